Source: an optimization exercise on an open RTL-to-GDS flow (aim: small area and few clock cycles). Production flows keep margins and buffers that such runs may drop.
Where RTL was checked, it was by simulation tests only, not by an equivalence proof against the original.
Order is by start time. A run may have started before the one above it ended, and the first run may already hold edits.
Some runs may be left out. An edit can pass the tests and still lose a function that they never use.
No functional check of the RTL was part of runs 4, 5 and 7.
No activity file was given, so power comes from the tool's default toggle rates. The flow treats the clock pin as an ideal source, which a real chip does not have.

==> flow/design.v <==
module fifo (i_clk, i_reset, i_wr, i_data, i_rd,  o_data );
  parameter WIDTH = 8;  
  parameter M_WIDTH  = 8;  
  input wire i_clk;
  input wire i_reset;
  input wire i_wr;
  input wire [(WIDTH-1):0] i_data;
  input wire i_rd;
  output reg [(WIDTH-1):0] o_data;
  reg o_full;
  reg o_empty;
  reg [(WIDTH-1):0] fifo_mem [0:(1<<M_WIDTH)-1];  
  wire w_wr = (i_wr && !o_full);  
  wire w_rd = i_rd &&!o_empty;    
  reg [M_WIDTH:0] wr_addr;  
  reg [M_WIDTH:0] rd_addr;
  always @ (posedge i_clk) begin
    if (i_reset) begin
        wr_addr <= 0;
        rd_addr <= 0;
    end else begin
    if (w_wr)
        wr_addr <= wr_addr + 1;
    if (w_rd)
        rd_addr <= rd_addr + 1;
    end
  end
  always @ (posedge i_clk) begin
    if (w_wr)
        fifo_mem[wr_addr[M_WIDTH-1:0]] <= i_data;
    if (w_rd)
        o_data <= fifo_mem[rd_addr[M_WIDTH-1:0]];
  end
  reg [M_WIDTH:0] o_fill;
  always @ (*)
    o_fill = wr_addr - rd_addr;
  always @ (*)
    o_empty = (o_fill == 0);
  always @ (*)
    o_full = (o_fill == {1'b1,{(M_WIDTH){1'b0}} });
endmodule  
module dive2d (i_clk, i_reset, i_datax, i_datay, i_start, o_read, o_data, o_address, o_valid, o_bussy);
  input  wire        i_clk;
  input  wire        i_reset;
  input  wire [31:0] i_datax;
  input  wire [31:0] i_datay;
  input  wire        i_start;
  output wire        o_read;
  output wire [31:0] o_data;
  output wire [11:0] o_address;
  output wire        o_valid;
  output wire        o_bussy;
  reg  [31:0] dl [0:63];    
  reg  [31:0] py;           
  reg  [31:0] c0;           
  reg  [31:0] r_data;
  reg  [11:0] r_addr;
  reg         r_valid;
  reg  [12:0] cnt;          
  reg         busy, rd, dv;
  wire x0   = (cnt[5:0] == 6'd0);
  wire fin  = busy & cnt[12] & cnt[6] & (cnt[5:0] == 6'd0) & ~dv;  
  wire last = busy & cnt[12] & cnt[6] & (cnt[5:0] == 6'd1);        
  wire [31:0] t = dl[63] - i_datax - i_datay;
  integer i;
  always @(posedge i_clk) begin
    dl[0] <= i_datax;
    for (i = 1; i < 64; i = i + 1)
      dl[i] <= dl[i-1];
    py <= i_datay;
    if (x0)
      c0 <= t;
    r_data <= (x0 ? c0 : t) + py;
    r_addr[5:0] <= cnt[5:0];
    if (!x0)
      r_addr[11:6] <= cnt[11:6];
  end
  always @(posedge i_clk) begin
    if (i_reset) begin
      busy    <= 1'b0;
      rd      <= 1'b0;
      dv      <= 1'b0;
      r_valid <= 1'b0;
    end else begin
      dv      <= rd;
      r_valid <= (dv & (cnt[12:6] != 7'd0) & (~x0 | (cnt[12:7] != 6'd0))) | fin;
      if (i_start) begin
        busy <= 1'b1;
        rd   <= 1'b1;
      end else begin
        if (last)
          busy <= 1'b0;
        if (cnt[12] & ~cnt[6] & (cnt[5:0] == 6'd62))
          rd <= 1'b0;
      end
    end
  end
  always @(posedge i_clk) begin
    if (i_start)
      cnt <= 13'h1fff;
    else if (busy)
      cnt <= cnt + 13'd1;
  end
  assign o_read    = rd;
  assign o_bussy   = busy;
  assign o_valid   = r_valid;
  assign o_data    = r_data;
  assign o_address = r_addr;
endmodule
==> flow/run.sh <==
#!/bin/bash
# synth_recipe.tcl (not shown) runs the flow's synth.tcl, then flattens the netlist and writes it again
# the make line also repeats each setting of config.mk as NAME=value (left out here)
make -C /OpenROAD-flow-scripts/flow DESIGN_CONFIG=/design/flow/config.mk WORK_HOME=/design/flow/orfs CLKGATE_MAP_FILE= SYNTH_SCRIPT=/design/flow/synth_recipe.tcl finish
==> flow/config.mk <==
export PLATFORM = sky130hd
export DESIGN_NAME = dive2d
export DESIGN_NICKNAME = dive2d
export VERILOG_FILES = /design/flow/design.v
export SDC_FILE = /design/flow/constraint.sdc
export NUM_CORES = 4
export LEC_CHECK = 0
export CAP_MARGIN = 20
export CORE_MARGIN = 2
export CORE_UTILIZATION = 40
export SLEW_MARGIN = 20
==> flow/constraint.sdc <==
create_clock -name core_clock -period 10.0 [get_ports {i_clk}]
set_input_delay 2.0000 -clock core_clock [delete_from_list [all_inputs] [get_ports {i_clk}]]
set_output_delay 2.0000 -clock core_clock [all_outputs]
set_load 0.01 [all_outputs]
==> results by group, run 1 <==
Worst setup path
  – Startpoint Class: input port
  – Slowest-stage cell, CP: fa_1
  – CP endpoint kind: register
  – Critical path's top delay family: compound AO/OA/AOI/OAI gates
  – WP data required: ~11000 ps
  – Most used cell, CP: xnor2_1
  – R2R Path Start: dl[63][2]$_DFF_P_
  – R2R depth: 18
  – Max Fanout on Critical Path: 5
  – Largest stage delay on the critical path: about 600 ps
  – Buf/Inv on CP: 2
  – Crit Path Class: input port to register
  – Worst EP arrival: roughly 7200 ps
  – FF-to-FF End: r_data[31]$_DFF_P_
  – Critical-path cell list: clkdlybuf4s50_1, inv_1, fa_1, ha_1, nor2b_1, o31a_4, o21a_4, nor2_4, o31ai_2, a311oi_2, xnor2_1, mux2_2, ha_1, nand2_1, or3_1, nor3_1, a2111oi_4, o31ai_1, xnor2_1, xnor2_1
  – Reg2Reg Setup Slack: ~5000 ps

STA
  – Final WS setup: ~3500 ps
  – Max-slew headroom: 0.571
  – Worst-Margin Slew: roughly 640 ps
  – Setup_tns: 0 ps
  – Final Cycle Share: 0.654
  – Hold_ws: 313 ps
  – Unrepaired setup endpoints after global routing: no
  – Skew final: 24.3 ps
  – Slew Limit Fails: 0
  – Final-report hold violation count: 0
  – Achievable frequency: 0.153 GHz
  – Final setup fails: 0
  – Tmin final: 6540 ps

Place
  – Detail Placement HPWL: 40500 µm
  – Post-Place Cell Area: 52100 µm²
  – Port bufs: 113
  – Place WS: 2740 ps
  – GPL Wtd Cong: 0.776

Cells and area
  – Final instance area: 58600 µm²
  – Share of cells above drive strength 1: 0.107
  – Synth-to-Final Area Change: 19.6%
  – Most frequent cells in the layout: dfxtp_1 (2135), clkbuf_16 (198), clkdlybuf4s50_1 (113), inv_1 (86), nand2_1 (83)
  – Nets: around 3300
  – Most common cell after layout, fill and taps aside: dfxtp_1

Clocking
  – Max Root-Sink Buffers: 3
  – H-tree depth: 4
  – CTS Buf Count: between 150 and 200
  – Setup bufs post-CTS: 0
  – Clock transition at path regs: 60 ps
  – CTS Sinks: 2173
  – Worst-Skew Late Latency: 760 ps
  – Post-CTS Resized: 0
  – CTS tree: yes
  – Clock root buffer: clkbuf_16
  – CTS Hold Buffers Added: 0

Route
  – Remaining DRCs: 0
  – Final WL: ~66000 µm
  – Vias: ~19000
  – Routed Antenna Nets: 0
  – WL per Instance: between 10 and 15 µm
  – TritonRoute pass-1 iters: 11
  – Vias per cell: ~3.9
  – Initial DRC Count: between 700 and 800

Global routing
  – Most Used Layer, Global Route: met1
  – First-pass GRT wire length: ~110000 µm
  – Initial antenna violation count: 5
  – Vias in the first global route: just under 20000
  – GRT overflow: 0
  – Met3 GRT Util: 0.0315
  – M1 GR Usage: 0.156
  – Global Route met2 Usage: 0.147
  – GRT Util Overall: 0.108
  – Largest net degree at the start of global routing: 41

Run status
  – Status: timing/DRC/antenna clean

Yosys
  – Synth unique cells: 70
  – Ys async rst share: 0
  – Post-Syn Area: approximately 50000 µm²
  – Post-synth EDFFs: 38
  – Syn Nets: 3037
  – Yosys Warn Count: 2
  – Mapped Avg Cell Area: roughly 17 µm²
  – Seq/Total Area, Yosys: 0.896
  – Yosys reg bits: approximately 2200
  – Cells after Synth: 2868
  – Post-synth top flop: dfxtp_1

Job
  – Max Cap Violations: 0

Die
  – Core area: between 100000 and 150000 µm²
  – Top Ports: about 110
  – Die H: 354 µm
  – Initial core utilization: 0.402
  – Chip width: 354 µm
  – Row count: 128
  – Die area: approximately 130000 µm²

Power
  – P_leak: roughly 0.024 µW
  – Tot Pwr: 17400 µW
  – P per Cell Area: about 300 nW/µm²
  – Peak supply drop: 0.164 mV

Min path
  – Hold Path End: dl[35][21]$_DFF_P_
  – WHS Path Cells: 0
  – Hold path startpoint: dl[34][21]$_DFF_P_
  – Min-Delay Path Class: register to register
-- kinds of logic after synthesis --
family / synth area share
compound gates: 0.0311
simple gates: 0.0193
buf+inv: 0.00766
fa+ha+maj: 0.0310
mux: 0.00250
xor+xnor: 0.0125
flops: 0.896
-- synth_stat cells (all sizes together), types with 2 or more instances --
cell | n | area share
nor2b | 6 | 0.00077
nand2 | 84 | 0.0064
a2111oi | 7 | 0.0027
or2 | 2 | 0.00026
mux2 | 10 | 0.0023
edfxtp | 38 | 0.023
o211a | 3 | 0.00061
a21oi | 59 | 0.0063
nor2 | 53 | 0.0043
a31oi | 6 | 0.00089
a221oi | 2 | 0.00036
o21bai | 15 | 0.0024
o2111ai | 4 | 0.0011
o31ai | 5 | 0.00097
a211oi | 12 | 0.0020
clkbuf | 10 | 0.00077
a22o | 2 | 0.00036
xnor2 | 44 | 0.0079
nand2b | 4 | 0.00051
inv | 86 | 0.0066
o21a | 9 | 0.0015
or3 | 5 | 0.00064
fa | 32 | 0.013
dfxtp | 2135 | 0.87
and2 | 6 | 0.00079
o211ai | 2 | 0.00031
o2111a | 4 | 0.00092
nor3 | 8 | 0.00092
a211o | 3 | 0.00054
nand4 | 7 | 0.00089
ha | 70 | 0.018
buf | 2 | 0.00023
a21o | 25 | 0.0038
o21ai | 42 | 0.0044
xor2 | 26 | 0.0046
and3 | 7 | 0.00089
nand3 | 14 | 0.0014
nor4 | 3 | 0.00038
-- layout make-up --
type	count	area, µm²
timing repair buffer	115	1150
fill	10400	63100
tap	1625	2030
multi-input combinational	596	4720
clock buffer	276	5690
inverter	87	327
clock inverter	71	766
antenna	1	2.50
sequential	2173	43900
-- how the worst max path moves through the flow --
stage | from | cells after the start | endpoint
finish | i_datax[2] | 20 | r_data[31]$_DFF_P_
global route | i_datax[12] | 21 | r_data[28]$_DFF_P_
CTS | i_datax[2] | 20 | r_data[31]$_DFF_P_
detailed placement | i_datax[2] | 20 | r_data[31]$_DFF_P_
global placement | i_datax[12] | 20 | r_data[31]$_DFF_P_
floorplan | i_datax[2] | 19 | r_data[31]$_DFF_P_
-- power breakdown --
group,total (µW),switching [µW],internal (µW)
Clock,7270,3020,4250
Combinational,884,485,399
Sequential,9270,146,9130
Total,17400,3650,13800
-- sequential cells by signal, indices dropped and copies added (netlist names) --
| register | cells |
|---|---|
| rd | 1 |
| r_addr | 12 |
| py | 32 |
| r_data | 32 |
| cnt | 13 |
| c0 | 32 |
| dl | 2048 |
| dv | 1 |
| r_valid | 1 |
| busy | 1 |
-- metal layers --
layer	vias up	routed length, µm
li1	9809	-
met2	351	26100
met4	2	2310
met5	-	14
met3	170	3280
met1	8982	34800
-- metrics by stage --
stage	instances	utilization
after floorplan	2868	-
after global placement	4596	0.428
after detailed placement	4596	0.428
after CTS	4943	0.481
after global routing	4943	0.481
final	4944	0.481
Testbench counts, summed over its fixed seeds: cycles 99,912.
==> run 2, diff against run 1 <==
--- a/flow/config.mk
+++ b/flow/config.mk
@@ -8,4 +8,6 @@
 export CAP_MARGIN = 20
 export CORE_MARGIN = 2
 export CORE_UTILIZATION = 40
+export CTS_CLUSTER_DIAMETER = 60
+export CTS_CLUSTER_SIZE = 30
 export SLEW_MARGIN = 20
==> run 2 against run 1 <==
  * First-iteration DRC count up 5.9%
  * Count of clock-buffer cells in the layout down 150
  * Combinational power about the same
  * Non-clock buffer count unchanged
  * Via count down 3.2%
  * Clock skew up 18 ps
  * Critical path depth unchanged
  * Global-route usage down 0.48 points
  * Sequential power about the same
  * Critical endpoint unchanged
  * Highest routed layer unchanged
  * Cell count down 2.8%
==> results by group, run 2 <==
Clocking
  – Setup bufs post-CTS: 0
  – Max Root-Sink Buffers: 3
  – Clock root buffer: clkbuf_16
  – Clock transition at path regs: about 100 ps
  – CTS Buf Count: 113
  – H-tree depth: 3
  – Post-CTS Resized: 0
  – CTS Hold Buffers Added: 0
  – Worst-Skew Late Latency: about 730 ps
  – CTS Sinks: roughly 2200
  – CTS tree: yes

Global routing
  – Largest net degree at the start of global routing: 41
  – GRT overflow: 0
  – Initial antenna violation count: 5
  – GRT Util Overall: 0.104
  – First-pass GRT wire length: between 100000 and 150000 µm
  – Vias in the first global route: around 19000

STA
  – Final-report hold violation count: 0
  – Slew Limit Fails: 0
  – Final Cycle Share: 0.656
  – Setup_tns: 0 ps
  – Max-slew headroom: 0.595
  – Skew final: ~42 ps
  – Unrepaired setup endpoints after global routing: no
  – Tmin final: 6560 ps
  – Worst-Margin Slew: about 600 ps
  – Achievable frequency: between 0.15 and 0.2 GHz
  – Final setup fails: 0

Worst setup path
  – Max Fanout on Critical Path: 5
  – Crit Path Class: input port to register
  – Reg2Reg Setup Slack: 4980 ps
  – WP data required: approximately 11000 ps
  – Critical path launch point: i_datax[2]
  – Startpoint Class: input port
  – FF-to-FF End: r_data[31]$_DFF_P_
  – R2R Path Start: dl[63][2]$_DFF_P_
  – Worst EP arrival: approximately 7100 ps
  – R2R depth: 18
  – CP endpoint kind: register

Die
  – Initial core utilization: 0.402
  – Core area: ~120000 µm²
  – Top Ports: around 110
  – Row count: about 130
  – Die area: between 100000 and 150000 µm²
  – Die H: between 300 and 400 µm
  – Chip width: 354 µm

Power
  – P_sw: 3630 µW
  – Peak supply drop: 0.161 mV
  – P per Cell Area: between 200 and 300 nW/µm²
  – P_leak: 0.0232 µW
  – Clock power share: 0.349
  – Sw Ratio: 0.233
  – Seq pwr share: 0.594
  – Tot Pwr: between 15000 and 20000 µW
  – P_int: ~12000 µW
  – Comb power frac: 0.057

Cells and area
  – Top reg by flops: dl
  – Most common cell after layout, fill and taps aside: dfxtp_1
  – Share of cells above drive strength 1: 0.0755
  – Fill cells: 10600
  – Fin cells: 4804
  – Nets: 3255
  – Most frequent cells in the layout: dfxtp_1 (2135), clkbuf_16 (113), clkdlybuf4s50_1 (113), inv_1 (86), nand2_1 (83)
  – Max reg flops: between 2000 and 2500
  – Synth-to-Final Area Change: 15.0%

Yosys
  – Post-synth EDFFs: 38
  – Mapped Avg Cell Area: 17.1 µm²
  – Seq/Total Area, Yosys: 0.896
  – Ys async rst share: 0
  – Post-synth top flop: dfxtp_1
  – Syn Nets: 3037
  – Most common cell in the synthesized netlist: dfxtp_1
  – Top post-synthesis cells by area: dfxtp_1 (87%), edfxtp_1 (2.3%), ha_1 (1.8%), fa_1 (1.3%), xnor2_1 (0.79%)
  – Synth top cells by count: dfxtp_1 (2135), inv_1 (86), nand2_1 (84), ha_1 (70), a21oi_1 (58)
  – Post-synth top area share: 0.873
  – Yosys reg bits: around 2200
  – Synth area leader: dfxtp_1
  – Yosys Warn Count: 2
  – Post-Syn Area: between 40000 and 50000 µm²
  – Cells after Synth: around 2900
  – Synth unique cells: 70

Route
  – Final WL: roughly 64000 µm
  – Remaining DRCs: 0
  – TritonRoute pass-1 iters: 5
  – Vias per cell: 3.89
  – Initial DRC Count: around 820
  – WL per Instance: between 10 and 15 µm
  – Vias: between 15000 and 20000
  – Routed Antenna Nets: 0

Min path
  – Min-Delay Path Class: register to register
  – Hold Path End: dl[42][0]$_DFF_P_
  – Hold path startpoint: dl[41][0]$_DFF_P_
  – WHS Path Cells: 0

Place
  – Port bufs: ~110
  – Dpl cells: about 4600
  – GPL Wtd Cong: 0.776
  – Detail Placement HPWL: 40500 µm

Job
  – Max Cap Violations: 0

Run status
  – Status: timing/DRC/antenna clean
## run 2: how the worst max path moves through the flow
stage | to | cells past startpoint
6_report | r_data[31]$_DFF_P_ | 20
5_1_grt | r_data[28]$_DFF_P_ | 21
4_1_cts | r_data[31]$_DFF_P_ | 20
3_5_place_dp | r_data[31]$_DFF_P_ | 20
3_3_place_gp | r_data[31]$_DFF_P_ | 20
2_1_floorplan | r_data[31]$_DFF_P_ | 19
## run 2: kinds of logic (layout without fill, tap and decap cells)
logic type      Yosys count  in the layout  share of synthesized area
xor+xnor                 70             70                     0.0125
flops                  2173           2173                      0.896
other cells               0              1                          0
compound gates          208            208                     0.0311
mux                      11             11                    0.00250
simple gates            205            205                     0.0193
buf+inv                  99            409                    0.00766
fa+ha+maj               102            102                     0.0310
## run 2: area by class of cell
class / instances / area, µm² / area share
Sequential cell: 2173 / 43900 / 0.779
Multi-Input combinational cell: 596 / 4720 / 0.0839
Clock buffer: 126 / 2930 / 0.0520
Tap cell: 1625 / 2030 / 0.0361
Clock inverter: 81 / 1290 / 0.0229
Timing Repair Buffer: 115 / 1150 / 0.0203
Inverter: 87 / 327 / 0.00580
Antenna cell: 1 / 2.50 / 0.0000444
## run 2: power groups by stage
stage | sequential (µW) | clock [µW] | combinational, µW
2_1_floorplan | 9420 | 0 | 487
3_3_place_gp | 9470 | 0 | 889
3_5_place_dp | 9470 | 0 | 893
4_1_cts | 9280 | 5650 | 898
5_1_grt | 9310 | 5970 | 972
6_report | 9260 | 5440 | 884
## run 2: layer usage
layer | vias up | share of wire | global-route usage
met5 | - | 0.00020 | 0
met4 | 2 | 0.030 | 0.0378
met3 | 122 | 0.041 | 0.0257
met2 | 256 | 0.39 | 0.145
met1 | 8743 | 0.54 | 0.155
li1 | 9579 | - | -
## run 2: metrics by stage
stage | setup WS [ps] | hold WS, ps | cell area, µm² | utilization
after floorplan | 3810 | 310 | 49000 | -
after global placement | 2800 | 310 | 52100 | 0.428
after detailed placement | 2740 | 312 | 52100 | 0.428
after CTS | 3510 | 287 | 56300 | 0.463
after global routing | 3170 | 290 | 56300 | 0.463
final | 3440 | 294 | 56300 | 0.463
## run 2: critical path: stages
cell	delay, ps
clkdlybuf4s50_1	480
inv_1	60
fa_1	600
ha_1	420
nor2b_1	230
o31a_4	180
o21a_4	160
nor2_4	50
o31ai_2	500
a311oi_2	180
xnor2_1	170
mux2_2	290
ha_1	340
nand2_1	100
or3_1	330
nor3_1	340
a2111oi_4	160
o31ai_1	310
xnor2_1	170
xnor2_1	80
==> run 3, diff against run 2 <==
--- a/flow/config.mk
+++ b/flow/config.mk
@@ -7,7 +7,8 @@
 export LEC_CHECK = 0
 export CAP_MARGIN = 20
 export CORE_MARGIN = 2
-export CORE_UTILIZATION = 40
+export CORE_UTILIZATION = 70
 export CTS_CLUSTER_DIAMETER = 60
 export CTS_CLUSTER_SIZE = 30
+export PLACE_DENSITY = 0.8
 export SLEW_MARGIN = 20
==> run 3 against run 2 <==
  * Sequential power about the same
  * Cell count fell by 16%
  * Utilization rose by 32 points
  * Worst setup slack got worse by 120 ps
  * Still clean
  * Combinational power fell by 2.6%
  * Routed wire length grew 16%
  * Cell area decreased by 4.3%
  * Via count is 2.4% higher
==> results by group, run 3 <==
Cells and area
  – Most frequent cells in the layout: dfxtp_1 (2135), clkdlybuf4s50_1 (113), clkbuf_16 (91), inv_1 (86), nand2_1 (83)
  – Synth-to-Final Area Change: 10.0%
  – Final instance area: about 54000 µm²
  – Nets: 3229
  – Max reg flops: between 2000 and 2500
  – Area of the multi-input gates: roughly 4700 µm²
  – Top reg by flops: dl
  – Fill cells: between 3000 and 4000
  – Core Util, Final: 0.782
  – Fin cells: 4030
  – Most common cell after layout, fill and taps aside: dfxtp_1
  – Share of cells above drive strength 1: 0.0504
  – Register area: about 44000 µm²

Yosys
  – Top post-synthesis cells by area: dfxtp_1 (87%), edfxtp_1 (2.3%), ha_1 (1.8%), fa_1 (1.3%), xnor2_1 (0.79%)
  – Post-synth EDFFs: 38
  – Syn Nets: between 3000 and 4000
  – Post-Syn Area: about 49000 µm²
  – Most common cell in the synthesized netlist: dfxtp_1
  – Synth top cells by count: dfxtp_1 (2135), inv_1 (86), nand2_1 (84), ha_1 (70), a21oi_1 (58)
  – Yosys reg bits: between 2000 and 2500
  – Post-synth top area share: 0.873
  – Yosys Warn Count: 2
  – Seq/Total Area, Yosys: 0.896
  – Cells after Synth: ~2900
  – Synth area leader: dfxtp_1
  – Mapped Avg Cell Area: roughly 17 µm²
  – Post-synth top flop: dfxtp_1
  – Synth unique cells: 70
  – Ys async rst share: 0

Global routing
  – Largest net degree at the start of global routing: 58
  – Initial antenna violation count: 0
  – First-pass GRT wire length: 118000 µm
  – GRT Util Overall: 0.214
  – GRT overflow: 0
  – Vias in the first global route: ~21000

Worst setup path
  – Worst EP arrival: about 7200 ps
  – CP endpoint kind: register
  – Crit Path Class: input port to register
  – Startpoint Class: input port
  – Slowest-stage cell, CP: clkdlybuf4s50_1
  – WP data required: around 11000 ps
  – Critical path's top delay family: compound AO/OA/AOI/OAI gates
  – Largest stage delay on the critical path: approximately 630 ps
  – Critical-path cell list: clkdlybuf4s50_1, inv_1, fa_1, ha_1, a21oi_1, nand2_1, a211o_1, a31o_2, nor2_1, nor2_1, xor2_1, mux2_2, ha_1, nand2_1, or3_1, nor3_1, a2111oi_4, o31ai_1, a21oi_1, xnor2_1
  – Buf/Inv on CP: 2
  – Max Fanout on Critical Path: 6

STA
  – Unrepaired setup endpoints after global routing: no
  – Hold_ws: roughly 310 ps
  – Achievable frequency: 0.150 GHz
  – Worst-Margin Slew: 749 ps
  – Skew final: approximately 53 ps
  – Final setup fails: 0
  – Setup_tns: 0 ps
  – Final Cycle Share: 0.668
  – Final-report hold violation count: 0
  – Max-slew headroom: 0.501
  – Tmin final: 6680 ps
  – Slew Limit Fails: 0

Power
  – Sw Ratio: 0.219
  – P per Cell Area: between 200 and 300 nW/µm²
  – P_leak: between 0.02 and 0.025 µW
  – Comb power frac: 0.060
  – Seq pwr share: 0.642
  – P_sw: around 3200 µW
  – Peak supply drop: roughly 0.29 mV
  – P_int: ~11000 µW
  – Clock power share: 0.299

Clocking
  – Max Root-Sink Buffers: 3
  – CTS Buf Count: 87
  – Setup bufs post-CTS: 0
  – CTS Hold Buffers Added: 0
  – Post-CTS Resized: 0
  – Clock transition at path regs: approximately 100 ps
  – Worst-Skew Late Latency: roughly 700 ps
  – Clock root buffer: clkbuf_16
  – H-tree depth: 3
  – CTS Sinks: between 2000 and 2500
  – CTS tree: yes

Route
  – Highest metal layer with signal wires: met4
  – Final WL: roughly 75000 µm
  – Initial DRC Count: 1170
  – Vias: 19200
  – Routed Antenna Nets: 0
  – Metal3 WL: 2210 µm
  – Vias per cell: approximately 4.8
  – Remaining DRCs: 0
  – WL per Instance: between 15 and 20 µm
  – Met1 WL: approximately 34000 µm
  – Met2 WL: between 30000 and 40000 µm
  – TritonRoute pass-1 iters: 5

Die
  – Die H: between 200 and 300 µm
  – Chip width: approximately 270 µm
  – Initial core utilization: 0.710
  – Core area: around 69000 µm²
  – Row count: between 90 and 100
  – Top Ports: 114
  – Die area: between 70000 and 80000 µm²

Min path
  – Min-Delay Path Class: register to register

Job
  – Max Cap Violations: 0

Place
  – GPL Wtd Cong: about 0.85
  – Detail Placement HPWL: 41200 µm
  – Dpl cells: 3902
  – Post-Place Cell Area: 51200 µm²
  – Port bufs: between 100 and 150

Run status
  – Status: timing/DRC/antenna clean
[run 3: power groups by stage]
stage / clock network [µW] / registers [µW] / logic (µW)
2_1_floorplan: 0 / 9420 / 487
5_1_grt: 4670 / 9320 / 935
6_report: 4320 / 9290 / 861
3_3_place_gp: 0 / 9450 / 825
3_5_place_dp: 0 / 9470 / 847
4_1_cts: 4400 / 9300 / 860
[run 3: per-stage QoR]
step / worst slack (ps) / total power (µW)
6_report: 3320 / 14500
5_1_grt: 3100 / 14900
4_1_cts: 3440 / 14600
3_5_place_dp: 2800 / 10300
3_3_place_gp: 2940 / 10300
2_1_floorplan: 3810 / 9910
[run 3: kinds of logic (layout without fill, tap and decap cells)]
| family | Yosys count | count (layout) | share of synthesized area |
|---|---|---|---|
| AO/OA/AOI/OAI | 208 | 208 | 0.0311 |
| XOR/XNOR | 70 | 70 | 0.0125 |
| adder cells (fa/ha/maj) | 102 | 102 | 0.0310 |
| buffers and inverters | 99 | 329 | 0.00766 |
| multiplexers | 11 | 11 | 0.00250 |
| flip-flops | 2173 | 2173 | 0.896 |
| other | 0 | 1 | 0 |
| AND/OR/NAND/NOR | 205 | 205 | 0.0193 |
[run 3: path summary, 6_finish.rpt]
check                                   startpoint            endpoint  slack (ps)  depth (start not counted)
worst max register to register   dl[63][8]$_DFF_P_  r_data[27]$_DFF_P_        5010                         17
worst min register to register  dl[48][30]$_DFF_P_  dl[49][30]$_DFF_P_         310                          0
worst min-delay path            dl[48][30]$_DFF_P_  dl[49][30]$_DFF_P_         310                          0
worst max-delay path                   i_datax[12]  r_data[27]$_DFF_P_        3320                         20
[run 3: final cells by class]
type / count / share of cell area
Timing Repair Buffer: 115 / 0.0213
Clock buffer: 104 / 0.0433
Clock inverter: 23 / 0.00592
Antenna cell: 1 / 0.0000464
Inverter: 87 / 0.00606
Tap cell: 931 / 0.0216
Sequential cell: 2173 / 0.814
Multi-Input combinational cell: 596 / 0.0876
[run 3: per-layer routing]
layer	up-vias	global-route usage
met5	-	0
met4	0	0.0580
met3	125	0.0318
met2	313	0.363
met1	9250	0.293
li1	9466	-
==> run 4, diff against run 3 <==
--- a/flow/design.v
+++ b/flow/design.v
@@ -61,7 +61,32 @@
   wire x0   = (cnt[5:0] == 6'd0);
   wire fin  = busy & cnt[12] & cnt[6] & (cnt[5:0] == 6'd0) & ~dv;  
   wire last = busy & cnt[12] & cnt[6] & (cnt[5:0] == 6'd1);        
-  wire [31:0] t = dl[63] - i_datax - i_datay;
+  wire [31:0] a = dl[63];
+  wire [31:0] b = ~i_datax;
+  wire [31:0] e = ~i_datay;
+  wire [31:0] cs_s = a ^ b ^ e;
+  wire [31:0] cs_c = (a & b) | (a & e) | (b & e);
+  wire [31:0] u = {cs_c[30:0], 1'b1};    
+  wire [32:0] k1;                        
+  wire [31:0] t;
+  assign k1[0] = 1'b1;
+  genvar g;
+  generate
+    for (g = 0; g < 32; g = g + 1) begin : rc1
+      assign t[g]    = cs_s[g] ^ u[g] ^ k1[g];
+      assign k1[g+1] = (cs_s[g] & u[g]) | (cs_s[g] & k1[g]) | (u[g] & k1[g]);
+    end
+  endgenerate
+  wire [31:0] m = x0 ? c0 : t;
+  wire [32:0] k2;
+  wire [31:0] r;
+  assign k2[0] = 1'b0;
+  generate
+    for (g = 0; g < 32; g = g + 1) begin : rc2
+      assign r[g]    = m[g] ^ py[g] ^ k2[g];
+      assign k2[g+1] = (m[g] & py[g]) | (m[g] & k2[g]) | (py[g] & k2[g]);
+    end
+  endgenerate
   integer i;
   always @(posedge i_clk) begin
     dl[0] <= i_datax;
@@ -70,7 +95,7 @@
     py <= i_datay;
     if (x0)
       c0 <= t;
-    r_data <= (x0 ? c0 : t) + py;
+    r_data <= r;
     r_addr[5:0] <= cnt[5:0];
     if (!x0)
       r_addr[11:6] <= cnt[11:6];
==> flow/flow/run.sh (new file) <==
#!/bin/bash
# Standard ORFS layout (standard.sh), with CTS run without dummy loads
# and larger sink clusters, and the ports buffered with buf_1.
set -uo pipefail
export CTS_ARGS="-sink_clustering_enable -repair_clock_nets -dont_use_dummy_load -sink_clustering_size 30 -sink_clustering_max_diameter 60"
export BUFFER_PORTS_ARGS="-buffer_cell sky130_fd_sc_hd__buf_1"
bash standard.sh > standard.log 2>&1
==> flow/standard.sh (new file) <==
#!/bin/bash
# synth_recipe.tcl (not shown) runs the flow's synth.tcl, then flattens the netlist and writes it again
# the make line also repeats each setting of config.mk as NAME=value (left out here)
make -C /OpenROAD-flow-scripts/flow DESIGN_CONFIG=/design/flow/config.mk WORK_HOME=/design/flow/orfs CLKGATE_MAP_FILE= SYNTH_SCRIPT=/design/flow/synth_recipe.tcl "${@:-finish}"
--- a/flow/config.mk
+++ b/flow/config.mk
@@ -8,7 +8,5 @@
 export CAP_MARGIN = 20
 export CORE_MARGIN = 2
 export CORE_UTILIZATION = 70
-export CTS_CLUSTER_DIAMETER = 60
-export CTS_CLUSTER_SIZE = 30
 export PLACE_DENSITY = 0.8
 export SLEW_MARGIN = 20
removed: flow/run.sh
==> run 4 against run 3 <==
  * Now fails the layout checks on negative setup slack
  * Sequential power barely moved
  * Cell count fell by 12%
  * Synthesized cell count shrank 14%
  * Fmax shrank 51%
  * Sequential cell count unchanged
  * Utilization down 1.3 points
==> results by group, run 4 <==
Run status
  – Status: finished with violations
  – Fail Reasons: negative setup slack

Global routing
  – Initial antenna violation count: 5
  – First-pass GRT wire length: 95600 µm
  – GRT Util Overall: 0.179
  – Vias in the first global route: ~17000
  – Largest net degree at the start of global routing: 41
  – GRT overflow: 0

Worst setup path
  – Startpoint Class: input port
  – Crit Path Class: input port to register
  – Largest stage delay on the critical path: approximately 450 ps
  – R2R depth: 37
  – CP endpoint kind: register
  – Worst EP arrival: 14080 ps
  – Slowest-stage cell, CP: fa_1
  – WP data required: 10580 ps
  – Most used cell, CP: fa_2
  – Max Fanout on Critical Path: 2

STA
  – Final setup fails: 20
  – Max-slew headroom: 0.601
  – Final Cycle Share: 1.35
  – Achievable frequency: about 0.074 GHz
  – Tmin final: 13500 ps
  – Skew final: a little over 50 ps
  – Final-report hold violation count: 0
  – Final WS setup: -3500 ps
  – Slew Limit Fails: 0
  – Unrepaired setup endpoints after global routing: yes
  – Setup_tns: -36020 ps
  – Worst-Margin Slew: between 500 and 600 ps

Yosys
  – Post-synth top flop: dfxtp_1
  – Synth unique cells: 37
  – Seq/Total Area, Yosys: 0.935
  – Mapped Avg Cell Area: between 15 and 20 µm²
  – Synth top cells by count: dfxtp_1 (2135), fa_1 (90), inv_1 (85), edfxtp_1 (38), mux2_2 (27)
  – Yosys Warn Count: 2
  – Syn Nets: between 2000 and 3000
  – Top post-synthesis cells by area: dfxtp_1 (91%), fa_1 (3.8%), edfxtp_1 (2.4%), inv_1 (0.68%), mux2_2 (0.65%)
  – Yosys reg bits: about 2200
  – Post-synth EDFFs: 38
  – Post-synth top area share: 0.911
  – Post-Syn Area: 46900 µm²
  – Ys async rst share: 0
  – Synth area leader: dfxtp_1
  – Cells after Synth: approximately 2500
  – Most common cell in the synthesized netlist: dfxtp_1

Power
  – Sw Ratio: 0.201
  – P_leak: between 0.02 and 0.025 µW
  – Seq pwr share: 0.683
  – Clock power share: 0.283
  – Tot Pwr: roughly 14000 µW
  – Comb power frac: 0.034
  – P_sw: approximately 2700 µW
  – P_int: 10800 µW
  – P per Cell Area: roughly 270 nW/µm²
  – Peak supply drop: 0.214 mV

Clocking
  – CTS Hold Buffers Added: 0
  – CTS Sinks: ~2200
  – Clock root buffer: clkbuf_16
  – CTS Buf Count: 84
  – Clock transition at path regs: ~110 ps
  – CTS tree: yes
  – Max Root-Sink Buffers: 3
  – Worst-Skew Late Latency: about 650 ps
  – H-tree depth: 3

Route
  – Remaining DRCs: 0
  – Final WL: about 60000 µm
  – Vias per cell: between 4 and 5
  – TritonRoute pass-1 iters: 4
  – Vias: approximately 16000
  – WL per Instance: approximately 17 µm
  – Routed Antenna Nets: 0
  – Initial DRC Count: between 700 and 800

Cells and area
  – Max reg flops: between 2000 and 2500
  – Top reg by flops: dl
  – Most frequent cells in the layout: dfxtp_1 (2135), buf_1 (109), clkbuf_16 (84), inv_1 (80), fa_2 (57)
  – Fill cells: between 3000 and 4000
  – Share of cells above drive strength 1: 0.0764
  – Nets: about 2800
  – Synth-to-Final Area Change: 8.29%
  – Most common cell after layout, fill and taps aside: dfxtp_1

Die
  – Die H: between 200 and 300 µm
  – Die area: 69100 µm²
  – Core area: roughly 66000 µm²
  – Top Ports: about 110
  – Row count: between 90 and 100
  – Initial core utilization: 0.710
  – Chip width: 263 µm

Place
  – GPL Wtd Cong: 0.796
  – Port bufs: around 110
  – Detail Placement HPWL: around 32000 µm

Job
  – Max Cap Violations: 0

Min path
  – Min-Delay Path Class: register to register
  – WHS Path Cells: 0
[run 4: cell types whose count changed after synthesis, moves of 22 or more]
cell / delta
xor2_1: -22
o21ai_0: -28
a21o_1: -25
a21oi_1: -55
ha_1: -64
fa_1: +58
xnor2_1: -35
nand2_1: -67
nor2_1: -50
[run 4: logic make-up after synthesis]
logic type | share of synthesized area
AOI/OAI and AO/OA | 0.00168
DFF | 0.935
and+or+nand+nor | 0.00547
muxes | 0.00669
adders and majority gates | 0.0400
buffers and inverters | 0.00797
xor gates and xnor gates | 0.00291
[run 4: cell type report]
type	instances	area, µm²	area share
Multi-Input combinational cell	195	2830	0.0557
Antenna cell	2	5.00	0.0000985
Timing Repair Buffer	131	581	0.0114
Inverter	86	325	0.00640
Sequential cell	2173	43900	0.864
Clock buffer	84	2100	0.0414
Tap cell	864	1080	0.0213
[run 4: layer usage]
metal / track usage / vias to the layer above / share of wire
met5: 0 / - / 0.00063
met4: 0.0525 / 6 / 0.027
met3: 0.0387 / 115 / 0.039
met2: 0.290 / 214 / 0.46
met1: 0.248 / 7647 / 0.47
li1: - / 7883 / -
[run 4: path summary, 6_finish.rpt]
check / startpoint / end / slack (ps)
worst max-delay path: i_datax[1] / r_data[30]$_DFF_P_ / -3500
worst min-delay path: dl[15][12]$_DFF_P_ / dl[16][12]$_DFF_P_ / 300
worst max register to register: dl[63][1]$_DFF_P_ / r_data[30]$_DFF_P_ / -2430
worst min register to register: dl[15][12]$_DFF_P_ / dl[16][12]$_DFF_P_ / 300
[run 4: timing repair]
| item | 4_1_cts | 5_1_grt |
|---|---|---|
| setup endpoints to repair | 21 | 21 |
| buffers inserted | 1 | 0 |
| pin swaps | 0 | 0 |
| resized for setup | 8 | 3 |
[run 4: critical path, delay by kind of cell]
family | cells | cell delay (ps)
fa+ha+maj | 32 | 11460
buf+inv | 4 | 300
mux | 1 | 290
[run 4: stage by stage]
step / cell area [µm²] / instances / hold slack [ps] / worst slack (ps) / util
5_1_grt: 50800 / 3533 / 309 / -3700 / 0.769
2_1_floorplan: 47100 / 2461 / 310 / -3530 / -
3_3_place_gp: 48700 / 3448 / 310 / -4010 / 0.736
6_report: 50800 / 3535 / 301 / -3500 / 0.769
4_1_cts: 50800 / 3533 / 298 / -3570 / 0.768
3_5_place_dp: 48700 / 3448 / 312 / -4270 / 0.736
[run 4: power by group through the flow]
stage / Combinational [µW] / Clock (µW) / Sequential [µW]
6_report: 467 / 3840 / 9260
4_1_cts: 471 / 3920 / 9270
3_5_place_dp: 464 / 0 / 9450
5_1_grt: 513 / 4190 / 9310
2_1_floorplan: 218 / 0 / 9430
3_3_place_gp: 420 / 0 / 9440
==> run 5, diff against run 4 <==
==> flow/run.sh (new file) <==
#!/bin/bash
# synth_recipe.tcl (not shown) runs the flow's synth.tcl, then flattens the netlist and writes it again
# the make line also repeats each setting of config.mk as NAME=value (left out here)
make -C /OpenROAD-flow-scripts/flow DESIGN_CONFIG=/design/flow/config.mk WORK_HOME=/design/flow/orfs CLKGATE_MAP_FILE= SYNTH_SCRIPT=/design/flow/synth_recipe.tcl finish
--- a/flow/config.mk
+++ b/flow/config.mk
@@ -8,5 +8,7 @@
 export CAP_MARGIN = 20
 export CORE_MARGIN = 2
 export CORE_UTILIZATION = 70
+export CTS_CLUSTER_DIAMETER = 60
+export CTS_CLUSTER_SIZE = 30
 export PLACE_DENSITY = 0.8
 export SLEW_MARGIN = 20
removed: flow/flow/run.sh
removed: flow/standard.sh
==> run 5 against run 4 <==
  * Still fails the layout checks on negative setup slack
  * Sequential share of layout area down 1.6 points
  * Total power up 2.3%
  * Highest routed layer unchanged
  * Clock skew down 24 ps
  * Non-clock buffer count down 2
  * Area after synthesis unchanged
  * Largest power group unchanged
  * Sequential cell count unchanged
  * Worst setup slack better by 90 ps
  * Sequential power about the same
  * Register-to-register slack better by 20 ps
==> results by group, run 5 <==
Route
  – TritonRoute pass-1 iters: 4
  – Vias per cell: approximately 4.5
  – Vias: about 16000
  – Final WL: 59800 µm
  – Routed Antenna Nets: 0
  – Initial DRC Count: 828
  – WL per Instance: between 15 and 20 µm
  – Remaining DRCs: 0

Run status
  – Fail Reasons: negative setup slack
  – Status: finished with violations

Worst setup path
  – Crit Path Class: input port to register
  – R2R Path Start: dl[63][1]$_DFF_P_
  – Most used cell, CP: fa_2
  – CP endpoint kind: register
  – Largest stage delay on the critical path: approximately 460 ps
  – Max Fanout on Critical Path: 2
  – R2R depth: 38
  – WP data required: ~11000 ps
  – Reg2Reg Setup Slack: -2410 ps
  – Worst EP arrival: 14000 ps
  – Slowest-stage cell, CP: fa_1
  – FF-to-FF End: r_data[31]$_DFF_P_
  – Startpoint Class: input port

Yosys
  – Synth area leader: dfxtp_1
  – Cells after Synth: around 2500
  – Ys async rst share: 0
  – Synth unique cells: 37
  – Syn Nets: ~2600
  – Seq/Total Area, Yosys: 0.935
  – Yosys reg bits: 2173
  – Top post-synthesis cells by area: dfxtp_1 (91%), fa_1 (3.8%), edfxtp_1 (2.4%), inv_1 (0.68%), mux2_2 (0.65%)
  – Post-synth EDFFs: 38
  – Post-Syn Area: between 40000 and 50000 µm²
  – Mapped Avg Cell Area: ~19 µm²
  – Post-synth top area share: 0.911
  – Most common cell in the synthesized netlist: dfxtp_1
  – Yosys Warn Count: 2
  – Synth top cells by count: dfxtp_1 (2135), fa_1 (90), inv_1 (85), edfxtp_1 (38), mux2_2 (27)
  – Post-synth top flop: dfxtp_1

Global routing
  – M1 GR Usage: 0.251
  – Met3 GRT Util: 0.0325
  – GRT overflow: 0
  – Initial antenna violation count: 6
  – Most Used Layer, Global Route: met2
  – First-pass GRT wire length: approximately 96000 µm
  – Vias in the first global route: 17400
  – Global Route met2 Usage: 0.291
  – GRT Util Overall: 0.178
  – Largest net degree at the start of global routing: between 40 and 50

STA
  – Achievable frequency: 0.0745 GHz
  – Tmin final: 13410 ps
  – Max-slew headroom: 0.590
  – Slew Limit Fails: 0
  – Unrepaired setup endpoints after global routing: yes
  – Worst-Margin Slew: ~620 ps
  – Final-report hold violation count: 0
  – Final WS setup: -3410 ps
  – Skew final: roughly 28 ps
  – Final setup fails: 20
  – Final Cycle Share: 1.34

Cells and area
  – Most common cell after layout, fill and taps aside: dfxtp_1
  – Diode count: 0
  – Share of cells above drive strength 1: 0.0834
  – Max reg flops: 2048
  – Top reg by flops: dl
  – Fill cells: 3437
  – Nets: 2832
  – Synth-to-Final Area Change: 10.3%
  – Final instance area: 51700 µm²
  – Most frequent cells in the layout: dfxtp_1 (2135), clkdlybuf4s50_1 (105), clkbuf_16 (84), inv_1 (78), fa_2 (57)

Clocking
  – CTS Buf Count: between 80 and 90
  – Clock transition at path regs: about 100 ps
  – Worst-Skew Late Latency: 670 ps
  – Max Root-Sink Buffers: 3
  – H-tree depth: 3
  – CTS tree: yes
  – CTS Sinks: roughly 2200
  – Clock root buffer: clkbuf_16

Die
  – Chip width: approximately 260 µm
  – Die H: between 200 and 300 µm
  – Top Ports: ~110
  – Core area: between 60000 and 70000 µm²
  – Die area: 69100 µm²
  – Initial core utilization: 0.710
  – Row count: 94

Job
  – Max Cap Violations: 0

Min path
  – Hold path startpoint: dl[51][6]$_DFF_P_
  – Hold Path End: dl[52][6]$_DFF_P_
  – WHS Path Cells: 0
  – Min-Delay Path Class: register to register

Place
  – Post-Place Cell Area: about 49000 µm²
  – Port bufs: around 110
  – Detail Placement HPWL: 31900 µm
  – GPL Wtd Cong: 0.802

Power
  – Tot Pwr: roughly 14000 µW
  – Sw Ratio: 0.203
  – P_leak: 0.0213 µW
  – P_sw: between 2000 and 3000 µW
  – Seq pwr share: 0.668
  – P_int: roughly 11000 µW
  – Comb power frac: 0.041
  – Peak supply drop: between 0.2 and 0.3 mV
  – Clock power share: 0.291
  – P per Cell Area: 268 nW/µm²
[run 5: how the worst max path moves through the flow]
stage | from | endpoint | slack, ps | cells past startpoint
2_1_floorplan | i_datax[1] | r_data[30]$_DFF_P_ | -3530 | 36
6_report | i_datax[1] | r_data[31]$_DFF_P_ | -3410 | 38
4_1_cts | i_datax[1] | r_data[31]$_DFF_P_ | -3460 | 38
5_1_grt | i_datax[1] | r_data[31]$_DFF_P_ | -3630 | 38
3_5_place_dp | i_datay[1] | r_data[31]$_DFF_P_ | -4570 | 38
3_3_place_gp | i_datax[1] | r_data[30]$_DFF_P_ | -4390 | 37
[run 5: critical path: cells and delay by family]
family,cells,cell delay [ps]
buffers and inverters,3,230
multiplexers,1,290
adder cells (fa/ha/maj),32,11210
XOR/XNOR,2,260
[run 5: kinds of logic after synthesis]
kind of cell,Yosys count,synth area share
buffers and inverters,93,0.00797
adder cells (fa/ha/maj),96,0.0400
flip-flops,2173,0.935
multiplexers,28,0.00669
AO/OA/AOI/OAI,14,0.00168
XOR/XNOR,14,0.00291
AND/OR/NAND/NOR,43,0.00547
[run 5: timing repair]
action	4_1_cts	5_1_grt
endpoints found under the hold margin	0	0
setup endpoints to repair	22	20
gates resized for setup	31	2
hold buffers	0	0
setup buffers	2	0
[run 5: through the flow]
stage          utilization  setup WS [ps]  hold slack [ps]  setup TNS, ps  std cells
3_3_place_gp         0.747          -4390              310         -55910       3445
6_report             0.783          -3410              326         -33630       3561
5_1_grt              0.783          -3630              332         -37020       3561
3_5_place_dp         0.747          -4570              312         -58940       3445
2_1_floorplan            -          -3530              310         -37720       2461
4_1_cts              0.783          -3460              325         -34330       3561
[run 5: per-layer routing]
metal  share of wire  vias up
li1                -     7907
met1            0.48     7665
met2            0.47      233
met3           0.034       98
met4           0.022        2
met5         0.00022        -
[run 5: area by class of cell]
class	count	area (µm²)	area share
sequential	2173	43900	0.848
multi-input combinational	195	2850	0.0550
clock buffer	96	2160	0.0417
timing repair buffer	129	1240	0.0240
tap	864	1080	0.0209
inverter	86	325	0.00629
clock inverter	18	210	0.00406
[run 5: power groups by stage]
stage / Sequential (µW) / Clock (µW) / Combinational [µW]
2_1_floorplan: 9430 / 0 / 218
3_3_place_gp: 9440 / 0 / 524
3_5_place_dp: 9450 / 0 / 564
4_1_cts: 9280 / 4130 / 577
5_1_grt: 9310 / 4400 / 615
6_report: 9270 / 4040 / 568
==> run 6, diff against run 5 <==
--- a/flow/design.v
+++ b/flow/design.v
@@ -61,32 +61,7 @@
   wire x0   = (cnt[5:0] == 6'd0);
   wire fin  = busy & cnt[12] & cnt[6] & (cnt[5:0] == 6'd0) & ~dv;  
   wire last = busy & cnt[12] & cnt[6] & (cnt[5:0] == 6'd1);        
-  wire [31:0] a = dl[63];
-  wire [31:0] b = ~i_datax;
-  wire [31:0] e = ~i_datay;
-  wire [31:0] cs_s = a ^ b ^ e;
-  wire [31:0] cs_c = (a & b) | (a & e) | (b & e);
-  wire [31:0] u = {cs_c[30:0], 1'b1};    
-  wire [32:0] k1;                        
-  wire [31:0] t;
-  assign k1[0] = 1'b1;
-  genvar g;
-  generate
-    for (g = 0; g < 32; g = g + 1) begin : rc1
-      assign t[g]    = cs_s[g] ^ u[g] ^ k1[g];
-      assign k1[g+1] = (cs_s[g] & u[g]) | (cs_s[g] & k1[g]) | (u[g] & k1[g]);
-    end
-  endgenerate
-  wire [31:0] m = x0 ? c0 : t;
-  wire [32:0] k2;
-  wire [31:0] r;
-  assign k2[0] = 1'b0;
-  generate
-    for (g = 0; g < 32; g = g + 1) begin : rc2
-      assign r[g]    = m[g] ^ py[g] ^ k2[g];
-      assign k2[g+1] = (m[g] & py[g]) | (m[g] & k2[g]) | (py[g] & k2[g]);
-    end
-  endgenerate
+  wire [31:0] t = dl[63] - i_datax - i_datay;
   integer i;
   always @(posedge i_clk) begin
     dl[0] <= i_datax;
@@ -95,7 +70,7 @@
     py <= i_datay;
     if (x0)
       c0 <= t;
-    r_data <= r;
+    r_data <= (x0 ? c0 : t) + py;
     r_addr[5:0] <= cnt[5:0];
     if (!x0)
       r_addr[11:6] <= cnt[11:6];
==> flow/flow/run.sh (new file) <==
#!/bin/bash
# Standard ORFS layout (standard.sh), with CTS run without dummy loads
# and larger sink clusters, and the ports buffered with buf_1.
set -uo pipefail
export CTS_ARGS="-sink_clustering_enable -repair_clock_nets -dont_use_dummy_load -sink_clustering_size 30 -sink_clustering_max_diameter 60"
export BUFFER_PORTS_ARGS="-buffer_cell sky130_fd_sc_hd__buf_1"
bash standard.sh > standard.log 2>&1
==> flow/standard.sh (new file) <==
#!/bin/bash
# synth_recipe.tcl (not shown) runs the flow's synth.tcl, then flattens the netlist and writes it again
# the make line also repeats each setting of config.mk as NAME=value (left out here)
make -C /OpenROAD-flow-scripts/flow DESIGN_CONFIG=/design/flow/config.mk WORK_HOME=/design/flow/orfs CLKGATE_MAP_FILE= SYNTH_SCRIPT=/design/flow/synth_recipe.tcl "${@:-finish}"
--- a/flow/config.mk
+++ b/flow/config.mk
@@ -8,7 +8,5 @@
 export CAP_MARGIN = 20
 export CORE_MARGIN = 2
 export CORE_UTILIZATION = 70
-export CTS_CLUSTER_DIAMETER = 60
-export CTS_CLUSTER_SIZE = 30
 export PLACE_DENSITY = 0.8
 export SLEW_MARGIN = 20
removed: flow/run.sh
==> run 6 against run 5 <==
  * Now clean on timing, DRC and antenna
  * Worst hold slack got worse by 28 ps
  * First-iteration DRC count rose by 18%
  * Area after synthesis rose by 4.4%
  * Clock power fell by 3%
  * Highest routed layer unchanged
==> results by group, run 6 <==
Run status
  – Status: timing/DRC/antenna clean

Yosys
  – Post-synth top area share: 0.873
  – Synth area leader: dfxtp_1
  – Mapped Avg Cell Area: roughly 17 µm²
  – Post-Syn Area: about 49000 µm²
  – Seq/Total Area, Yosys: 0.896
  – Most common cell in the synthesized netlist: dfxtp_1
  – Syn Nets: around 3000
  – Post-synth EDFFs: 38
  – Synth unique cells: 70
  – Cells after Synth: 2868
  – Top post-synthesis cells by area: dfxtp_1 (87%), edfxtp_1 (2.3%), ha_1 (1.8%), fa_1 (1.3%), xnor2_1 (0.79%)
  – Ys async rst share: 0
  – Post-synth top flop: dfxtp_1
  – Yosys reg bits: about 2200
  – Synth top cells by count: dfxtp_1 (2135), inv_1 (86), nand2_1 (84), ha_1 (70), a21oi_1 (58)
  – Yosys Warn Count: 2

Worst setup path
  – Max Fanout on Critical Path: 6
  – Startpoint Class: input port
  – Crit Path Class: input port to register
  – Worst EP arrival: around 6900 ps
  – WP data required: about 10000 ps
  – CP endpoint kind: register

Cells and area
  – Fin cells: approximately 4000
  – Nets: 3228
  – Max reg flops: 2048
  – Most frequent cells in the layout: dfxtp_1 (2135), buf_1 (113), inv_1 (86), clkbuf_16 (86), nand2_1 (83)
  – Core Util, Final: 0.764
  – Top reg by flops: dl
  – Most common cell after layout, fill and taps aside: dfxtp_1
  – Fill cells: 3756
  – Synth-to-Final Area Change: 7.58%
  – Share of cells above drive strength 1: 0.0415

Place
  – GPL Wtd Cong: 0.850
  – Port bufs: ~110
  – Dpl cells: 3902
  – Detail Placement HPWL: about 40000 µm

Min path
  – Min-Delay Path Class: register to register

Die
  – Core area: about 70000 µm²
  – Top Ports: 114
  – Chip width: around 270 µm
  – Die area: slightly above 70000 µm²
  – Row count: 96
  – Initial core utilization: 0.710
  – Die H: between 200 and 300 µm

Clocking
  – Setup bufs post-CTS: 0
  – Max Root-Sink Buffers: 3
  – Clock transition at path regs: approximately 100 ps
  – Clock root buffer: clkbuf_16
  – H-tree depth: 3
  – CTS Buf Count: 86
  – Worst-Skew Late Latency: 670 ps
  – Post-CTS Resized: 0
  – CTS Sinks: between 2000 and 2500
  – CTS tree: yes
  – CTS Hold Buffers Added: 0

Power
  – P_leak: ~0.022 µW
  – Peak supply drop: 0.227 mV
  – P per Cell Area: 265 nW/µm²

Global routing
  – First-pass GRT wire length: 114000 µm
  – Largest net degree at the start of global routing: 54
  – GRT Util Overall: 0.206
  – Initial antenna violation count: 6
  – GRT overflow: 0
  – Vias in the first global route: just over 20000

STA
  – Setup_tns: 0 ps
  – Tmin final: 6410 ps
  – Final-report hold violation count: 0
  – Final Cycle Share: 0.641
  – Slew Limit Fails: 0
  – Final setup fails: 0
  – Skew final: between 80 and 90 ps
  – Achievable frequency: 0.156 GHz
  – Max-slew headroom: 0.543
  – Worst-Margin Slew: slightly below 700 ps
  – Unrepaired setup endpoints after global routing: no

Route
  – Routed Antenna Nets: 0
  – Remaining DRCs: 0
  – Initial DRC Count: 975
  – Final WL: 72000 µm
  – Vias per cell: approximately 4.7
  – WL per Instance: 18.0 µm
  – TritonRoute pass-1 iters: 5
  – Vias: between 15000 and 20000

Job
  – Max Cap Violations: 0
run 6: cell count changes after synthesis, sizes merged, moves of 12 or more:
| cell | delta |
|---|---|
| nand2 | +66 |
| a211oi | +12 |
| fa | -58 |
| o21ai | +35 |
| xor2 | +22 |
| ha | +64 |
| a21oi | +56 |
| a21o | +25 |
| nor2 | +52 |
| mux2 | -17 |
| xnor2 | +35 |
| o21bai | +15 |
run 6: layout make-up:
cell class | count | area [µm²] | share of cell area
flip-flops and latches | 2173 | 43900 | 0.833
multi-input cells | 596 | 4720 | 0.0896
clock buffers | 86 | 2150 | 0.0408
well taps | 931 | 1160 | 0.0221
repair buffers | 115 | 439 | 0.00833
inverters | 87 | 327 | 0.00620
diodes | 1 | 2.50 | 0.0000475
run 6: worst max-delay path, stage by stage:
cell and delay [ps]:
buf_1 280, inv_1 130, fa_1 500, ha_1 390
a21oi_1 360, nand2_1 150, a211o_1 260, a31o_2 270
a21oi_1 180, xnor2_1 160, nand2_1 80, nand2_1 90
ha_1 290, a21o_1 210, a21o_1 170, a21oi_1 160
o21ai_0 160, a2111oi_2 490, o32ai_2 200, o2111ai_1 210
o311ai_1 110
run 6: cell families (layout without fill, tap and decap cells):
family | count (synthesis) | after routing | share of synthesized area
buffers and inverters | 99 | 288 | 0.00766
DFF | 2173 | 2173 | 0.896
other | 0 | 1 | 0
xor gates and xnor gates | 70 | 70 | 0.0125
and+or+nand+nor | 205 | 205 | 0.0193
AOI/OAI and AO/OA | 208 | 208 | 0.0311
muxes | 11 | 11 | 0.00250
adders and majority gates | 102 | 102 | 0.0310
run 6: per-stage QoR:
step	hold slack [ps]	total power (µW)	cell area [µm²]	setup slack (ps)
after floorplan	310	9910	49000	3810
after global placement	311	10200	50500	3270
after detailed placement	312	10200	50500	3120
after CTS	303	14000	52700	3740
after global routing	304	14400	52700	3320
final	298	13900	52700	3590
run 6: power breakdown:
| group | internal [µW] | leakage, µW | total [µW] | switching [µW] |
|---|---|---|---|---|
| logic | 294 | 0.00273 | 754 | 460 |
| registers | 9120 | 0.0182 | 9280 | 165 |
| clock network | 1550 | 0.00106 | 3910 | 2350 |
| total | 11000 | 0.0220 | 13900 | 2980 |
run 6: routing by layer:
metal,share of wire,track usage,vias up
met5,0.00068,0,-
met3,0.035,0.0391,123
met2,0.49,0.348,268
met1,0.45,0.278,9101
met4,0.023,0.0536,8
li1,-,-,9417
run 6: final timing paths:
check,from,end,slack [ps],cells past startpoint
hold reg to reg,dl[26][26]$_DFF_P_,dl[27][26]$_DFF_P_,300,0
hold / removal,dl[26][26]$_DFF_P_,dl[27][26]$_DFF_P_,300,0
setup reg to reg,dl[63][0]$_DFF_P_,r_data[28]$_DFF_P_,5040,20
setup / recovery,i_datax[12],r_data[28]$_DFF_P_,3590,21
Testbench counts for the RTL of run 6, summed over its fixed seeds: cycles 99,912.
==> run 7, diff against run 6 <==
--- a/flow/design.v
+++ b/flow/design.v
@@ -61,7 +61,20 @@
   wire x0   = (cnt[5:0] == 6'd0);
   wire fin  = busy & cnt[12] & cnt[6] & (cnt[5:0] == 6'd0) & ~dv;  
   wire last = busy & cnt[12] & cnt[6] & (cnt[5:0] == 6'd1);        
-  wire [31:0] t = dl[63] - i_datax - i_datay;
+  wire [31:0] a  = dl[63];
+  wire [31:0] b  = ~i_datax;
+  wire [31:0] e  = ~i_datay;
+  wire [31:0] s1 = a ^ b ^ e;
+  wire [31:0] c1 = (a & b) | (a & e) | (b & e);
+  wire [31:0] u1 = {c1[30:0], 1'b1};
+  wire [31:0] t;
+  cia_add #(.N(32), .L1(16), .L2(32)) add_t (.a(s1), .b(u1), .ci(1'b1), .s(t));
+  wire [31:0] xa = x0 ? c0 : s1;
+  wire [31:0] xb = x0 ? 32'd0 : u1;
+  wire [31:0] s2 = xa ^ xb ^ py;
+  wire [31:0] c2 = (xa & xb) | (xa & py) | (xb & py);
+  wire [31:0] r;
+  cia_add #(.N(32), .L1(11), .L2(22)) add_r (.a(s2), .b({c2[30:0], ~x0}), .ci(1'b0), .s(r));
   integer i;
   always @(posedge i_clk) begin
     dl[0] <= i_datax;
@@ -70,7 +83,7 @@
     py <= i_datay;
     if (x0)
       c0 <= t;
-    r_data <= (x0 ? c0 : t) + py;
+    r_data <= r;
     r_addr[5:0] <= cnt[5:0];
     if (!x0)
       r_addr[11:6] <= cnt[11:6];
@@ -107,3 +120,30 @@
   assign o_data    = r_data;
   assign o_address = r_addr;
 endmodule
+module cia_add #(parameter N = 32, L1 = 16, L2 = 32) (a, b, ci, s);
+  input  wire [N-1:0] a, b;
+  input  wire         ci;
+  output wire [N-1:0] s;
+  wire [N:0]   k;      
+  wire [N-1:0] s0;     
+  wire [N:0]   p;      
+  wire [N:0]   bc;     
+  genvar g;
+  generate
+    for (g = 0; g < N; g = g + 1) begin : bt
+      wire kin = (g == 0) ? ci : ((g == L1 || g == L2) ? 1'b0 : k[g]);
+      assign s0[g]  = a[g] ^ b[g] ^ kin;
+      assign k[g+1] = (a[g] & b[g]) | (a[g] & kin) | (b[g] & kin);
+      if (g < L1) begin : lo
+        assign s[g] = s0[g];
+      end else begin : hi
+        wire pin = (g == L1 || g == L2) ? 1'b1 : p[g];
+        assign p[g+1] = pin & s0[g];
+        wire cin = (g < L2) ? bc[L1] : bc[L2];
+        assign s[g] = s0[g] ^ (cin & pin);
+      end
+    end
+  endgenerate
+  assign bc[L1] = k[L1];
+  assign bc[L2] = (L2 < N) ? (k[L2] | (bc[L1] & p[L2])) : 1'b0;
+endmodule
==> run 7 against run 6 <==
  * Routed wire length fell by 13%
  * Count of clock-buffer cells in the layout rose by 2
  * Cell count fell by 5.6%
  * Non-clock buffer count rose by 8
  * Fmax fell by 34%
  * Combinational power fell by 27%
  * Sequential cell count did not move
  * Global-route usage fell by 2.5 points
  * First-iteration DRC count fell by 24%
  * Critical path depth rose by 3
  * Critical endpoint is now c0[31]$_DFFE_PP_
==> results by group, run 7 <==
Cells and area
  – Max reg flops: between 2000 and 2500
  – Area of the multi-input gates: between 3000 and 4000 µm²
  – Most common cell after layout, fill and taps aside: dfxtp_1
  – Share of cells above drive strength 1: 0.0368
  – Fin cells: roughly 3800
  – Register area: about 44000 µm²
  – Most frequent cells in the layout: dfxtp_1 (2135), inv_1 (128), fa_1 (115), buf_1 (113), clkbuf_16 (88)
  – Synth-to-Final Area Change: 7.82%
  – Top reg by flops: dl
  – Core Util, Final: 0.760
  – Fill cells: between 3000 and 4000
  – Nets: 3079

Yosys
  – Top post-synthesis cells by area: dfxtp_1 (89%), fa_1 (4.9%), edfxtp_1 (2.4%), inv_1 (0.99%), nand2_1 (0.51%)
  – Cells after Synth: around 2700
  – Seq/Total Area, Yosys: 0.909
  – Syn Nets: 2878
  – Post-synth top flop: dfxtp_1
  – Yosys Warn Count: 2
  – Post-synth top area share: 0.885
  – Post-synth EDFFs: 38
  – Ys async rst share: 0
  – Synth top cells by count: dfxtp_1 (2135), inv_1 (128), fa_1 (117), nand2_1 (65), edfxtp_1 (38)
  – Yosys reg bits: roughly 2200
  – Post-Syn Area: around 48000 µm²
  – Synth area leader: dfxtp_1
  – Synth unique cells: 38
  – Mapped Avg Cell Area: about 18 µm²
  – Most common cell in the synthesized netlist: dfxtp_1

Power
  – Tot Pwr: between 10000 and 15000 µW
  – Sw Ratio: 0.205
  – P_int: approximately 11000 µW
  – P_sw: between 2000 and 3000 µW
  – Clock power share: 0.285
  – Peak supply drop: 0.278 mV
  – P_leak: 0.0216 µW
  – Comb power frac: 0.040
  – P per Cell Area: roughly 260 nW/µm²
  – Seq pwr share: 0.675

Clocking
  – CTS tree: yes
  – Clock root buffer: clkbuf_16
  – CTS Sinks: ~2200
  – CTS Buf Count: 88
  – Clock transition at path regs: 110 ps
  – Worst-Skew Late Latency: around 650 ps
  – Setup bufs post-CTS: 0
  – Max Root-Sink Buffers: 3
  – H-tree depth: 3

STA
  – Max-slew headroom: 0.589
  – Final Cycle Share: 0.966
  – Achievable frequency: around 0.10 GHz
  – Unrepaired setup endpoints after global routing: no
  – Final setup fails: 0
  – Tmin final: roughly 9700 ps
  – Worst-Margin Slew: between 600 and 700 ps
  – Slew Limit Fails: 0
  – Skew final: around 55 ps
  – Final-report hold violation count: 0

Global routing
  – GRT Util Overall: 0.181
  – First-pass GRT wire length: 98300 µm
  – GRT overflow: 0
  – Largest net degree at the start of global routing: 53
  – Vias in the first global route: around 18000
  – Initial antenna violation count: 6

Die
  – Chip width: ~270 µm
  – Core area: around 70000 µm²
  – Row count: 96
  – Die area: 71100 µm²
  – Initial core utilization: 0.705
  – Die H: 267 µm
  – Top Ports: 114

Worst setup path
  – Max Fanout on Critical Path: 4
  – Crit Path Class: input port to register
  – Worst EP arrival: about 10000 ps
  – WP data required: 10340 ps
  – CP endpoint kind: register
  – Startpoint Class: input port

Place
  – Dpl cells: 3675
  – Detail Placement HPWL: between 30000 and 40000 µm
  – Port bufs: about 110
  – GPL Wtd Cong: around 0.73

Route
  – Vias: 17000
  – WL per Instance: about 17 µm
  – Vias per cell: roughly 4.5
  – Routed Antenna Nets: 0
  – Remaining DRCs: 0
  – Final WL: between 60000 and 70000 µm
  – TritonRoute pass-1 iters: 4
  – Initial DRC Count: approximately 750

Min path
  – Min-Delay Path Class: register to register

Job
  – Max Cap Violations: 0

Run status
  – Status: timing/DRC/antenna clean
## run 7: cell count changes after synthesis, sizes merged, moves of 20 or more
cell   delta
inv      +43
o21ai    -32
ha       -58
a21oi    -40
fa       +85
nor2     -24
xnor2    -20
a21o     -25
## run 7: worst max-delay path: stages
cell,delay [ps]
buf_1,100
fa_1,550
ha_1,150
inv_1,60
fa_2,450
fa_1,480
fa_1,480
fa_1,470
fa_1,470
fa_1,470
fa_1,480
fa_1,490
fa_1,480
fa_1,480
fa_2,440
fa_1,480
fa_1,420
inv_1,90
fa_1,220
nand4bb_1,160
nand2b_1,160
or4b_4,160
nor4_1,80
xor2_1,170
## run 7: through the flow
| stage | cell area (µm²) | hold WS, ps | setup slack, ps | setup TNS [ps] |
|---|---|---|---|---|
| floorplan | 48300 | 310 | 139 | 0 |
| detailed placement | 49900 | 312 | -624 | -6440 |
| finish | 52100 | 274 | 344 | 0 |
| global route | 52100 | 287 | 11.0 | 0 |
| CTS | 52100 | 283 | 5.07 | 0 |
| global placement | 49900 | 310 | -428 | -3460 |
## run 7: timing repair
action	in CTS	in global routing
hold buffers	0	0
setup endpoints to repair	0	8
gates resized for setup	0	3
## run 7: path summary, 6_finish.rpt
check	slack [ps]	from	cells after the start	endpoint
max	340	i_datax[1]	24	c0[31]$_DFFE_PP_
min	270	dl[61][23]$_DFF_P_	0	dl[62][23]$_DFF_P_
max reg2reg	1290	cnt[3]$_SDFFE_PP1P_	23	r_data[28]$_DFF_P_
min reg2reg	270	dl[61][23]$_DFF_P_	0	dl[62][23]$_DFF_P_
## run 7: cell families (layout without fill, tap and decap cells)
logic type      after synthesis  after routing  share of synthesized area
compound gates               39             39                    0.00482
xor+xnor                     45             45                    0.00816
fa+ha+maj                   129            129                     0.0516
buf+inv                     141            340                     0.0110
flops                      2173           2173                      0.909
mux                           5              5                    0.00104
other cells                   0              1                          0
simple gates                150            150                     0.0147
## run 7: final cells by class
cell class / instances / share of cell area
antenna: 1 / 0.0000481
clock buffer: 88 / 0.0423
timing repair buffer: 123 / 0.00959
multi-input combinational: 368 / 0.0747
sequential: 2173 / 0.843
tap: 882 / 0.0212
inverter: 129 / 0.00932
## run 7: power groups by stage
| stage | clock, µW | sequential [µW] | combinational, µW |
|---|---|---|---|
| 5_1_grt | 4300 | 9310 | 615 |
| 6_report | 3920 | 9270 | 553 |
| 3_3_place_gp | 0 | 9450 | 518 |
| 3_5_place_dp | 0 | 9470 | 551 |
| 4_1_cts | 4020 | 9280 | 561 |
| 2_1_floorplan | 0 | 9420 | 318 |
## run 7: metal layers
layer | wire [µm] | vias up | track usage
met5 | 42 | - | 0
met4 | 1300 | 6 | 0.0528
met3 | 2660 | 91 | 0.0322
met2 | 29100 | 251 | 0.290
met1 | 29200 | 8152 | 0.258
li1 | - | 8535 | -
==> run 8, diff against run 7 <==
--- a/flow/design.v
+++ b/flow/design.v
@@ -54,13 +54,12 @@
   reg  [31:0] py;           
   reg  [31:0] c0;           
   reg  [31:0] r_data;
-  reg  [11:0] r_addr;
   reg         r_valid;
   reg  [12:0] cnt;          
   reg         busy, rd, dv;
-  wire x0   = (cnt[5:0] == 6'd0);
-  wire fin  = busy & cnt[12] & cnt[6] & (cnt[5:0] == 6'd0) & ~dv;  
-  wire last = busy & cnt[12] & cnt[6] & (cnt[5:0] == 6'd1);        
+  wire x0   = (cnt[5:0] == 6'd63);                                   
+  wire fin  = busy & cnt[12] & ~cnt[6] & (cnt[5:0] == 6'd63) & ~dv;   
+  wire last = busy & cnt[12] & cnt[6] & (cnt[5:0] == 6'd0);           
   wire [31:0] a  = dl[63];
   wire [31:0] b  = ~i_datax;
   wire [31:0] e  = ~i_datay;
@@ -84,9 +83,6 @@
     if (x0)
       c0 <= t;
     r_data <= r;
-    r_addr[5:0] <= cnt[5:0];
-    if (!x0)
-      r_addr[11:6] <= cnt[11:6];
   end
   always @(posedge i_clk) begin
     if (i_reset) begin
@@ -96,29 +92,30 @@
       r_valid <= 1'b0;
     end else begin
       dv      <= rd;
-      r_valid <= (dv & (cnt[12:6] != 7'd0) & (~x0 | (cnt[12:7] != 6'd0))) | fin;
+      r_valid <= (dv & (cnt[12:6] != 7'd0) & (cnt[12:6] != 7'h7f)) | fin;
       if (i_start) begin
         busy <= 1'b1;
         rd   <= 1'b1;
       end else begin
         if (last)
           busy <= 1'b0;
-        if (cnt[12] & ~cnt[6] & (cnt[5:0] == 6'd62))
+        if (cnt[12] & ~cnt[6] & (cnt[5:0] == 6'd61))
           rd <= 1'b0;
       end
     end
   end
   always @(posedge i_clk) begin
     if (i_start)
-      cnt <= 13'h1fff;
-    else if (busy)
+      cnt <= 13'h1ffe;
+    else
       cnt <= cnt + 13'd1;
   end
+  wire [5:0] row = cnt[11:6] - {5'd0, (cnt[5:0] == 6'd0)};
   assign o_read    = rd;
   assign o_bussy   = busy;
   assign o_valid   = r_valid;
   assign o_data    = r_data;
-  assign o_address = r_addr;
+  assign o_address = {row, cnt[5:0]};
 endmodule
 module cia_add #(parameter N = 32, L1 = 16, L2 = 32) (a, b, ci, s);
   input  wire [N-1:0] a, b;
==> flow/flow/run.sh (replaced) <==
#!/bin/bash
# Standard ORFS layout (standard.sh) with two changes: CTS without
# dummy loads, clustering 10 sinks per clkbuf_4, and the ports buffered with buf_1.
set -uo pipefail
export CTS_ARGS="-sink_clustering_enable -repair_clock_nets -dont_use_dummy_load -sink_clustering_size 10 -sink_clustering_max_diameter 40 -buf_list sky130_fd_sc_hd__clkbuf_4"
export BUFFER_PORTS_ARGS="-buffer_cell sky130_fd_sc_hd__buf_1"
bash standard.sh > standard.log 2>&1
==> run 8 against run 7 <==
  * Highest routed layer unchanged
  * Largest power group unchanged
  * Sequential share of layout area increased by 0.36 points
  * Area after synthesis is 0.23% lower
  * Fmax is 4.9% higher
  * Still clean
  * Register-to-register slack better by 180 ps
  * Worst hold slack worse by 50 ps
  * Routed wire length is 2.7% lower
  * Combinational power increased by 29%
  * Sequential cell count fell by 12
  * Largest cell class unchanged
==> results by group, run 8 <==
Clocking
  – Clock root buffer: clkbuf_4
  – CTS Hold Buffers Added: 0
  – Worst-Skew Late Latency: 1090 ps
  – Clock transition at path regs: 110 ps
  – CTS Buf Count: between 200 and 250
  – H-tree depth: 4
  – Post-CTS Resized: 0
  – CTS Sinks: around 2200
  – CTS tree: yes
  – Max Root-Sink Buffers: 3
  – Setup bufs post-CTS: 0

Place
  – Detail Placement HPWL: ~38000 µm
  – Post-Place Cell Area: roughly 50000 µm²
  – GPL Wtd Cong: 0.814
  – Port bufs: ~110
  – Place WS: -326 ps

Worst setup path
  – Startpoint Class: input port
  – Reg2Reg Setup Slack: between 1000 and 1500 ps
  – Max Fanout on Critical Path: 3
  – R2R depth: 24
  – Critical path launch point: i_datax[1]
  – Worst EP arrival: 10000 ps
  – WP data required: roughly 11000 ps
  – FF-to-FF End: c0[31]$_DFFE_PP_
  – CP endpoint kind: register
  – R2R Path Start: dl[63][1]$_DFF_P_
  – Crit Path Class: input port to register

Yosys
  – Yosys Warn Count: 2
  – Synth top cells by count: dfxtp_1 (2129), inv_1 (132), fa_1 (117), nand2_1 (52), edfxtp_1 (32)
  – Top post-synthesis cells by area: dfxtp_1 (88%), fa_1 (4.9%), edfxtp_1 (2.0%), inv_1 (1.0%), xnor2_1 (0.49%)
  – Cells after Synth: 2674
  – Most common cell in the synthesized netlist: dfxtp_1
  – Post-synth top flop: dfxtp_1
  – Ys async rst share: 0
  – Post-synth EDFFs: 32
  – Mapped Avg Cell Area: 18.0 µm²
  – Syn Nets: 2871
  – Seq/Total Area, Yosys: 0.905
  – Post-Syn Area: between 40000 and 50000 µm²
  – Yosys reg bits: 2161
  – Synth unique cells: 44
  – Post-synth top area share: 0.885
  – Synth area leader: dfxtp_1

Min path
  – Hold Path End: dl[37][11]$_DFF_P_
  – Min-Delay Path Class: register to register
  – WHS Path Cells: 0
  – Hold path startpoint: dl[36][11]$_DFF_P_

Route
  – Final WL: roughly 61000 µm
  – Remaining DRCs: 0
  – Vias per cell: between 4 and 5
  – Vias: between 15000 and 20000
  – WL per Instance: 15.5 µm
  – Initial DRC Count: 748
  – TritonRoute pass-1 iters: 5
  – Routed Antenna Nets: 0

STA
  – Skew final: ~120 ps
  – Final-report hold violation count: 0
  – Unrepaired setup endpoints after global routing: no
  – Final setup fails: 0
  – Slew Limit Fails: 0
  – Final WS setup: between 700 and 800 ps
  – Max-slew headroom: 0.609
  – Worst-Margin Slew: a little under 600 ps
  – Achievable frequency: between 0.1 and 0.15 GHz
  – Final Cycle Share: 0.921
  – Hold_ws: between 200 and 250 ps
  – Tmin final: between 9000 and 10000 ps

Power
  – P per Cell Area: approximately 260 nW/µm²
  – Peak supply drop: approximately 0.18 mV
  – Tot Pwr: about 13000 µW
  – P_leak: 0.0216 µW

Global routing
  – GRT overflow: 0
  – Initial antenna violation count: 7
  – GRT Util Overall: 0.183
  – Vias in the first global route: 19500
  – First-pass GRT wire length: approximately 100000 µm
  – Largest net degree at the start of global routing: 34

Cells and area
  – Most common cell after layout, fill and taps aside: dfxtp_1
  – Share of cells above drive strength 1: 0.0866
  – Most frequent cells in the layout: dfxtp_1 (2129), clkbuf_4 (238), inv_1 (131), fa_1 (117), buf_1 (113)
  – Synth-to-Final Area Change: 6.87%
  – Top reg by flops: dl
  – Nets: between 3000 and 4000
  – Final instance area: 51500 µm²
  – Max reg flops: slightly above 2000

Die
  – Core area: approximately 68000 µm²
  – Die H: roughly 270 µm
  – Row count: 96
  – Chip width: 266 µm
  – Top Ports: between 100 and 150
  – Die area: 70900 µm²
  – Initial core utilization: 0.705

Run status
  – Status: timing/DRC/antenna clean

Job
  – Max Cap Violations: 0
-- run 8: cells by family (layout without fill, tap and decap cells) --
group	Yosys count	count (layout)	share of synthesized area
fa+ha+maj	130	130	0.0520
other cells	0	8	0
buf+inv	153	493	0.0124
simple gates	142	142	0.0155
mux	18	18	0.00374
compound gates	23	23	0.00327
xor+xnor	47	47	0.00854
flops	2161	2161	0.905
-- run 8: worst max-delay path by stage --
stage                                  end  slack, ps  cells past startpoint
after CTS                 c0[31]$_DFFE_PP_        870                     24
final                     c0[31]$_DFFE_PP_        790                     24
after global placement    c0[31]$_DFFE_PP_       -200                     24
after global routing      c0[31]$_DFFE_PP_        590                     24
after detailed placement  c0[31]$_DFFE_PP_       -330                     24
after floorplan           c0[31]$_DFFE_PP_        170                     24
-- run 8: layout make-up --
class	instances	area, µm²
Antenna cell	8	20.0
Clock buffer	238	1790
Fill cell	3862	16900
Timing Repair Buffer	123	499
Inverter	132	495
Sequential cell	2161	43600
Multi-Input combinational cell	360	4000
Tap cell	882	1100
-- run 8: critical path: stages --
cell and delay [ps]:
buf_1 100, fa_1 540, ha_1 160, inv_1 60
fa_1 490, fa_1 480, fa_1 470, fa_1 480
fa_1 460, fa_1 470, fa_1 490, fa_1 490
fa_1 480, fa_1 460, fa_1 460, fa_1 470
fa_1 460, inv_1 90, fa_1 190, nand4bb_2 140
or3b_1 180, or4_4 170, nor3_4 50, xor2_1 170
-- run 8: where the power goes --
group	internal [µW]	total (µW)	leakage [µW]	switching, µW
registers	9080	9260	0.0181	173
logic	299	713	0.00238	414
clock network	1090	3410	0.00110	2320
-- run 8: per-layer routing --
metal,part of all wire,up-vias,routed length (µm),GRT usage
li1,-,8830,-,-
met1,0.47,8363,28400,0.255
met2,0.45,367,27100,0.275
met3,0.066,108,4000,0.0544
met4,0.020,6,1220,0.0714
met5,0.00068,-,41,0
-- run 8: metrics by stage --
step | cells | TNS [ps] | util
finish | 3904 | 0 | 0.753
floorplan | 2674 | 0 | -
detailed placement | 3658 | -2600 | 0.727
CTS | 3896 | 0 | 0.753
global placement | 3658 | -1110 | 0.727
global route | 3902 | 0 | 0.753
Testbench counts for the RTL of run 8, summed over its fixed seeds: cycles 99,912.
==> run 9, diff against run 8 <==
==> flow/flow/run.sh (replaced) <==
#!/bin/bash
# Standard ORFS layout (standard.sh) with two changes: CTS without
# dummy loads, clustering 11 sinks per clkbuf_4, and the ports buffered with buf_1.
set -uo pipefail
export CTS_ARGS="-sink_clustering_enable -repair_clock_nets -dont_use_dummy_load -sink_clustering_size 11 -sink_clustering_max_diameter 40 -buf_list sky130_fd_sc_hd__clkbuf_4"
export BUFFER_PORTS_ARGS="-buffer_cell sky130_fd_sc_hd__buf_1"
bash standard.sh > standard.log 2>&1
==> run 9 against run 8 <==
  * Register-to-register slack got worse by 30 ps
  * Via count decreased by 0.54%
  * Area after synthesis unchanged
  * Sequential share of layout area increased by 0.25 points
==> results by group, run 9 <==
Yosys
  – Largest family of logic cells by synthesized area: adder cells
  – Post-Syn Area: 48200 µm²
  – Post-synth top flop: dfxtp_1
  – Seq/Total Area, Yosys: 0.905
  – Synth top cells by count: dfxtp_1 (2129), inv_1 (132), fa_1 (117), nand2_1 (52), edfxtp_1 (32)
  – Post-synth top area share: 0.885
  – Post-Synth Simple-Gate Area: 0.0155
  – Mapped Avg Cell Area: 18.0 µm²
  – Synth Area in XOR/XNOR: 0.00854
  – Synth Area in Adders: 0.0520
  – Multiplexer share of the synthesized area: 0.00374
  – Most common cell in the synthesized netlist: dfxtp_1
  – Top post-synthesis cells by area: dfxtp_1 (88%), fa_1 (4.9%), edfxtp_1 (2.0%), inv_1 (1.0%), xnor2_1 (0.49%)
  – Synth area leader: dfxtp_1
  – Yosys reg bits: between 2000 and 2500
  – Synth Area in Compound Gates: 0.00327
  – Syn Nets: between 2000 and 3000
  – Post-synth EDFFs: 32
  – Synth unique cells: 44
  – Yosys Warn Count: 2
  – Cells after Synth: between 2000 and 3000
  – Ys async rst share: 0

Clocking
  – Setup bufs post-CTS: 0
  – Clock root buffer: clkbuf_4
  – CTS Hold Buffers Added: 0
  – Max Root-Sink Buffers: 3
  – Post-CTS Resized: 0
  – H-tree depth: 4
  – CTS Sinks: approximately 2200
  – CTS tree: yes
  – Worst-Skew Late Latency: about 1100 ps
  – Clock transition at path regs: around 110 ps
  – CTS Buf Count: 219

Cells and area
  – Share of cells above drive strength 1: 0.0808
  – Top reg by flops: dl
  – Fill cells: 3873
  – Most frequent cells in the layout: dfxtp_1 (2129), clkbuf_4 (219), inv_1 (131), fa_1 (117), buf_1 (113)
  – Core Util, Final: 0.751
  – Synth-to-Final Area Change: 6.55%
  – Most common cell after layout, fill and taps aside: dfxtp_1
  – Max reg flops: 2048
  – Fin cells: 3881
  – Final instance area: slightly above 50000 µm²
  – Nets: approximately 3200

STA
  – Final-report hold violation count: 0
  – Final Cycle Share: 0.928
  – Tmin final: just over 9000 ps
  – Unrepaired setup endpoints after global routing: no
  – Final setup fails: 0
  – Worst-Margin Slew: ~560 ps
  – Max-slew headroom: 0.625
  – Slew Limit Fails: 0
  – Skew final: roughly 160 ps
  – Achievable frequency: about 0.11 GHz

Die
  – Initial core utilization: 0.705
  – Core area: 68300 µm²
  – Top Ports: 114
  – Die area: around 71000 µm²
  – Die H: roughly 270 µm
  – Chip width: 266 µm
  – Row count: 96

Route
  – TritonRoute pass-1 iters: 5
  – Vias per cell: approximately 4.5
  – Final WL: 60600 µm
  – Routed Antenna Nets: 0
  – Vias: approximately 18000
  – Initial DRC Count: around 790
  – WL per Instance: between 15 and 20 µm
  – Remaining DRCs: 0

Worst setup path
  – Largest stage delay on the critical path: approximately 540 ps
  – Critical path's top delay family: adder cells
  – R2R Path Start: dl[63][1]$_DFF_P_
  – Slowest-stage cell, CP: fa_1
  – CP endpoint kind: register
  – R2R depth: 24
  – Reg2Reg Setup Slack: 1440 ps
  – Crit Path Class: input port to register
  – Startpoint Class: input port
  – Buf/Inv on CP: 3
  – Most used cell, CP: fa_1
  – Worst EP arrival: 10000 ps
  – Max Fanout on Critical Path: 3
  – WP data required: between 10000 and 15000 ps
  – FF-to-FF End: c0[31]$_DFFE_PP_
  – Critical-path cell list: buf_1, fa_1, ha_1, inv_1, fa_1, fa_1, fa_1, fa_1, fa_1, fa_1, fa_1, fa_1, fa_1, fa_1, fa_1, fa_1, fa_1, inv_1, fa_1, nand4bb_2, or3b_1, or4_4, nor3_4, xor2_1

Global routing
  – Initial antenna violation count: 7
  – First-pass GRT wire length: 99900 µm
  – GRT overflow: 0
  – Vias in the first global route: between 15000 and 20000
  – Largest net degree at the start of global routing: 34
  – GRT Util Overall: 0.183

Place
  – GPL Wtd Cong: about 0.81
  – Post-Place Cell Area: between 40000 and 50000 µm²
  – Port bufs: 113
  – Dpl cells: about 3700
  – Detail Placement HPWL: approximately 38000 µm

Min path
  – Hold path startpoint: dl[36][11]$_DFF_P_
  – Min-Delay Path Class: register to register
  – WHS Path Cells: 0
  – Hold Path End: dl[37][11]$_DFF_P_

Power
  – Peak supply drop: 0.155 mV
  – P per Cell Area: approximately 260 nW/µm²
  – P_leak: between 0.02 and 0.025 µW

Job
  – Max Cap Violations: 0

Run status
  – Status: timing/DRC/antenna clean
run 9: changes by cell type in the layout (fill, tap and decap cells not counted):
cell      before  now
diode_2        8    4
clkbuf_4     238  219
run 9: cells by family (layout without fill, tap and decap cells):
group / Yosys count / after routing
xor+xnor: 47 / 47
mux: 18 / 18
other cells: 0 / 4
buf+inv: 153 / 474
compound gates: 23 / 23
simple gates: 142 / 142
flops: 2161 / 2161
fa+ha+maj: 130 / 130
run 9: worst max-delay path by stage:
stage               slack, ps       start  cells after the start               end
finish                    720  i_datax[1]                     24  c0[31]$_DFFE_PP_
global placement         -200  i_datax[1]                     24  c0[31]$_DFFE_PP_
CTS                       800  i_datax[1]                     24  c0[31]$_DFFE_PP_
floorplan                 170  i_datax[1]                     24  c0[31]$_DFFE_PP_
detailed placement       -330  i_datax[1]                     24  c0[31]$_DFFE_PP_
global route              470  i_datax[1]                     24  c0[31]$_DFFE_PP_
run 9: cell type report:
| class | instances | area (µm²) | area share |
|---|---|---|---|
| diodes | 4 | 10.0 | 0.000195 |
| clock buffers | 219 | 1640 | 0.0320 |
| inverters | 132 | 495 | 0.00965 |
| multi-input cells | 360 | 4000 | 0.0780 |
| flip-flops and latches | 2161 | 43600 | 0.849 |
| well taps | 882 | 1100 | 0.0215 |
| repair buffers | 123 | 499 | 0.00972 |
run 9: power breakdown:
group,internal (µW),leakage (µW),switching (µW)
Clock,1010,0.00101,2300
Sequential,9090,0.0181,172
Combinational,299,0.00238,412
Total,10400,0.0215,2880
run 9: routing by layer:
layer,track usage,vias up,routed length [µm]
met5,0,-,47
met4,0.0762,8,1450
met3,0.0504,133,3590
met2,0.276,369,27200
met1,0.255,8299,28300
li1,-,8770,-
run 9: metrics by stage:
step	total power [µW]	setup TNS, ps	hold WS [ps]	worst slack (ps)
final	13300	0	227	720
after global routing	13900	0	246	471
after detailed placement	10200	-2600	312	-326
after global placement	10100	-1110	310	-199
after floorplan	9850	0	310	167
after CTS	13400	0	221	798
==> run 10, diff against run 9 <==
--- a/flow/design.v
+++ b/flow/design.v
@@ -50,39 +50,38 @@
   output wire [11:0] o_address;
   output wire        o_valid;
   output wire        o_bussy;
-  reg  [31:0] dl [0:63];    
-  reg  [31:0] py;           
+  reg  [31:0] dl [0:62];    
+  reg  [31:0] d63;          
   reg  [31:0] c0;           
   reg  [31:0] r_data;
   reg         r_valid;
   reg  [12:0] cnt;          
   reg         busy, rd, dv;
   wire x0   = (cnt[5:0] == 6'd63);                                   
+  wire x63  = (cnt[5:0] == 6'd62);                                   
   wire fin  = busy & cnt[12] & ~cnt[6] & (cnt[5:0] == 6'd63) & ~dv;   
   wire last = busy & cnt[12] & cnt[6] & (cnt[5:0] == 6'd0);           
-  wire [31:0] a  = dl[63];
+  wire [31:0] f;
+  cia_add #(.N(32), .L1(11), .L2(22)) add_f (.a(x63 ? c0 : dl[62]), .b(i_datay), .ci(1'b0), .s(f));
+  wire [31:0] a  = d63;
   wire [31:0] b  = ~i_datax;
   wire [31:0] e  = ~i_datay;
   wire [31:0] s1 = a ^ b ^ e;
   wire [31:0] c1 = (a & b) | (a & e) | (b & e);
   wire [31:0] u1 = {c1[30:0], 1'b1};
-  wire [31:0] t;
-  cia_add #(.N(32), .L1(16), .L2(32)) add_t (.a(s1), .b(u1), .ci(1'b1), .s(t));
-  wire [31:0] xa = x0 ? c0 : s1;
-  wire [31:0] xb = x0 ? 32'd0 : u1;
-  wire [31:0] s2 = xa ^ xb ^ py;
-  wire [31:0] c2 = (xa & xb) | (xa & py) | (xb & py);
   wire [31:0] r;
-  cia_add #(.N(32), .L1(11), .L2(22)) add_r (.a(s2), .b({c2[30:0], ~x0}), .ci(1'b0), .s(r));
+  cia_add #(.N(32), .L1(11), .L2(22)) add_r (.a(s1), .b(u1), .ci(1'b1), .s(r));
   integer i;
   always @(posedge i_clk) begin
     dl[0] <= i_datax;
-    for (i = 1; i < 64; i = i + 1)
+    for (i = 1; i < 63; i = i + 1)
       dl[i] <= dl[i-1];
-    py <= i_datay;
+    d63 <= x63 ? dl[62] : f;
     if (x0)
-      c0 <= t;
-    r_data <= r;
+      c0 <= r;
+    else if (x63)
+      c0 <= f;
+    r_data <= x0 ? c0 : r;
   end
   always @(posedge i_clk) begin
     if (i_reset) begin
==> flow/flow/run.sh (replaced) <==
#!/bin/bash
# Standard ORFS layout (standard.sh) with two changes: CTS without
# dummy loads, clustering 10 sinks per clkbuf_4, and the ports buffered with buf_1.
set -uo pipefail
export CTS_ARGS="-sink_clustering_enable -repair_clock_nets -dont_use_dummy_load -sink_clustering_size 10 -sink_clustering_max_diameter 40 -buf_list sky130_fd_sc_hd__clkbuf_4"
export BUFFER_PORTS_ARGS="-buffer_cell sky130_fd_sc_hd__buf_1"
bash standard.sh > standard.log 2>&1
==> run 10 against run 9 <==
  * Largest cell class unchanged
  * Die area fell by 0.61%
  * Via count rose by 4.8%
  * Critical endpoint is now c0[27]$_DFFE_PP_
  * Routed wire length is 1.2% higher
  * First-iteration DRC count is 4.0% higher
  * Cell area decreased by 0.49%
  * Synthesized cell count grew 3.7%
  * Fmax is 5.4% higher
  * Non-clock buffer count decreased by 5
==> results by group, run 10 <==
Die
  – Die area: approximately 71000 µm²
  – Top Ports: between 100 and 150
  – Chip width: roughly 270 µm
  – Initial core utilization: 0.710
  – Die H: 266 µm
  – Core area: 67400 µm²
  – Row count: 95

Min path
  – WHS Path Cells: 0
  – Hold Path End: dl[42][18]$_DFF_P_
  – Min-Delay Path Class: register to register
  – Hold path startpoint: dl[41][18]$_DFF_P_

STA
  – Worst-Margin Slew: between 900 and 1000 ps
  – Final Cycle Share: 0.881
  – Tmin final: 8810 ps
  – Skew final: 73.5 ps
  – Max-slew headroom: 0.390
  – Setup_tns: 0 ps
  – Achievable frequency: ~0.11 GHz
  – Final-report hold violation count: 0
  – Unrepaired setup endpoints after global routing: no
  – Final setup fails: 0
  – Slew Limit Fails: 0

Clocking
  – CTS Hold Buffers Added: 0
  – CTS Sinks: roughly 2100
  – Clock root buffer: clkbuf_4
  – CTS tree: yes
  – Worst-Skew Late Latency: approximately 1100 ps
  – Setup bufs post-CTS: 0
  – Clock transition at path regs: around 100 ps
  – CTS Buf Count: approximately 230
  – Post-CTS Resized: 0
  – Max Root-Sink Buffers: 3
  – H-tree depth: 4

Cells and area
  – Final instance area: 51100 µm²
  – Share of cells above drive strength 1: 0.0941
  – Nets: between 3000 and 4000
  – Synth-to-Final Area Change: 6.70%
  – Max reg flops: around 2000
  – Most frequent cells in the layout: dfxtp_1 (2097), clkbuf_4 (233), buf_1 (113), inv_1 (111), nand2_1 (110)
  – Fill cells: between 3000 and 4000
  – Top reg by flops: dl
  – Most common cell after layout, fill and taps aside: dfxtp_1
  – Fin cells: 3976

Route
  – Final WL: 61300 µm
  – Remaining DRCs: 0
  – TritonRoute pass-1 iters: 5
  – Routed Antenna Nets: 0
  – Vias per cell: 4.63
  – Initial DRC Count: ~800
  – WL per Instance: 15.4 µm
  – Vias: 18400

Worst setup path
  – R2R Path Start: d63[10]$_DFF_P_
  – Reg2Reg Setup Slack: a little over 2000 ps
  – R2R depth: 21
  – CP endpoint kind: register
  – WP data required: roughly 11000 ps
  – Max Fanout on Critical Path: 7
  – Buf/Inv on CP: 3
  – Startpoint Class: input port
  – Largest stage delay on the critical path: approximately 660 ps
  – Critical path's top delay family: adder cells
  – FF-to-FF End: c0[27]$_DFFE_PP_
  – Worst EP arrival: 9530 ps
  – Crit Path Class: input port to register
  – Critical-path cell list: buf_1, fa_1, inv_1, ha_1, inv_1, fa_1, fa_1, fa_1, fa_1, fa_1, fa_1, fa_1, fa_1, fa_1, fa_1, nor4bb_1, nand4_1, a2111oi_0, xnor2_1, nor2_1, a21oi_1
  – Slowest-stage cell, CP: a2111oi_0
  – Most used cell, CP: fa_1

Yosys
  – Multiplexer share of the synthesized area: 0.0122
  – Synth Area in Compound Gates: 0.00781
  – Post-synth EDFFs: 32
  – Mapped Avg Cell Area: 17.3 µm²
  – Post-Syn Area: ~48000 µm²
  – Seq/Total Area, Yosys: 0.897
  – Post-synth top area share: 0.877
  – Synth unique cells: 46
  – Top post-synthesis cells by area: dfxtp_1 (88%), fa_1 (3.6%), edfxtp_1 (2.0%), mux2_2 (0.96%), nand2_1 (0.89%)
  – Ys async rst share: 0
  – Post-synth top flop: dfxtp_1
  – Synth area leader: dfxtp_1
  – Yosys Warn Count: 2
  – Synth Area in Adders: 0.0401
  – Most common cell in the synthesized netlist: dfxtp_1
  – Cells after Synth: 2774
  – Synth Area in XOR/XNOR: 0.00988
  – Synth top cells by count: dfxtp_1 (2097), nand2_1 (113), inv_1 (111), fa_1 (86), nor2_1 (52)
  – Yosys reg bits: ~2100
  – Post-Synth Simple-Gate Area: 0.0212
  – Largest family of logic cells by synthesized area: adder cells
  – Syn Nets: ~2900

Global routing
  – Largest net degree at the start of global routing: 77
  – GRT Util Overall: 0.184
  – Initial antenna violation count: 8
  – GRT overflow: 0
  – Vias in the first global route: roughly 20000
  – First-pass GRT wire length: between 100000 and 150000 µm

Job
  – Max Cap Violations: 0

Power
  – P_leak: roughly 0.022 µW
  – Peak supply drop: about 0.18 mV
  – P per Cell Area: ~280 nW/µm²

Place
  – GPL Wtd Cong: 0.786
  – Dpl cells: ~3700
  – Port bufs: between 100 and 150
  – Detail Placement HPWL: about 37000 µm
  – Post-Place Cell Area: approximately 49000 µm²

Run status
  – Status: timing/DRC/antenna clean
==> run 10: cell count changes after synthesis, moves of 6 or more <==
cell | before | now
inv_1 | 132 | 111
mux2i_1 | 18 | 12
nor2_1 | 23 | 52
a21oi_1 | 5 | 46
nand3_1 | 7 | 16
and2_1 | 11 | 2
nand2_1 | 52 | 113
mux2_2 | 0 | 41
fa_1 | 117 | 86
dfxtp_1 | 2129 | 2097
buf_1 | 2 | 9
==> run 10: how the worst max path moves through the flow <==
| stage | from | endpoint | slack, ps | cells after the start |
|---|---|---|---|---|
| final | i_datax[11] | c0[27]$_DFFE_PP_ | 1190 | 21 |
| after global routing | i_datax[11] | c0[27]$_DFFE_PP_ | 920 | 21 |
| after CTS | i_datax[11] | c0[27]$_DFFE_PP_ | 1310 | 21 |
| after detailed placement | i_datax[11] | c0[27]$_DFFE_PP_ | 170 | 21 |
| after global placement | i_datax[11] | c0[27]$_DFFE_PP_ | 310 | 21 |
| after floorplan | i_datax[11] | c0[27]$_DFFE_PP_ | 1170 | 20 |
==> run 10: power by group <==
group | leakage [µW] | switching (µW) | internal (µW)
combinational | 0.00263 | 949 | 710
sequential | 0.0179 | 236 | 9090
clock | 0.00107 | 2280 | 1070
total | 0.0216 | 3460 | 10900
==> run 10: metrics by stage <==
step | util | worst slack (ps) | hold WS [ps] | power (µW)
finish | 0.758 | 1190 | 291 | 14300
floorplan | - | 1170 | 310 | 10600
detailed placement | 0.731 | 172 | 312 | 11200
global route | 0.758 | 919 | 267 | 15100
CTS | 0.757 | 1310 | 263 | 14500
global placement | 0.731 | 307 | 310 | 11100
==> run 10: cells by family after synthesis <==
logic type | count (synthesis)
AO/OA/AOI/OAI | 66
XOR/XNOR | 54
adder cells (fa/ha/maj) | 102
buffers and inverters | 144
flip-flops | 2129
multiplexers | 53
AND/OR/NAND/NOR | 226
==> run 10: final cells by class <==
cell class,count,area [µm²],share of cell area
Multi-Input combinational cell,501,4380,0.0858
Timing Repair Buffer,118,474,0.00928
Inverter,111,417,0.00816
Clock buffer,233,1750,0.0342
Sequential cell,2129,42900,0.841
Tap cell,873,1090,0.0214
Antenna cell,11,27.5,0.000539
==> run 10: metal layers <==
layer	wire, µm	share of wire	up-vias	global-route usage
met4	1580	0.026	8	0.0834
met3	3680	0.060	129	0.0539
met5	50	0.00082	-	0
met2	27300	0.45	412	0.274
li1	-	-	9176	-
met1	28700	0.47	8690	0.254
==> run 10: worst register-to-register path: cells and delay by family, from the launching register on <==
kind	cells	cell delay, ps
XOR/XNOR	1	170
AND/OR/NAND/NOR	3	790
adder cells (fa/ha/maj)	12	5360
AO/OA/AOI/OAI	2	720
flip-flops	1	340
buffers and inverters	3	270
Testbench counts for the RTL of run 10, summed over its fixed seeds: cycles 99,912.
==> run 11, diff against run 10 <==
==> flow/flow/run.sh (replaced) <==
#!/bin/bash
# Standard ORFS layout (standard.sh) with two changes: CTS without
# dummy loads, clustering 11 sinks per clkbuf_4, and the ports buffered with buf_1.
set -uo pipefail
export CTS_ARGS="-sink_clustering_enable -repair_clock_nets -dont_use_dummy_load -sink_clustering_size 11 -sink_clustering_max_diameter 40 -buf_list sky130_fd_sc_hd__clkbuf_4"
export BUFFER_PORTS_ARGS="-buffer_cell sky130_fd_sc_hd__buf_1"
bash standard.sh > standard.log 2>&1
==> run 11 against run 10 <==
  * Register-to-register slack about the same
  * Critical path depth unchanged
  * Utilization is 0.20 points lower
  * Sequential power is essentially flat
  * Worst hold slack lost 0.66 ps
  * Worst setup slack lost 51 ps
  * Sequential cell count unchanged
  * Non-clock buffer count unchanged
  * Die area stayed put
  * Total power is 0.61% lower
  * Fmax is 0.58% lower
  * Combinational power is essentially flat
  * Largest power group unchanged
  * Highest routed layer unchanged
==> results by group, run 11 <==
Run status
  – Status: timing/DRC/antenna clean

Cells and area
  – Share of cells above drive strength 1: 0.0888
  – Most common cell after layout, fill and taps aside: dfxtp_1
  – Fill cells: between 3000 and 4000
  – Synth-to-Final Area Change: 6.41%
  – Top reg by flops: dl
  – Core Util, Final: 0.756
  – Max reg flops: between 2000 and 2500
  – Nets: about 3200
  – Most frequent cells in the layout: dfxtp_1 (2097), clkbuf_4 (215), buf_1 (113), inv_1 (111), nand2_1 (110)

Power
  – Peak supply drop: ~0.16 mV
  – P_leak: 0.0215 µW
  – P_int: ~11000 µW
  – Seq pwr share: 0.655
  – Comb power frac: 0.117
  – Tot Pwr: about 14000 µW
  – Clock power share: 0.228
  – P_sw: ~3400 µW
  – P per Cell Area: between 200 and 300 nW/µm²
  – Sw Ratio: 0.242

Die
  – Top Ports: around 110
  – Die H: 266 µm
  – Die area: 70500 µm²
  – Initial core utilization: 0.710
  – Row count: 95
  – Chip width: approximately 270 µm
  – Core area: around 67000 µm²

Global routing
  – Vias in the first global route: 19600
  – First-pass GRT wire length: ~100000 µm
  – GRT overflow: 0
  – Largest net degree at the start of global routing: 77
  – GRT Util Overall: 0.183
  – Initial antenna violation count: 8

Route
  – Remaining DRCs: 0
  – WL per Instance: 15.5 µm
  – Initial DRC Count: ~780
  – Routed Antenna Nets: 0
  – Vias per cell: between 4 and 5
  – Vias: roughly 18000
  – TritonRoute pass-1 iters: 5
  – Final WL: approximately 61000 µm

Worst setup path
  – Crit Path Class: input port to register
  – Stages on the worst setup path: 21
  – R2R Path Start: d63[10]$_DFF_P_
  – R2R depth: 21
  – Most used cell, CP: fa_1
  – WP data required: approximately 11000 ps
  – Worst EP arrival: between 9000 and 10000 ps
  – Buf/Inv on CP: 3
  – Critical path launch point: i_datax[11]
  – FF-to-FF End: c0[27]$_DFFE_PP_
  – Critical-path cell list: buf_1, fa_1, inv_1, ha_1, inv_1, fa_1, fa_1, fa_1, fa_1, fa_1, fa_1, fa_1, fa_1, fa_1, fa_1, nor4bb_1, nand4_1, a2111oi_0, xnor2_1, nor2_1, a21oi_1
  – Reg2Reg Setup Slack: a little over 2000 ps
  – CP endpoint kind: register
  – Largest stage delay on the critical path: ~650 ps
  – Slowest-stage cell, CP: a2111oi_0
  – Worst setup path end: c0[27]$_DFFE_PP_
  – Critical path's top delay family: adder cells
  – Max Fanout on Critical Path: 7
  – Startpoint Class: input port

Clocking
  – CTS Buf Count: approximately 220
  – Max Root-Sink Buffers: 3
  – Post-CTS Resized: 0
  – CTS Sinks: around 2100
  – Worst-Skew Late Latency: around 1000 ps
  – Clock transition at path regs: around 100 ps
  – Clock root buffer: clkbuf_4
  – CTS tree: yes
  – CTS Hold Buffers Added: 0
  – Setup bufs post-CTS: 0
  – H-tree depth: 4

Yosys
  – Syn Nets: 2943
  – Yosys Warn Count: 2
  – Post-synth EDFFs: 32
  – Synth top cells by count: dfxtp_1 (2097), nand2_1 (113), inv_1 (111), fa_1 (86), nor2_1 (52)
  – Cells after Synth: between 2000 and 3000
  – Post-Syn Area: between 40000 and 50000 µm²
  – Synth area leader: dfxtp_1
  – Seq/Total Area, Yosys: 0.897
  – Post-synth top flop: dfxtp_1
  – Yosys reg bits: between 2000 and 2500
  – Synth unique cells: 46
  – Most common cell in the synthesized netlist: dfxtp_1
  – Mapped Avg Cell Area: ~17 µm²
  – Post-synth top area share: 0.877
  – Ys async rst share: 0
  – Top post-synthesis cells by area: dfxtp_1 (88%), fa_1 (3.6%), edfxtp_1 (2.0%), mux2_2 (0.96%), nand2_1 (0.89%)

Min path
  – Min-Delay Path Class: register to register
  – Hold path startpoint: dl[43][18]$_DFF_P_

Place
  – Detail Placement HPWL: approximately 37000 µm
  – Port bufs: about 110
  – GPL Wtd Cong: 0.786
  – Place WS: about 170 ps

STA
  – Worst-Margin Slew: approximately 910 ps
  – Final-report hold violation count: 0
  – Final Cycle Share: 0.886
  – Tmin final: 8860 ps
  – Final WS setup: 1140 ps
  – Unrepaired setup endpoints after global routing: no
  – Achievable frequency: 0.113 GHz
  – Slew Limit Fails: 0
  – Hold_ws: approximately 290 ps
  – Setup_tns: 0 ps
  – Skew final: slightly above 90 ps
  – Final setup fails: 0
  – Max-slew headroom: 0.394

Job
  – Max Cap Violations: 0
run 11: final cells by class:
type | instances | area (µm²) | area share
multi-input combinational | 501 | 4380 | 0.0861
inverter | 111 | 417 | 0.00818
clock buffer | 215 | 1610 | 0.0317
sequential | 2129 | 42900 | 0.843
timing repair buffer | 118 | 474 | 0.00931
antenna | 10 | 25.0 | 0.000491
tap | 873 | 1090 | 0.0214
run 11: cell families after synthesis:
kind of cell               count (synthesis)  share of synthesized area
xor gates and xnor gates                  54                    0.00988
DFF                                     2129                      0.897
buffers and inverters                    144                     0.0119
muxes                                     53                     0.0122
and+or+nand+nor                          226                     0.0212
adders and majority gates                102                     0.0401
AOI/OAI and AO/OA                         66                    0.00781
run 11: layer usage:
layer,up-vias,track usage,part of all wire
met5,-,0,0.00093
met4,8,0.0863,0.027
met3,126,0.0506,0.059
met2,403,0.271,0.44
met1,8636,0.254,0.47
li1,9138,-,-
run 11: worst reg2reg max path, stage by stage, from the launching register on:
cell       delay [ps]
dfxtp_1           340
inv_1              60
fa_1              410
inv_1             150
ha_1              170
inv_1              60
fa_1              460
fa_1              490
fa_1              470
fa_1              480
fa_1              470
fa_1              470
fa_1              460
fa_1              470
fa_1              470
fa_1              550
nor4bb_1          320
nand4_1           370
a2111oi_0         650
xnor2_1           170
nor2_1            110
a21oi_1            60
run 11: per-stage QoR:
stage | cell area, µm² | cells
global placement | 49300 | 3731
finish | 50900 | 3957
detailed placement | 49300 | 3731
CTS | 50900 | 3946
global route | 50900 | 3956
floorplan | 47900 | 2774
run 11: power by group through the flow:
stage	Clock [µW]	Sequential, µW	Combinational [µW]
3_5_place_dp	0	9530	1640
5_1_grt	3710	9400	1860
2_1_floorplan	0	9440	1210
6_report	3250	9330	1660
3_3_place_gp	0	9500	1560
4_1_cts	3380	9350	1660
run 11: how the worst min path moves through the flow:
stage	end	depth (start not counted)
6_report	dl[44][18]$_DFF_P_	0
5_1_grt	dl[62][30]$_DFF_P_	0
4_1_cts	dl[51][19]$_DFF_P_	0
3_5_place_dp	dl[26][23]$_DFF_P_	0
3_3_place_gp	dl[61][13]$_DFF_P_	0
2_1_floorplan	dl[10][0]$_DFF_P_	0
==> run 12, diff against run 11 <==
==> flow/flow/run.sh (replaced) <==
#!/bin/bash
# Standard ORFS layout (standard.sh) with two changes: CTS without
# dummy loads, clustering 12 sinks per clkbuf_4, and the ports buffered with buf_1.
set -uo pipefail
export CTS_ARGS="-sink_clustering_enable -repair_clock_nets -dont_use_dummy_load -sink_clustering_size 12 -sink_clustering_max_diameter 35 -buf_list sky130_fd_sc_hd__clkbuf_4"
export BUFFER_PORTS_ARGS="-buffer_cell sky130_fd_sc_hd__buf_1"
bash standard.sh > standard.log 2>&1
==> run 12 against run 11 <==
  * Still clean
  * First-iteration DRC count is 17% higher
  * Routed wire length is 0.91% lower
  * Total power is 0.54% lower
  * Die area stayed put
  * Cell count is 0.43% lower
  * Fmax is 0.37% lower
  * Sequential share of layout area is 0.15 points higher
  * Clock skew is 32 ps higher
  * Highest routed layer unchanged
==> results by group, run 12 <==
Run status
  – Status: timing/DRC/antenna clean

Global routing
  – First-pass GRT wire length: about 100000 µm
  – Initial antenna violation count: 7
  – GRT overflow: 0
  – Vias in the first global route: roughly 19000
  – GRT Util Overall: 0.182
  – Largest net degree at the start of global routing: slightly below 80

STA
  – Skew final: between 100 and 150 ps
  – Final Cycle Share: 0.889
  – Worst-Margin Slew: 922 ps
  – Achievable frequency: 0.112 GHz
  – Final-report hold violation count: 0
  – Final setup fails: 0
  – Tmin final: between 8000 and 9000 ps
  – Max-slew headroom: 0.385
  – Setup_tns: 0 ps
  – Slew Limit Fails: 0
  – Final WS setup: around 1100 ps
  – Unrepaired setup endpoints after global routing: no

Worst setup path
  – R2R depth: 21
  – Max Fanout on Critical Path: 7
  – Largest stage delay on the critical path: between 600 and 700 ps
  – CP endpoint kind: register
  – WP data required: about 11000 ps
  – Worst EP arrival: ~9500 ps
  – Critical-path cell list: buf_1, fa_1, inv_1, ha_1, inv_1, fa_1, fa_1, fa_1, fa_1, fa_1, fa_1, fa_1, fa_1, fa_1, fa_1, nor4bb_1, nand4_1, a2111oi_0, xnor2_1, nor2_1, a21oi_1
  – Crit Path Class: input port to register
  – Slowest-stage cell, CP: a2111oi_0
  – Startpoint Class: input port
  – Most used cell, CP: fa_1

Clocking
  – Worst-Skew Late Latency: about 1000 ps
  – Setup bufs post-CTS: 0
  – CTS Hold Buffers Added: 0
  – Clock root buffer: clkbuf_4
  – CTS Buf Count: slightly above 200
  – CTS tree: yes
  – Max Root-Sink Buffers: 3
  – H-tree depth: 4
  – CTS Sinks: between 2000 and 2500
  – Clock transition at path regs: 100 ps
  – Post-CTS Resized: 0

Route
  – Vias per cell: 4.65
  – Final WL: around 61000 µm
  – Initial DRC Count: about 910
  – Remaining DRCs: 0
  – Vias: 18300
  – Routed Antenna Nets: 0
  – TritonRoute pass-1 iters: 7
  – WL per Instance: between 15 and 20 µm

Power
  – Tot Pwr: between 10000 and 15000 µW
  – Comb power frac: 0.117
  – P_leak: between 0.02 and 0.025 µW
  – P_sw: about 3400 µW
  – Seq pwr share: 0.659
  – Sw Ratio: 0.241
  – P per Cell Area: between 200 and 300 nW/µm²
  – Peak supply drop: around 0.15 mV
  – Clock power share: 0.224
  – P_int: 10800 µW

Cells and area
  – Area of the multi-input gates: around 4400 µm²
  – Most frequent cells in the layout: dfxtp_1 (2097), clkbuf_4 (205), buf_1 (113), inv_1 (111), nand2_1 (110)
  – Fill cells: about 3900
  – Most common cell after layout, fill and taps aside: dfxtp_1
  – Synth-to-Final Area Change: 6.22%
  – Fin cells: just under 4000
  – Top reg by flops: dl
  – Nets: between 3000 and 4000
  – Register area: around 43000 µm²
  – Max reg flops: 2016
  – Share of cells above drive strength 1: 0.0858

Yosys
  – Mapped Avg Cell Area: between 15 and 20 µm²
  – Synth unique cells: 46
  – Yosys Warn Count: 2
  – Post-synth top flop: dfxtp_1
  – Synth area leader: dfxtp_1
  – Ys async rst share: 0
  – Post-synth EDFFs: 32
  – Cells after Synth: 2774
  – Top post-synthesis cells by area: dfxtp_1 (88%), fa_1 (3.6%), edfxtp_1 (2.0%), mux2_2 (0.96%), nand2_1 (0.89%)
  – Post-synth top area share: 0.877
  – Seq/Total Area, Yosys: 0.897
  – Most common cell in the synthesized netlist: dfxtp_1
  – Syn Nets: slightly below 3000
  – Post-Syn Area: 47900 µm²
  – Yosys reg bits: between 2000 and 2500
  – Synth top cells by count: dfxtp_1 (2097), nand2_1 (113), inv_1 (111), fa_1 (86), nor2_1 (52)

Die
  – Top Ports: ~110
  – Row count: 95
  – Initial core utilization: 0.710
  – Core area: approximately 67000 µm²
  – Die H: approximately 270 µm
  – Die area: about 71000 µm²
  – Chip width: between 200 and 300 µm

Min path
  – WHS Path Cells: 0
  – Min-Delay Path Class: register to register

Place
  – Dpl cells: approximately 3700
  – GPL Wtd Cong: ~0.8
  – Port bufs: approximately 110
  – Place WS: ~170 ps
  – Detail Placement HPWL: roughly 37000 µm

Job
  – Max Cap Violations: 0
## run 12: cell count changes in the layout (fill, tap and decap cells not counted)
cell	change
diode_2	-7
clkbuf_4	-10
## run 12: path summary, 6_finish.rpt
path / from / to / slack [ps]
min: dl[61][30]$_DFF_P_ / dl[62][30]$_DFF_P_ / 270
max: i_datax[11] / c0[27]$_DFFE_PP_ / 1110
min reg2reg: dl[61][30]$_DFF_P_ / dl[62][30]$_DFF_P_ / 270
max reg2reg: d63[10]$_DFF_P_ / c0[27]$_DFFE_PP_ / 2020
## run 12: metrics by stage
step	cell area, µm²	hold WS [ps]	utilization
6_report	50900	268	0.755
3_3_place_gp	49300	310	0.731
4_1_cts	50800	262	0.754
3_5_place_dp	49300	312	0.731
5_1_grt	50900	268	0.754
2_1_floorplan	47900	310	-
## run 12: cell type report
cell class	instances	area share
flip-flops and latches	2129	0.844
repair buffers	118	0.00932
well taps	873	0.0215
diodes	3	0.000148
multi-input cells	501	0.0862
clock buffers	205	0.0303
inverters	111	0.00819
## run 12: metal layers
layer / part of all wire / GRT usage
met1: 0.47 / 0.254
met2: 0.45 / 0.272
met4: 0.025 / 0.0721
met5: 0.00066 / 0
met3: 0.060 / 0.0538
## run 12: critical path, delay by kind of cell
family,cells,cell delay (ps)
AND/OR/NAND/NOR,3,770
adder cells (fa/ha/maj),12,5420
XOR/XNOR,1,170
buffers and inverters,3,450
AO/OA/AOI/OAI,2,720
## run 12: kinds of logic after synthesis
group           share of synthesized area
simple gates                       0.0212
mux                                0.0122
compound gates                    0.00781
flops                               0.897
xor+xnor                          0.00988
fa+ha+maj                          0.0401
buf+inv                            0.0119
## run 12: power groups by stage
stage               logic (µW)  registers [µW]  clock network (µW)
floorplan                 1210            9440                   0
global placement          1560            9500                   0
detailed placement        1640            9530                   0
CTS                       1660            9350                3310
global route              1860            9400                3620
finish                    1660            9330                3170
==> run 13, diff against run 12 <==
==> flow/flow/run.sh (replaced) <==
#!/bin/bash
# Standard ORFS layout (standard.sh) with two changes: CTS without
# dummy loads, clustering 11 sinks per clkbuf_4, and the ports buffered with buf_1.
set -uo pipefail
export CTS_ARGS="-sink_clustering_enable -repair_clock_nets -dont_use_dummy_load -sink_clustering_size 11 -sink_clustering_max_diameter 40 -buf_list sky130_fd_sc_hd__clkbuf_4"
export BUFFER_PORTS_ARGS="-buffer_cell sky130_fd_sc_hd__buf_1"
bash standard.sh > standard.log 2>&1
--- a/flow/config.mk
+++ b/flow/config.mk
@@ -7,6 +7,6 @@
 export LEC_CHECK = 0
 export CAP_MARGIN = 20
 export CORE_MARGIN = 2
-export CORE_UTILIZATION = 70
-export PLACE_DENSITY = 0.8
+export CORE_UTILIZATION = 75
+export PLACE_DENSITY = 0.85
 export SLEW_MARGIN = 20
==> run 13 against run 12 <==
  * Still clean on timing, DRC and antenna
  * Critical path depth rose by 1
  * Count of clock-buffer cells in the layout increased by 9
  * Sequential share of layout area is essentially flat
  * Critical endpoint is now c0[31]$_DFFE_PP_
  * Largest power group unchanged
  * Highest routed layer unchanged
==> results by group, run 13 <==
Clocking
  – Worst-Skew Late Latency: 1040 ps
  – CTS Sinks: between 2000 and 2500
  – Post-CTS Resized: 0
  – H-tree depth: 4
  – CTS tree: yes
  – CTS Buf Count: roughly 210
  – CTS Hold Buffers Added: 0
  – Max Root-Sink Buffers: 3
  – Setup bufs post-CTS: 0
  – Clock transition at path regs: approximately 110 ps
  – Clock root buffer: clkbuf_4

Yosys
  – Yosys reg bits: roughly 2100
  – Yosys Warn Count: 2
  – Synth unique cells: 46
  – Synth Area in Adders: 0.0401
  – Post-synth EDFFs: 32
  – Syn Nets: about 2900
  – Post-synth top area share: 0.877
  – Most common cell in the synthesized netlist: dfxtp_1
  – Post-synth top flop: dfxtp_1
  – Synth area leader: dfxtp_1
  – Post-Syn Area: about 48000 µm²
  – Top post-synthesis cells by area: dfxtp_1 (88%), fa_1 (3.6%), edfxtp_1 (2.0%), mux2_2 (0.96%), nand2_1 (0.89%)
  – Synth Area in Compound Gates: 0.00781
  – Cells after Synth: 2774
  – Ys async rst share: 0
  – Mapped Avg Cell Area: 17.3 µm²
  – Synth Area in XOR/XNOR: 0.00988
  – Seq/Total Area, Yosys: 0.897
  – Largest family of logic cells by synthesized area: adder cells
  – Synth top cells by count: dfxtp_1 (2097), nand2_1 (113), inv_1 (111), fa_1 (86), nor2_1 (52)
  – Multiplexer share of the synthesized area: 0.0122
  – Post-Synth Simple-Gate Area: 0.0212

Die
  – Row count: 92
  – Initial core utilization: 0.759
  – Top Ports: 114
  – Core area: 63100 µm²
  – Die H: between 200 and 300 µm
  – Chip width: approximately 260 µm
  – Die area: roughly 66000 µm²

Route
  – Vias: 18400
  – Routed Antenna Nets: 0
  – WL per Instance: 16.6 µm
  – Vias per cell: 4.69
  – Final WL: around 65000 µm
  – Remaining DRCs: 0
  – TritonRoute pass-1 iters: 5
  – Initial DRC Count: between 800 and 900

Power
  – Tot Pwr: between 10000 and 15000 µW
  – P_leak: around 0.021 µW
  – Peak supply drop: ~0.16 mV
  – P per Cell Area: between 200 and 300 nW/µm²

STA
  – Final-report hold violation count: 0
  – Skew final: between 70 and 80 ps
  – Max-slew headroom: 0.255
  – Unrepaired setup endpoints after global routing: no
  – Final setup fails: 0
  – Final WS setup: around 1400 ps
  – Worst-Margin Slew: approximately 1100 ps
  – Final Cycle Share: 0.862
  – Setup_tns: 0 ps
  – Tmin final: about 8600 ps
  – Slew Limit Fails: 0
  – Achievable frequency: 0.116 GHz

Global routing
  – GRT overflow: 0
  – Largest net degree at the start of global routing: 78
  – Vias in the first global route: roughly 20000
  – First-pass GRT wire length: 105000 µm
  – GRT Util Overall: 0.207
  – Initial antenna violation count: 8

Cells and area
  – Share of cells above drive strength 1: 0.0879
  – Top reg by flops: dl
  – Most common cell after layout, fill and taps aside: dfxtp_1
  – Fill cells: 3182
  – Nets: ~3200
  – Most frequent cells in the layout: dfxtp_1 (2097), clkbuf_4 (214), buf_1 (113), inv_1 (111), nand2_1 (110)
  – Fin cells: slightly below 4000
  – Max reg flops: about 2000
  – Synth-to-Final Area Change: 6.25%

Job
  – Max Cap Violations: 0

Place
  – Port bufs: approximately 110
  – Dpl cells: roughly 3700
  – Detail Placement HPWL: 41200 µm
  – GPL Wtd Cong: between 0.8 and 0.9
  – Place WS: roughly 340 ps

Worst setup path
  – Max Fanout on Critical Path: 6
  – CP endpoint kind: register
  – R2R depth: 20
  – Reg2Reg Setup Slack: ~1900 ps
  – FF-to-FF End: c0[27]$_DFFE_PP_
  – Crit Path Class: input port to register
  – Critical path launch point: i_datax[11]
  – Startpoint Class: input port
  – Worst EP arrival: between 9000 and 10000 ps
  – R2R Path Start: cnt[2]$_SDFF_PP1_
  – WP data required: roughly 11000 ps

Min path
  – WHS Path Cells: 0
  – Hold path startpoint: dl[18][11]$_DFF_P_
  – Min-Delay Path Class: register to register
  – Hold Path End: dl[19][11]$_DFF_P_

Run status
  – Status: timing/DRC/antenna clean
## run 13: changes by cell type in the layout (fill, tap and decap cells not counted), sizes merged
cell / previous run / this run
clkbuf: 205 / 214
buf: 118 / 116
diode: 3 / 7
## run 13: layer usage
metal	wire, µm	global-route usage	share of wire	vias up
met5	27	0	0.00041	-
met4	1470	0.0790	0.023	4
met3	3600	0.0590	0.055	112
met2	30300	0.323	0.46	433
met1	29800	0.278	0.46	8739
li1	-	-	-	9124
## run 13: logic make-up (layout without fill, tap and decap cells)
logic type      Yosys count  in the layout
flops                  2129           2129
simple gates            226            226
buf+inv                 144            441
fa+ha+maj               102            102
compound gates           66             66
xor+xnor                 54             54
mux                      53             53
other cells               0              7
## run 13: worst max path at each step
stage / to / slack [ps]
floorplan: c0[27]$_DFFE_PP_ / 1170
global placement: c0[31]$_DFFE_PP_ / 690
detailed placement: c0[31]$_DFFE_PP_ / 340
CTS: c0[31]$_DFFE_PP_ / 1510
global route: c0[27]$_DFFE_PP_ / 1050
finish: c0[31]$_DFFE_PP_ / 1380
## run 13: layout make-up
class	count	area, µm²	share of cell area
diodes	7	17.5	0.000344
clock buffers	214	1610	0.0316
inverters	111	417	0.00819
multi-input cells	501	4380	0.0862
flip-flops and latches	2129	42900	0.844
well taps	846	1060	0.0208
repair buffers	116	447	0.00878
## run 13: worst max-delay path: stages
cell and delay (ps):
buf_1 210, fa_1 480, inv_1 80, ha_1 190, inv_1 80, fa_1 460, fa_1 480, fa_1 470
fa_1 470, fa_1 460, fa_1 460, fa_1 460, fa_1 470, fa_1 470, fa_1 550, nor4bb_1 270
nand4_1 230, buf_4 240, a211oi_2 320, nor2b_1 220, xnor2_1 170, mux2i_1 110
## run 13: per-stage QoR
| step | util | hold slack, ps | instance area [µm²] |
|---|---|---|---|
| final | 0.806 | 289 | 50900 |
| after global routing | 0.806 | 271 | 50900 |
| after CTS | 0.806 | 272 | 50900 |
| after detailed placement | 0.781 | 312 | 49200 |
| after global placement | 0.781 | 310 | 49200 |
| after floorplan | - | 310 | 47900 |
## run 13: where the power goes
group	total, µW	internal, µW	switching (µW)
Combinational	1730	719	1010
Clock	3250	985	2260
Sequential	9340	9100	242
Total	14300	10800	3520
==> run 14, diff against run 13 <==
==> flow/flow/run.sh (replaced) <==
#!/bin/bash
# Standard ORFS layout (standard.sh) with two changes: CTS without
# dummy loads, clustering 12 sinks per clkbuf_4, and the ports buffered with buf_1.
set -uo pipefail
export CTS_ARGS="-sink_clustering_enable -repair_clock_nets -dont_use_dummy_load -sink_clustering_size 12 -sink_clustering_max_diameter 35 -buf_list sky130_fd_sc_hd__clkbuf_4"
export BUFFER_PORTS_ARGS="-buffer_cell sky130_fd_sc_hd__buf_1"
bash standard.sh > standard.log 2>&1
==> run 14 against run 13 <==
  * Die area stayed put
  * Cell count down 0.20%
  * Utilization fell by 0.063 points
  * Non-clock buffer count grew 1
  * Critical path depth fell by 1
  * Worst setup slack worse by 74 ps
  * Clock skew rose by 16 ps
  * Largest cell class unchanged
==> results by group, run 14 <==
Cells and area
  – Most frequent cells in the layout: dfxtp_1 (2097), clkbuf_4 (205), buf_1 (113), inv_1 (111), nand2_1 (110)
  – Register area: ~43000 µm²
  – Core Util, Final: 0.806
  – Most common cell after layout, fill and taps aside: dfxtp_1
  – Top reg by flops: dl
  – Share of cells above drive strength 1: 0.0855
  – Fill cells: 3192
  – Area of the multi-input gates: between 4000 and 5000 µm²
  – Synth-to-Final Area Change: 6.17%
  – Nets: 3234
  – Max reg flops: between 2000 and 2500

Power
  – P_int: approximately 11000 µW
  – P per Cell Area: between 200 and 300 nW/µm²
  – Clock power share: 0.223
  – Peak supply drop: approximately 0.16 mV
  – Sw Ratio: 0.246
  – Seq pwr share: 0.654
  – P_sw: 3510 µW
  – P_leak: ~0.021 µW
  – Comb power frac: 0.123

Route
  – Vias per cell: between 4 and 5
  – Vias: between 15000 and 20000
  – TritonRoute pass-1 iters: 4
  – Routed Antenna Nets: 0
  – Remaining DRCs: 0
  – Initial DRC Count: 905
  – Final WL: roughly 65000 µm
  – WL per Instance: between 15 and 20 µm

Yosys
  – Most common cell in the synthesized netlist: dfxtp_1
  – Synth unique cells: between 40 and 50
  – Synth area leader: dfxtp_1
  – Post-synth EDFFs: 32
  – Post-Syn Area: around 48000 µm²
  – Post-synth top flop: dfxtp_1
  – Syn Nets: between 2000 and 3000
  – Top post-synthesis cells by area: dfxtp_1 (88%), fa_1 (3.6%), edfxtp_1 (2.0%), mux2_2 (0.96%), nand2_1 (0.89%)
  – Synth top cells by count: dfxtp_1 (2097), nand2_1 (113), inv_1 (111), fa_1 (86), nor2_1 (52)
  – Ys async rst share: 0
  – Yosys Warn Count: 2
  – Seq/Total Area, Yosys: 0.897
  – Cells after Synth: around 2800
  – Post-synth top area share: 0.877
  – Yosys reg bits: about 2100
  – Mapped Avg Cell Area: approximately 17 µm²

Clocking
  – CTS Hold Buffers Added: 0
  – Worst-Skew Late Latency: roughly 1000 ps
  – Post-CTS Resized: 0
  – Setup bufs post-CTS: 0
  – CTS Buf Count: 205
  – CTS tree: yes
  – CTS Sinks: about 2100
  – H-tree depth: 4
  – Clock transition at path regs: approximately 120 ps
  – Max Root-Sink Buffers: 3
  – Clock root buffer: clkbuf_4

Run status
  – Status: timing/DRC/antenna clean

STA
  – Final Cycle Share: 0.870
  – Worst-Margin Slew: 981 ps
  – Unrepaired setup endpoints after global routing: no
  – Max-slew headroom: 0.344
  – Slew Limit Fails: 0
  – Achievable frequency: 0.115 GHz
  – Skew final: between 80 and 90 ps
  – Tmin final: a little under 9000 ps
  – Setup_tns: 0 ps
  – Hold_ws: around 260 ps
  – Final setup fails: 0
  – Final WS setup: between 1000 and 1500 ps
  – Final-report hold violation count: 0

Place
  – Place WS: ~340 ps
  – GPL Wtd Cong: 0.808
  – Port bufs: between 100 and 150
  – Detail Placement HPWL: roughly 41000 µm

Die
  – Initial core utilization: 0.759
  – Die area: between 60000 and 70000 µm²
  – Row count: between 90 and 100
  – Top Ports: approximately 110
  – Chip width: 257 µm
  – Die H: 257 µm
  – Core area: around 63000 µm²

Worst setup path
  – Startpoint Class: input port
  – Critical path's top delay family: adder cells
  – R2R Path Start: cnt[2]$_SDFF_PP1_
  – Critical-path cell list: buf_1, fa_1, inv_1, ha_1, inv_1, fa_1, fa_1, fa_1, fa_1, fa_1, fa_1, fa_1, fa_1, fa_1, fa_1, nor4bb_1, nand4_1, a2111oi_0, xnor2_1, nor2_1, a21oi_1
  – Buf/Inv on CP: 3
  – Worst EP arrival: about 9400 ps
  – Most used cell, CP: fa_1
  – Max Fanout on Critical Path: 3
  – Slowest-stage cell, CP: a2111oi_0
  – WP data required: 10720 ps
  – Largest stage delay on the critical path: 710 ps
  – Critical path launch point: i_datax[11]
  – CP endpoint kind: register
  – Crit Path Class: input port to register

Global routing
  – First-pass GRT wire length: 104000 µm
  – Vias in the first global route: between 20000 and 25000
  – Initial antenna violation count: 9
  – GRT overflow: 0
  – Largest net degree at the start of global routing: 78
  – GRT Util Overall: 0.207

Min path
  – Min-Delay Path Class: register to register
  – Hold path startpoint: dl[1][25]$_DFF_P_

Job
  – Max Cap Violations: 0
## run 14: cell counts after synthesis
No cell type changed its count.
## run 14: final timing paths
check / end / slack, ps / depth (start not counted)
setup / recovery: c0[27]$_DFFE_PP_ / 1300 / 21
hold / removal: dl[2][25]$_DFF_P_ / 260 / 0
setup reg to reg: c0[27]$_DFFE_PP_ / 1810 / 20
hold reg to reg: dl[2][25]$_DFF_P_ / 260 / 0
## run 14: layout make-up
cell class	count	area share
sequential	2129	0.845
tap	846	0.0208
antenna	7	0.000345
timing repair buffer	117	0.00933
clock buffer	205	0.0303
inverter	111	0.00820
multi-input combinational	501	0.0863
## run 14: worst register-to-register path: cells and delay by family, from the launching register on
family / cells / cell delay (ps)
adder cells (fa/ha/maj): 11 / 4560
AND/OR/NAND/NOR: 4 / 1530
AO/OA/AOI/OAI: 2 / 580
flip-flops: 1 / 470
multiplexers: 1 / 430
XOR/XNOR: 1 / 240
buffers and inverters: 1 / 80
## run 14: routing by layer
| metal | GRT usage | wire, µm | part of all wire |
|---|---|---|---|
| met1 | 0.277 | 29900 | 0.46 |
| met2 | 0.326 | 30600 | 0.47 |
| met3 | 0.0546 | 3190 | 0.049 |
| met4 | 0.0832 | 1670 | 0.026 |
| met5 | 0 | 43 | 0.00066 |
## run 14: stage by stage
stage | cell area, µm² | std cells | power (µW)
after floorplan | 47900 | 2774 | 10600
after global placement | 49200 | 3703 | 11100
after detailed placement | 49200 | 3703 | 11300
after CTS | 50800 | 3908 | 14400
after global routing | 50800 | 3915 | 14900
final | 50800 | 3916 | 14300
## run 14: power groups by stage
stage               Sequential [µW]  Combinational, µW  Clock, µW
global placement               9500               1580          0
global route                   9400               1940       3610
CTS                            9350               1730       3300
detailed placement             9530               1720          0
floorplan                      9440               1210          0
finish                         9340               1750       3190
## run 14: kinds of logic (layout without fill, tap and decap cells)
logic type	count (synthesis)	in the layout	share of synthesized area
simple gates	226	226	0.0212
fa+ha+maj	102	102	0.0401
compound gates	66	66	0.00781
buf+inv	144	433	0.0119
mux	53	53	0.0122
flops	2129	2129	0.897
xor+xnor	54	54	0.00988
other cells	0	7	0
==> run 15, diff against run 14 <==
--- a/flow/design.v
+++ b/flow/design.v
@@ -77,10 +77,7 @@
     for (i = 1; i < 63; i = i + 1)
       dl[i] <= dl[i-1];
     d63 <= x63 ? dl[62] : f;
-    if (x0)
-      c0 <= r;
-    else if (x63)
-      c0 <= f;
+    c0 <= ({32{x0}} & r) | ({32{x63}} & f) | ({32{~x0 & ~x63}} & c0);
     r_data <= x0 ? c0 : r;
   end
   always @(posedge i_clk) begin
==> flow/flow/run.sh (replaced) <==
#!/bin/bash
# Standard ORFS layout (standard.sh) with two changes: CTS without
# dummy loads, clustering 11 sinks per clkbuf_4, and the ports buffered with buf_1.
set -uo pipefail
export CTS_ARGS="-sink_clustering_enable -repair_clock_nets -dont_use_dummy_load -sink_clustering_size 11 -sink_clustering_max_diameter 40 -buf_list sky130_fd_sc_hd__clkbuf_4"
export BUFFER_PORTS_ARGS="-buffer_cell sky130_fd_sc_hd__buf_1"
bash standard.sh > standard.log 2>&1
==> run 15 against run 14 <==
  * Clock skew is 8.6 ps lower
  * Worst setup slack better by 25 ps
  * Cell count is 2.7% higher
  * Register-to-register slack better by 250 ps
  * Still clean
  * Routed wire length is 7.2% higher
  * Clock power is 2% higher
==> results by group, run 15 <==
Clocking
  – Post-CTS Resized: 0
  – CTS Sinks: between 2000 and 2500
  – Clock transition at path regs: ~110 ps
  – H-tree depth: 4
  – CTS Buf Count: approximately 210
  – Worst-Skew Late Latency: around 1000 ps
  – Clock root buffer: clkbuf_4
  – CTS tree: yes
  – CTS Hold Buffers Added: 0
  – Max Root-Sink Buffers: 3
  – Setup bufs post-CTS: 0

Cells and area
  – Synth-to-Final Area Change: 6.18%
  – Top reg by flops: dl
  – Fill cells: around 3300
  – Most common cell after layout, fill and taps aside: dfxtp_1
  – Max reg flops: 2016
  – Fin cells: between 4000 and 5000
  – Most frequent cells in the layout: dfxtp_1 (2129), clkbuf_4 (213), nand2_1 (194), inv_1 (127), buf_1 (113)
  – Share of cells above drive strength 1: 0.0723
  – Core Util, Final: 0.804
  – Nets: roughly 3300

Place
  – Dpl cells: approximately 3800
  – Detail Placement HPWL: about 45000 µm
  – GPL Wtd Cong: 0.810
  – Port bufs: between 100 and 150

Route
  – Vias: between 15000 and 20000
  – Vias per cell: ~4.8
  – Routed Antenna Nets: 0
  – WL per Instance: 17.4 µm
  – Initial DRC Count: 1070
  – TritonRoute pass-1 iters: 17
  – Final WL: around 70000 µm
  – Remaining DRCs: 0

Global routing
  – Most Used Layer, Global Route: met2
  – Global Route met2 Usage: 0.359
  – M1 GR Usage: 0.288
  – Largest net degree at the start of global routing: 62
  – Met3 GRT Util: 0.0626
  – GRT overflow: 0
  – First-pass GRT wire length: about 110000 µm
  – GRT Util Overall: 0.223
  – Initial antenna violation count: 14
  – Vias in the first global route: around 21000

Worst setup path
  – Slowest-stage cell, CP: or4b_1
  – R2R Path Start: cnt[0]$_SDFF_PP0_
  – Buf/Inv on CP: 3
  – Reg2Reg Setup Slack: around 2100 ps
  – Critical path launch point: i_datay[1]
  – Worst EP arrival: 9530 ps
  – Critical-path cell list: buf_1, inv_1, fa_1, inv_1, ha_1, fa_1, fa_1, fa_1, fa_1, fa_1, fa_1, fa_1, fa_1, fa_1, or4b_1, or4_4, a2111oi_4, xor2_1, o221ai_1
  – Most used cell, CP: fa_1
  – WP data required: 10860 ps
  – Worst setup path end: c0[30]$_DFF_P_
  – R2R depth: 23
  – Max Fanout on Critical Path: 12
  – Critical path's top delay family: adder cells
  – Largest stage delay on the critical path: approximately 700 ps
  – FF-to-FF End: c0[31]$_DFF_P_
  – Startpoint Class: input port
  – Crit Path Class: input port to register
  – CP endpoint kind: register
  – Stages on the worst setup path: 19

Yosys
  – Cells after Synth: between 2000 and 3000
  – Post-synth EDFFs: 0
  – Yosys reg bits: between 2000 and 2500
  – Mapped Avg Cell Area: ~17 µm²
  – Post-Syn Area: 47800 µm²
  – Top post-synthesis cells by area: dfxtp_1 (89%), fa_1 (3.6%), nand2_1 (1.5%), inv_1 (1.0%), xnor2_1 (0.44%)
  – Ys async rst share: 0
  – Synth unique cells: 52
  – Post-synth top flop: dfxtp_1
  – Most common cell in the synthesized netlist: dfxtp_1
  – Seq/Total Area, Yosys: 0.892
  – Synth top cells by count: dfxtp_1 (2129), nand2_1 (196), inv_1 (127), fa_1 (86), nor2_1 (51)
  – Syn Nets: between 3000 and 4000
  – Synth area leader: dfxtp_1
  – Yosys Warn Count: 2
  – Post-synth top area share: 0.892

Die
  – Chip width: between 200 and 300 µm
  – Top Ports: approximately 110
  – Die H: roughly 260 µm
  – Die area: 65700 µm²
  – Initial core utilization: 0.757
  – Core area: around 63000 µm²
  – Row count: between 90 and 100

Min path
  – Min-Delay Path Class: register to register
  – WHS Path Cells: 0

STA
  – Max-slew headroom: 0.231
  – Final Cycle Share: 0.867
  – Tmin final: about 8700 ps
  – Hold_ws: 276 ps
  – Final setup fails: 0
  – Setup_tns: 0 ps
  – Skew final: 80.2 ps
  – Final-report hold violation count: 0
  – Achievable frequency: 0.115 GHz
  – Worst-Margin Slew: around 1200 ps
  – Unrepaired setup endpoints after global routing: no
  – Slew Limit Fails: 0

Run status
  – Status: timing/DRC/antenna clean

Power
  – P per Cell Area: roughly 280 nW/µm²
  – P_leak: 0.0215 µW
  – Peak supply drop: approximately 0.18 mV

Job
  – Max Cap Violations: 0
[run 15: cell types whose count changed after synthesis, sizes merged, moves of 9 or more]
cell,delta
inv,+16
dfxtp,+32
o21ai,+16
nand2,+83
clkbuf,+18
mux2,-41
mux2i,-10
edfxtp,-32
o221ai,+13
a221o,+9
a21oi,-10
[run 15: per-layer routing]
layer	vias up	part of all wire
li1	9455	-
met1	9102	0.43
met2	513	0.48
met3	156	0.063
met4	12	0.029
met5	-	0.0011
[run 15: worst min path at each step]
stage	start	slack, ps	end
after detailed placement	dl[28][1]$_DFF_P_	310	dl[29][1]$_DFF_P_
after CTS	dl[17][15]$_DFF_P_	270	dl[18][15]$_DFF_P_
after global routing	dl[17][15]$_DFF_P_	250	dl[18][15]$_DFF_P_
after floorplan	dl[9][0]$_DFF_P_	310	dl[10][0]$_DFF_P_
final	dl[17][15]$_DFF_P_	280	dl[18][15]$_DFF_P_
after global placement	dl[22][15]$_DFF_P_	310	dl[23][15]$_DFF_P_
[run 15: metrics by stage]
step / worst slack (ps) / power (µW) / instance area, µm²
finish: 1330 / 14300 / 50700
global route: 1110 / 15000 / 50700
CTS: 1450 / 14400 / 50700
detailed placement: 296 / 11200 / 49100
global placement: 487 / 11100 / 49100
floorplan: 1020 / 10600 / 47800
[run 15: worst reg2reg max path: stages, from the launching register on]
cell,delay (ps)
dfxtp_1,460
inv_1,110
ha_1,250
and2_2,190
buf_4,270
nand2_1,130
nand2_1,100
ha_1,220
fa_1,410
fa_1,500
fa_1,460
fa_1,450
fa_1,450
fa_1,450
fa_1,450
fa_1,440
fa_1,420
inv_1,90
fa_1,460
nand4b_1,200
o31a_1,470
or3_1,480
a32oi_1,240
o211ai_1,110
[run 15: cell families (layout without fill, tap and decap cells)]
family | count (synthesis) | count (layout) | share of synthesized area
compound gates | 108 | 108 | 0.0151
xor+xnor | 46 | 46 | 0.00843
fa+ha+maj | 102 | 102 | 0.0402
buf+inv | 170 | 457 | 0.0140
flops | 2129 | 2129 | 0.892
mux | 2 | 2 | 0.000419
other cells | 0 | 5 | 0
simple gates | 325 | 325 | 0.0298
[run 15: power breakdown]
part / internal [µW] / total [µW] / switching [µW]
logic: 682 / 1740 / 1060
clock network: 980 / 3250 / 2270
registers: 9050 / 9320 / 273
[run 15: cell type report]
type                       count  area, µm²  share of cell area
multi-input combinational    583       4510              0.0889
timing repair buffer         117        454             0.00895
antenna                        5       12.5            0.000247
clock buffer                 213       1600              0.0315
sequential                  2129      42600               0.840
tap                          846       1060              0.0209
inverter                     127        477             0.00940
Testbench counts for the RTL of run 15, summed over its fixed seeds: cycles 99,912.

## afterwards: timing with drivers on the ports
How much do the figures lean on ideal ports? The routed layouts below were timed once more, with nothing changed but the port constraints. Step 1 (the two cells are an assumption about what drives the block):
set clk [get_ports {i_clk}]
set_driving_cell -lib_cell sky130_fd_sc_hd__clkbuf_16 $clk
set_driving_cell -lib_cell sky130_fd_sc_hd__buf_2 [delete_from_list [all_inputs] $clk]
Step 2, shift: input delay + t, output delay - t, t = (earliest + latest rising clock arrival at the registers) / 2. This alone moves slack from input paths to output paths. Slacks: ideal ports / drivers / drivers and shift; pairs: ideal ports / drivers.
| run | t (ns) | setup WS [ns] | hold WS [ns] | cell pins on the clock port's net |
|---|---|---|---|---|
| run 1 | 0.811 | 3.461 / 3.501 / 2.690 | 0.313 / 0.313 / 0.313 | 1 |
| run 2 | 0.777 | 3.444 / 3.485 / 2.708 | 0.294 / 0.294 / 0.294 | 1 |
| run 3 | 0.728 | 3.324 / 3.358 / 2.630 | 0.310 / 0.310 / 0.310 | 1 |
| run 4 | 0.694 | -3.505 / -3.482 / -4.176 | 0.301 / 0.301 / 0.301 | 1 |
| run 5 | 0.721 | -3.415 / -3.387 / -4.108 | 0.326 / 0.326 / 0.326 | 1 |
| run 6 | 0.694 | 3.593 / 3.633 / 2.940 | 0.298 / 0.298 / 0.298 | 1 |
| run 7 | 0.691 | 0.344 / 0.387 / -0.304 | 0.274 / 0.274 / 0.274 | 1 |
| run 8 | 1.088 | 0.792 / 0.828 / -0.260 | 0.224 / 0.224 / 0.224 | 1 |
| run 9 | 1.031 | 0.720 / 0.758 / -0.274 | 0.227 / 0.227 / 0.227 | 1 |
| run 10 | 1.106 | 1.194 / 1.227 / 0.121 | 0.291 / 0.291 / 0.291 | 1 |
| run 11 | 1.055 | 1.142 / 1.174 / 0.118 | 0.290 / 0.290 / 0.290 | 1 |
| run 12 | 1.006 | 1.109 / 1.136 / 0.131 | 0.268 / 0.268 / 0.268 | 1 |
| run 13 | 1.063 | 1.377 / 1.413 / 0.350 | 0.289 / 0.289 / 0.289 | 1 |
| run 14 | 1.060 | 1.303 / 1.340 / 0.280 | 0.260 / 0.260 / 0.260 | 1 |
| run 15 | 1.056 | 1.328 / 1.372 / 0.315 | 0.276 / 0.276 / 0.276 | 1 |
Met with ideal ports but missed after step 2: setup timing in run 7, run 8 and run 9. The setup slack of run 10, which loses most, moves by +0.033 ns with the drivers and by -1.073 ns with both steps.
